Context: an optimization exercise on an open-source flow, tuned for small area. The choices shown serve that exercise and are no tape-out recipe. Where RTL was checked, it was by simulation tests only, not by an equivalence proof against the original. Runs are listed by start time; runs that overlapped did not see each other's results, and the first one shown may already differ from the original design. Not every run is shown, and edits may drop behaviour that the tests do not exercise. Function not checked in runs 1 and 2: the RTL went through the layout flow alone. The clock cells of run 10 come from the design's own scripts or RTL, not from TritonCTS. The clock input has no modelled driver; a real chip could not lean on it and would need a root buffer or a full tree. Power figures rest on the tool's default switching activity, not on a simulated workload.

==> flow/design.v <==
module puzzle (clk, rst, direction, cells_flat, solved);
input           clk, rst;
input [1:0]     direction;
output [63:0]   cells_flat;  
output          solved;
reg[3:0]        cells[0:15];    
reg[1:0]        empty_x;  
reg[1:0]        empty_y;  
always @ (posedge clk) begin
  if (~rst) begin
    cells[4'd0] <= 4'd0;
    cells[4'd1] <= 4'd1;
    cells[4'd2] <= 4'd2;
    cells[4'd3] <= 4'd3;
    cells[4'd4] <= 4'd6;
    cells[4'd5] <= 4'd7;
    cells[4'd6] <= 4'd8;
    cells[4'd7] <= 4'd4;
    cells[4'd8] <= 4'd5;
    cells[4'd9] <= 4'd14;
    cells[4'd10] <= 4'd10;
    cells[4'd11] <= 4'd12;
    cells[4'd12] <= 4'd9;
    cells[4'd13] <= 4'd13;
    cells[4'd14] <= 4'd11;
    cells[4'd15] <= 4'd15;
    empty_x <= 2'd0;
    empty_y <= 2'd0;
  end else begin
    if (direction == 2'b00 && empty_y > 2'd0) begin  
        cells[{empty_x, empty_y}] <= cells[{empty_x, empty_y-2'd1}];
        cells[{empty_x, empty_y-2'd1}] <= 4'd0;
        empty_y <= empty_y-2'd1;
    end
    if (direction == 2'b01 && empty_y < 2'd3) begin  
        cells[{empty_x, empty_y}] <= cells[{empty_x, empty_y+2'd1}];
        cells[{empty_x, empty_y+2'd1}] <= 4'd0;
        empty_y <= empty_y+2'd1;
    end
    if (direction == 2'b10 && empty_x > 2'd0) begin  
        cells[{empty_x, empty_y}] <= cells[{empty_x-2'd1, empty_y}];
        cells[{empty_x-2'd1, empty_y}] <= 4'd0;
        empty_x <= empty_x-2'd1;
    end
    if (direction == 2'b11 && empty_x < 2'd3) begin  
        cells[{empty_x, empty_y}] <= cells[{empty_x+2'd1, empty_y}];
        cells[{empty_x+2'd1, empty_y}] <= 4'd0;
        empty_x <= empty_x+2'd1;
    end
  end
end
wire solution = cells[4'd0] == 4'd1 &
                cells[4'd1] == 4'd2 &
                cells[4'd2] == 4'd3 &
                cells[4'd3] == 4'd4 &
                cells[4'd4] == 4'd5 &
                cells[4'd5] == 4'd6 &
                cells[4'd6] == 4'd7 &
                cells[4'd7] == 4'd8 &
                cells[4'd8] == 4'd9 &
                cells[4'd9] == 4'd10 &
                cells[4'd10] == 4'd11 &
                cells[4'd11] == 4'd12 &
                cells[4'd12] == 4'd13 &
                cells[4'd13] == 4'd14 &
                cells[4'd14] == 4'd15 &
                cells[4'd15] == 4'd0;
assign solved = solution;
genvar gx, gy;
generate
  for (gx = 0; gx < 4; gx = gx + 1) begin : g_x
    for (gy = 0; gy < 4; gy = gy + 1) begin : g_y
      assign cells_flat[(gx*4+gy)*4 +: 4] = cells[4'(gx*4+gy)];
    end
  end
endgenerate
endmodule
==> flow/run.sh <==
#!/bin/bash
# synth_recipe.tcl (not shown) runs the flow's synth.tcl, then flattens the netlist and writes it again
# the make line also repeats each setting of config.mk as NAME=value (left out here)
make -C /OpenROAD-flow-scripts/flow DESIGN_CONFIG=/design/flow/config.mk WORK_HOME=/design/flow/orfs CLKGATE_MAP_FILE= SYNTH_SCRIPT=/design/flow/synth_recipe.tcl finish
==> flow/config.mk <==
export PLATFORM = sky130hd
export DESIGN_NAME = puzzle
export DESIGN_NICKNAME = puzzle
export VERILOG_FILES = /design/flow/design.v
export SDC_FILE = /design/flow/constraint.sdc
export NUM_CORES = 4
export LEC_CHECK = 0
export CAP_MARGIN = 20
export CORE_MARGIN = 2
export CORE_UTILIZATION = 40
export PLACE_DENSITY = 0.6
export SLEW_MARGIN = 20
==> flow/constraint.sdc <==
create_clock -name core_clock -period 5.0 [get_ports {clk}]
set_input_delay 1.0000 -clock core_clock [delete_from_list [all_inputs] [get_ports {clk}]]
set_output_delay 1.0000 -clock core_clock [all_outputs]
set_load 0.01 [all_outputs]
==> qor.yml, run 1 <==
grt_usage_pct: 29.9
syn_to_final_growth_pct: 19.9
peakVddDrop_v: 0.000176
fillCellCount: 1199
die_area_mm2: 0.0138
die_w_um: 117
seqPwrFrac_pct: 34.3
tritoncts: "built"
p_total_mw: 1.84
hold_slack_ns: 0.579
synth-seq-cells: 68
hold_violations: 0
comb_power_share_pct: 33.5
ant_nets: 0
syn_area_per_cell_um2: 9.37
period_share_pct: 76.7
synthArstFlopShare_pct: 0
worstMarginPinSlew_ns: 0.954
grt_pass1_wl_um: 31200
regArea_mm2: 0.00136
synthesis.nets: 561
max_cap_viol_count: 0
start_util_pct: 40.9
synth_ff_type: "dfxtp_1"
switching_share_pct: 37.1
layout_setup_ws_ns: 1.16
cts_max_level: 3
wl_per_cell_um: 26.6
worstPathCellList: "or4b_2, nor4_1, nand4_1, nor3_1, clkdlybuf4s50_1"
hp-class: "reg2reg"
grt_pass1_vias: 4902
drt-total-wl_um: 20600
critPathKind: "reg2out"
slew_viol_final: 0
layout_min_cycle_time_ns: 3.84
clock_latency_ns: 0.35
drt-initial-drc-count: 573
boundaryPins: 69
yosys_warnings: 1
grt_max_degree: 46
synth_edf_count: 0
layout_commonest_cell: "clkdlybuf4s50_1"
fp.coreArea_mm2: 0.0126
clock_power_share_pct: 32.2
outcome: "no timing/DRC/antenna violations"
tns_ns: 0
netlist_instances: 549
mostFrequentLayoutCells: "clkdlybuf4s50_1, dfxtp_1, nand2_1, mux2i_1, nor3_1"
nets: 610
place_ws_ns: 1.03
port-buffer-count: 68
worst_path_max_delay_cell: "or4b_2"
row_count: 41
post-synth-top-area-cell: "dfxtp_1"
ys_seq_area_share_pct: 26.5
syn_area_mm2: 0.00514
via_per_inst: 6.62
cts_num_sinks: 68
grt_setup_unrepaired: "false"
cpPeakStageDelay_ns: 0.62
critPathMaxFanout: 6
drc: 0
vias: 5128
cts_buffer_depth: 2
setup_viol: 0
dp_hpwl_um: 14600
endpoint_kind: "primary output"
die_h_um: 117
critPathLaunchType: "flop"
fin_skew_ns: 0.0110
antenna_found_initial: 0
cts_resized: 0
slew_headroom_pct: 34.6
path_clk_slew_ns: 0.06
place_congestion: 0.977
ys_types: 61
cts_hold_buffers: 0
p_sw_mw: 0.682
p_per_area_mw_per_mm2: 298
final_layout_size_suffix_gt1_share_pct: 14.6
fmax_ghz: 0.261
dp_cells: 759
cts_buffers: 9
instances_no_fill: 775
gr-total-overflow: 0
internal-power_mw: 1.16
post_cts_buffers: 0
cellLeakagePower_nw: 2.11
arrival_ns: 2.84
synth_area_leaders: "dfxtp_1, mux4_2, mux2i_1"
root_buffer: "clkbuf_16"
synth_top_area_share_pct: 26.5
crit_required_ns: 4.00
drtPass1Iterations: 7
multi_input_area_mm2: 0.00351
critical path, delay by kind of cell, from the launching register on:
| kind | cells | cell delay [ns] |
|---|---|---|
| DFF | 1 | 0.54 |
| buffers and inverters | 1 | 0.60 |
| and+or+nand+nor | 4 | 1.35 |
final timing paths:
kind	start	to	slack, ns	cells past startpoint
setup / recovery	cells[12][3]$_SDFFE_PP0P_	solved	1.16	5
hold / removal	cells[8][1]$_SDFFE_PP0P_	cells[8][1]$_SDFFE_PP0P_	0.58	2
setup reg to reg	empty_y[1]$_SDFFE_PN0P_	cells[9][0]$_SDFFE_PP0P_	1.31	8
hold reg to reg	cells[8][1]$_SDFFE_PP0P_	cells[8][1]$_SDFFE_PP0P_	0.58	2
per-stage QoR:
step	utilization [%]	instance area (um^2)
finish	49.0	6160
global route	49.0	6160
CTS	49.0	6160
detailed placement	46.9	5890
global placement	46.9	5890
floorplan	-	5140
registers in the layout (all words and copies together) (netlist names):
name / flops
empty_x: 2
empty_y: 2
cells: 64
synth_stat cells, types with 2 or more instances:
cell type  number
nor4_1          7
buf_2          13
nand2b_1        2
clkinv_1        3
a21oi_1        21
nor3_1         28
buf_1           3
a211oi_1       13
ha_1            8
a311oi_1        2
and3_1         26
or4b_2          2
mux2i_1        36
and2_1         15
and4b_1         2
o21a_1         12
nand2_1        56
nand3_1        18
mux4_2         23
o22ai_1         6
dfxtp_1        68
a211oi_2       11
clkbuf_1       18
o21ai_2         4
o31a_1          2
buf_6           3
nor2b_1         5
mux4_1         11
nor2_1         17
a22oi_1         6
nand4_1        21
nand4b_1        7
buf_12          2
a21o_1          2
inv_1           4
o311a_1         7
o22ai_2         2
o31ai_1         9
buf_4           4
and3b_1         2
o21ai_0        19
nor3b_1         4
nand3b_1        3
mux2_2          5
cell families after synthesis:
family | count (synthesis) | synth area share, %
DFF | 68 | 26.5
buffers and inverters | 50 | 5.33
muxes | 75 | 23.8
AOI/OAI and AO/OA | 125 | 18.7
and+or+nand+nor | 223 | 23.8
adders and majority gates | 8 | 1.95
power groups by stage:
stage / sequential [mW] / clock [mW] / combinational, mW
after global placement: 0.640 / 0 / 0.593
after CTS: 0.629 / 0.599 / 0.600
after detailed placement: 0.640 / 0 / 0.600
after floorplan: 0.623 / 0 / 0.424
final: 0.631 / 0.593 / 0.616
after global routing: 0.633 / 0.619 / 0.645
routing by layer:
| metal | part of all wire (%) | vias up | track usage, % |
|---|---|---|---|
| li1 | - | 2256 | - |
| met2 | 45 | 303 | 45.2 |
| met5 | 0 | - | 0 |
| met4 | 2.8 | 0 | 10.5 |
| met1 | 42 | 2531 | 41.1 |
| met3 | 10 | 38 | 8.32 |
layout make-up:
cell class | count | share of cell area [%]
Clock buffer | 9 | 3.65
Tap cell | 172 | 3.49
Sequential cell | 68 | 22.1
Antenna cell | 1 | 0.0406
Clock inverter | 6 | 0.690
Multi-Input combinational cell | 431 | 56.9
Inverter | 7 | 0.426
Timing Repair Buffer | 81 | 12.6
==> run 2, diff against run 1 <==
==> flow/design.v (replaced) <==
module puzzle (clk, rst, direction, cells_flat, solved);
input           clk, rst;
input [1:0]     direction;
output [63:0]   cells_flat;  
output          solved;
reg  [3:0]      cells[0:15];
localparam [63:0] INIT = {4'd15, 4'd11, 4'd13, 4'd9,
                          4'd12, 4'd10, 4'd14, 4'd5,
                          4'd4,  4'd8,  4'd7,  4'd6,
                          4'd3,  4'd2,  4'd1,  4'd0};
wire mv_l = direction == 2'd0;
wire mv_r = direction == 2'd1;
wire mv_u = direction == 2'd2;
wire mv_d = direction == 2'd3;
wire mv_h = ~direction[1];    
wire mv_v =  direction[1];    
wire [15:0] empty;            
wire [3:0]  erow, ecol;       
wire [3:0]  srow, scol;       
wire [15:0] src;              
genvar i;
generate
  for (i = 0; i < 16; i = i + 1) begin : g_empty
    assign empty[i] = cells[i] == 4'd0;
  end
  for (i = 0; i < 4; i = i + 1) begin : g_rc
    assign erow[i] = |empty[i*4 +: 4];
    assign ecol[i] = empty[i] | empty[4+i] | empty[8+i] | empty[12+i];
  end
endgenerate
assign srow[0] = (mv_h & erow[0]) | (mv_u & erow[1]);
assign srow[1] = (mv_h & erow[1]) | (mv_u & erow[2]) | (mv_d & erow[0]);
assign srow[2] = (mv_h & erow[2]) | (mv_u & erow[3]) | (mv_d & erow[1]);
assign srow[3] = (mv_h & erow[3])                    | (mv_d & erow[2]);
assign scol[0] = (mv_v & ecol[0]) | (mv_l & ecol[1]);
assign scol[1] = (mv_v & ecol[1]) | (mv_l & ecol[2]) | (mv_r & ecol[0]);
assign scol[2] = (mv_v & ecol[2]) | (mv_l & ecol[3]) | (mv_r & ecol[1]);
assign scol[3] = (mv_v & ecol[3])                    | (mv_r & ecol[2]);
reg [3:0] mval;
integer k;
always @* begin
  mval = 4'd0;
  for (k = 0; k < 16; k = k + 1)
    mval = mval | (cells[k] & {4{src[k]}});
end
generate
  for (i = 0; i < 16; i = i + 1) begin : g_cell
    assign src[i] = srow[i/4] & scol[i%4];
    always @(posedge clk) begin
      if (~rst)
        cells[i] <= INIT[i*4 +: 4];
      else if (empty[i])
        cells[i] <= mval;
      else if (src[i])
        cells[i] <= 4'd0;
    end
    assign cells_flat[i*4 +: 4] = cells[i];
  end
endgenerate
assign solved = &{cells[0][0],
                  cells[1][1],
                  cells[2][1], cells[2][0],
                  cells[3][2],
                  cells[4][2], cells[4][0],
                  cells[5][2], cells[5][1],
                  cells[6][2], cells[6][1], cells[6][0],
                  cells[7][3],
                  cells[8][3], cells[8][0],
                  cells[9][3], cells[9][1],
                  cells[10][3], cells[10][1], cells[10][0],
                  cells[11][3], cells[11][2],
                  cells[12][3], cells[12][2], cells[12][0],
                  cells[13][3], cells[13][2], cells[13][1],
                  cells[14][3], cells[14][2], cells[14][1], cells[14][0]};
endmodule
--- a/flow/config.mk
+++ b/flow/config.mk
@@ -7,6 +7,6 @@
 export LEC_CHECK = 0
 export CAP_MARGIN = 20
 export CORE_MARGIN = 2
-export CORE_UTILIZATION = 40
-export PLACE_DENSITY = 0.6
+export CORE_UTILIZATION = 70
+export PLACE_DENSITY = 0.8
 export SLEW_MARGIN = 20
==> qor.yml, run 2 <==
outcome: "no timing/DRC/antenna violations"
ys_types: 62  # +1.6%
layout_commonest_cell: "clkdlybuf4s50_1"
arrival_ns: 4.27  # +1.43 ns
yosys-top-cells-count: "dfxtp_1, a21oi_1, o21ai_0, nand2_1, nor2_1"
syn_area_per_cell_um2: 9.32  # -0.48%
place_congestion: 1.26  # +29%
drt-total-wl_um: 15800  # -23%
grt_max_degree: 37  # -20%
place_ws_ns: 0.788  # -0.244 ns
critPathMaxFanout: 14  # +8
max_cap_viol_count: 0  # unchanged
endpoint_kind: "flop"
hp-class: "reg2reg"
slew_viol_final: 0  # unchanged
row_count: 28  # -32%
port-buffer-count: 68  # unchanged
fmax_ghz: 0.248  # -4.8%
place_area_mm2: 0.00506  # -14%
regMostFlops: "cells"
period_share_pct: 80.6  # +3.9 points
cp_top_family: "simple AND/OR/NAND/NOR gates"
synthMuxAreaShare_pct: 0.230  # -24 points
cts_buffers: 9  # unchanged
die_area_mm2: 0.00685  # -50%
biggestRegsByFlops: "cells: 64 flops"
layout_min_cycle_time_ns: 4.03  # +0.193 ns
boundaryPins: 69  # unchanged
finalInstanceArea_mm2: 0.00525  # -15%
synth_top_area_share_pct: 29.5  # +3.0 points
syn_area_mm2: 0.00434  # -16%
grt_pass1_wl_um: 24900  # -20%
drtPass1Iterations: 10  # +3
setup_viol: 0  # unchanged
synth-adder-area-share_pct: 0  # -1.9 points
yosysMostFrequentCell: "dfxtp_1"
hold_path_end: "cells[0][0]$_SDFFE_PN0P_"
ant_nets: 0  # unchanged
critical_path_buf_inv_count: 2  # +1
ys_seq_area_share_pct: 29.5  # +3.0 points
mostFrequentLayoutCells: "clkdlybuf4s50_1, dfxtp_1, a21oi_1, o21ai_0, nand2_1"
synthSimpleGateAreaFrac_pct: 26.7  # +2.9 points
path_clk_slew_ns: 0.07  # about the same
root_buffer: "clkbuf_8"
drc: 0  # unchanged
drt-initial-drc-count: 994  # +73%
rr_startpoint: "cells[2][0]$_SDFFE_PN0P_"
rr_worst_depth: 8  # unchanged
crit_required_ns: 5.24  # +1.24 ns
antenna_found_initial: 0  # unchanged
fin_util_pct: 88.2  # +39 points
die_h_um: 82.8  # -29%
clock_latency_ns: 0.35  # about the same
synth_top_family_by_area: "compound AO/OA/AOI/OAI gates"
cpPeakStageDelay_ns: 0.81  # +0.19 ns
synth-seq-cells: 64  # -5.9%
synth_area_leaders: "dfxtp_1, nor4_4, a21oi_1"
via_per_inst: 8.27  # +25%
cts_max_level: 3  # unchanged
fin_skew_ns: 0.00872  # -0.00232 ns
wl_per_cell_um: 25.8  # -3.2%
insertedDiodeCount: 0  # -1
worst_path_max_delay_cell: "clkdlybuf4s50_1"
tritoncts: "built"
vias: 5088  # -0.78%
cts_resized: 0  # unchanged
cts_hold_buffers: 0  # unchanged
gr-total-overflow: 0  # unchanged
grt_usage_pct: 48.9  # +19 points
start_util_pct: 72.9  # +32 points
syn_to_final_growth_pct: 20.9
post_cts_buffers: 0  # unchanged
peakVddDrop_v: 0.000452  # +160%
timing.reg2reg.setup_slack_ns: 1.26  # -0.05 ns
p_per_area_mw_per_mm2: 504  # +69%
yosys_warnings: 2  # +1
dp_hpwl_um: 10500  # -28%
netlist_instances: 466  # -15%
layout_setup_ws_ns: 0.970  # -0.193 ns
synth_compound_area_share_pct: 38.5  # +20 points
cellLeakagePower_nw: 1.74  # -18%
synthArstFlopShare_pct: 0  # unchanged
cts_num_sinks: 64  # -5.9%
critPathKind: "in2reg"
die_w_um: 82.8  # -29%
synthesis.nets: 470  # -16%
r2r_end: "cells[3][2]$_SDFFE_PN0P_"
worstMarginPinSlew_ns: 1.05  # +0.0983 ns
grt_setup_unrepaired: "false"
largest_register_ffs: 64  # unchanged
worstPathCellList: "clkdlybuf4s50_1, nor2b_1, a22oi_2, and3_1, a32o_1, nor4_4, buf_4, a211oi_1"
grt_pass1_vias: 4656  # -5.0%
final_layout_size_suffix_gt1_share_pct: 17.8  # +3.2 points
synth_edf_count: 0  # unchanged
nets: 540  # -11%
synth_xor_area_share_pct: 0  # unchanged
critPathLaunchType: "input pin"
tns_ns: 0  # unchanged
synth_ff_type: "dfxtp_1"
fp.coreArea_mm2: 0.00596  # -53%
hold_depth: 2  # unchanged
hold_violations: 0  # unchanged
slew_headroom_pct: 29.8  # -4.8 points
cts_buffer_depth: 2  # unchanged
hp-start: "cells[0][0]$_SDFFE_PN0P_"
post-synth-top-area-cell: "dfxtp_1"
[run 2: cell count changes after synthesis, sizes merged, moves of 15 or more]
| cell | previous run | this run |
|---|---|---|
| o21ai | 24 | 55 |
| nor4 | 7 | 25 |
| a21oi | 21 | 54 |
| nor3 | 28 | 13 |
| inv | 4 | 22 |
| and3 | 26 | 2 |
| nand2 | 56 | 24 |
| mux4 | 34 | 0 |
| mux2i | 36 | 1 |
[run 2: power by group]
part	switching [mW]	total (mW)	internal, mW
Combinational	0.899	1.41	0.510
Clock	0.217	0.456	0.239
Sequential	0.184	0.782	0.598
[run 2: logic make-up (layout without fill, tap and decap cells)]
logic type,after synthesis,in the layout
simple gates,156,156
mux,1,1
flops,64,64
compound gates,203,203
buf+inv,42,116
[run 2: worst register-to-register path, delay by kind of cell (launching register included)]
family / cells / cell delay (ns)
AO/OA/AOI/OAI: 3 / 0.74
buffers and inverters: 1 / 0.34
AND/OR/NAND/NOR: 4 / 2.02
flip-flops: 1 / 0.53
[run 2: layout make-up]
type | count | area (um^2)
Sequential cell | 64 | 1280
Inverter | 22 | 82.6
Timing Repair Buffer | 79 | 763
Clock inverter | 4 | 45.0
Multi-Input combinational cell | 360 | 2840
Fill cell | 323 | 704
Tap cell | 75 | 93.8
Clock buffer | 11 | 141
[run 2: worst max path at each step]
| stage | start | to | cells after the start |
|---|---|---|---|
| floorplan | direction[1] | cells[9][2]$_SDFFE_PN1P_ | 10 |
| global placement | direction[1] | cells[3][2]$_SDFFE_PN0P_ | 8 |
| detailed placement | direction[1] | cells[6][1]$_SDFFE_PN0P_ | 8 |
| CTS | direction[1] | cells[3][2]$_SDFFE_PN0P_ | 8 |
| global route | direction[1] | cells[7][3]$_SDFFE_PN0P_ | 7 |
| finish | direction[1] | cells[3][2]$_SDFFE_PN0P_ | 8 |
[run 2: through the flow]
stage / instances / hold WS (ns) / total power, mW
2_1_floorplan: 466 / 0.528 / 1.62
3_3_place_gp: 600 / 0.527 / 2.04
3_5_place_dp: 600 / 0.538 / 2.08
4_1_cts: 615 / 0.550 / 2.54
5_1_grt: 615 / 0.583 / 2.72
6_report: 615 / 0.553 / 2.65
[run 2: routing by layer]
metal	vias up	track usage [%]	routed length, um
met5	-	0	0
met4	0	29.8	1320
met3	177	15.6	2240
met2	576	71.1	6710
met1	2302	62.7	5580
li1	2033	-	-
==> run 3, diff against run 2 <==
==> flow/design.v (replaced) <==
module puzzle_inv   (input a, output y);                  assign y = ~a;                         endmodule
module puzzle_nor2  (input a, b, output y);               assign y = ~(a | b);                   endmodule
module puzzle_nor4  (input a, b, c, d, output y);         assign y = ~(a | b | c | d);           endmodule
module puzzle_or4   (input a, b, c, d, output y);         assign y = a | b | c | d;              endmodule
module puzzle_nand2 (input a, b, output y);               assign y = ~(a & b);                   endmodule
module puzzle_nand3 (input a, b, c, output y);            assign y = ~(a & b & c);               endmodule
module puzzle_nand4 (input a, b, c, d, output y);         assign y = ~(a & b & c & d);           endmodule
module puzzle_and2  (input a, b, output y);               assign y = a & b;                      endmodule
module puzzle_o21a  (input a, b, c, output y);            assign y = (a | b) & c;                endmodule
module puzzle_a22oi (input a, b, c, d, output y);         assign y = ~(a & b | c & d);           endmodule
module puzzle_a222oi(input a, b, c, d, e, f, output y);   assign y = ~(a & b | c & d | e & f);   endmodule
module puzzle_a22o  (input a, b, c, d, output y);         assign y = a & b | c & d;              endmodule
module puzzle_a221o (input a, b, c, d, e, output y);      assign y = a & b | c & d | e;          endmodule
module puzzle_mval (input [15:0] src, input [15:0] bits, input rst,
                    output mval);
  wire [5:0] t;
  wire       na, nb;
  puzzle_a222oi u_t0 (src[0],  bits[0],  src[1],  bits[1],  src[2],  bits[2],  t[0]);
  puzzle_a222oi u_t1 (src[3],  bits[3],  src[4],  bits[4],  src[5],  bits[5],  t[1]);
  puzzle_a222oi u_t2 (src[6],  bits[6],  src[7],  bits[7],  src[8],  bits[8],  t[2]);
  puzzle_a222oi u_t3 (src[9],  bits[9],  src[10], bits[10], src[11], bits[11], t[3]);
  puzzle_a222oi u_t4 (src[12], bits[12], src[13], bits[13], src[14], bits[14], t[4]);
  puzzle_nand2  u_t5 (src[15], bits[15], t[5]);
  puzzle_nand3  u_na (t[0], t[1], t[2], na);
  puzzle_nand3  u_nb (t[3], t[4], t[5], nb);
  puzzle_o21a   u_m  (na, nb, rst, mval);
endmodule
module puzzle (clk, rst, direction, cells_flat, solved);
input           clk, rst;
input [1:0]     direction;
output [63:0]   cells_flat;  
output          solved;
reg  [63:0]     cells;
wire [63:0]     cells_d;
localparam [63:0] INIT = {4'd15, 4'd11, 4'd13, 4'd9,
                          4'd12, 4'd10, 4'd14, 4'd5,
                          4'd4,  4'd8,  4'd7,  4'd6,
                          4'd3,  4'd2,  4'd1,  4'd0};
wire [15:0] empty;            
wire [3:0]  erow, ecol;       
wire [3:0]  nsrow, nscol;     
wire [15:0] src;              
wire [15:0] keep;             
wire [3:0]  mval;             
wire        nrst;
wire mv_h, mv_v, nd0, mv_l, mv_r, mv_u, mv_d;
assign mv_v = direction[1];   
puzzle_inv  u_h  (direction[1], mv_h);  
puzzle_inv  u_d0 (direction[0], nd0);
puzzle_nor2 u_l  (direction[1], direction[0], mv_l);
puzzle_nor2 u_r  (direction[1], nd0, mv_r);
puzzle_nor2 u_u  (mv_h, direction[0], mv_u);
puzzle_nor2 u_dn (mv_h, nd0, mv_d);
puzzle_inv  u_nr (rst, nrst);
genvar i, b;
generate
  for (i = 0; i < 16; i = i + 1) begin : g_empty
    puzzle_nor4 u_z (cells[i*4], cells[i*4+1], cells[i*4+2], cells[i*4+3], empty[i]);
  end
  for (i = 0; i < 4; i = i + 1) begin : g_rc
    puzzle_or4 u_er (empty[i*4], empty[i*4+1], empty[i*4+2], empty[i*4+3], erow[i]);
    puzzle_or4 u_ec (empty[i], empty[4+i], empty[8+i], empty[12+i], ecol[i]);
  end
endgenerate
puzzle_a22oi  u_sr0 (mv_h, erow[0], mv_u, erow[1], nsrow[0]);
puzzle_a222oi u_sr1 (mv_h, erow[1], mv_u, erow[2], mv_d, erow[0], nsrow[1]);
puzzle_a222oi u_sr2 (mv_h, erow[2], mv_u, erow[3], mv_d, erow[1], nsrow[2]);
puzzle_a22oi  u_sr3 (mv_h, erow[3], mv_d, erow[2], nsrow[3]);
puzzle_a22oi  u_sc0 (mv_v, ecol[0], mv_l, ecol[1], nscol[0]);
puzzle_a222oi u_sc1 (mv_v, ecol[1], mv_l, ecol[2], mv_r, ecol[0], nscol[1]);
puzzle_a222oi u_sc2 (mv_v, ecol[2], mv_l, ecol[3], mv_r, ecol[1], nscol[2]);
puzzle_a22oi  u_sc3 (mv_v, ecol[3], mv_r, ecol[2], nscol[3]);
generate
  for (b = 0; b < 4; b = b + 1) begin : g_mval
    wire [15:0] bits;
    for (i = 0; i < 16; i = i + 1) begin : g_bits
      assign bits[i] = cells[i*4+b];
    end
    puzzle_mval u_mval (.src(src), .bits(bits), .rst(rst), .mval(mval[b]));
  end
  for (i = 0; i < 16; i = i + 1) begin : g_cell
    puzzle_nor2 u_src  (nsrow[i/4], nscol[i%4], src[i]);
    puzzle_nor2 u_keep (src[i], nrst, keep[i]);
    for (b = 0; b < 4; b = b + 1) begin : g_bit
      if (INIT[i*4+b]) begin : g_one
        puzzle_a221o u_d (empty[i], mval[b], keep[i], cells[i*4+b], nrst, cells_d[i*4+b]);
      end else begin : g_zero
        puzzle_a22o  u_d (empty[i], mval[b], keep[i], cells[i*4+b], cells_d[i*4+b]);
      end
    end
  end
endgenerate
always @(posedge clk)
  cells <= cells_d;
assign cells_flat = cells;
wire [7:0] ns;
wire [1:0] s;
puzzle_nand4 u_s0 (cells[0*4+0],  cells[1*4+1],  cells[2*4+1],  cells[2*4+0],  ns[0]);
puzzle_nand4 u_s1 (cells[3*4+2],  cells[4*4+2],  cells[4*4+0],  cells[5*4+2],  ns[1]);
puzzle_nand4 u_s2 (cells[5*4+1],  cells[6*4+2],  cells[6*4+1],  cells[6*4+0],  ns[2]);
puzzle_nand4 u_s3 (cells[7*4+3],  cells[8*4+3],  cells[8*4+0],  cells[9*4+3],  ns[3]);
puzzle_nand4 u_s4 (cells[9*4+1],  cells[10*4+3], cells[10*4+1], cells[10*4+0], ns[4]);
puzzle_nand4 u_s5 (cells[11*4+3], cells[11*4+2], cells[12*4+3], cells[12*4+2], ns[5]);
puzzle_nand4 u_s6 (cells[12*4+0], cells[13*4+3], cells[13*4+2], cells[13*4+1], ns[6]);
puzzle_nand4 u_s7 (cells[14*4+3], cells[14*4+2], cells[14*4+1], cells[14*4+0], ns[7]);
puzzle_nor4  u_s8 (ns[0], ns[1], ns[2], ns[3], s[0]);
puzzle_nor4  u_s9 (ns[4], ns[5], ns[6], ns[7], s[1]);
puzzle_and2  u_sd (s[0], s[1], solved);
endmodule
==> flow/flow/run.sh (new file) <==
#!/bin/bash
# Standard layout, with two changes: after the standard synthesis every
# combinational cell gets the smallest drive strength of its kind (the
# placer's repair upsizes any that need it), and the port buffers are buf_1.
set -euo pipefail
R=orfs/results/$FLOW_PLATFORM/puzzle/base
LIB=$FLOW_HOME/platforms/$FLOW_PLATFORM/lib/sky130_fd_sc_hd__tt_025C_1v80.lib
bash standard.sh "$PWD/$R/1_2_yosys.v" > synth.log 2>&1
python3 flow/downsize.py "$LIB" "$R/1_2_yosys.v" > downsize.log 2>&1
export BUFFER_PORTS_ARGS="-buffer_cell sky130_fd_sc_hd__buf_1"
bash standard.sh > layout.log 2>&1
==> flow/flow/downsize.py (new file) <==
#!/usr/bin/env python3
"""Give every combinational cell in a Yosys netlist the smallest drive strength
of its kind (same function and pins, least area). Flip-flops and latches are
left as they are. Usage: downsize.py LIBERTY NETLIST (rewritten in place)."""
import re
import sys

lib, netlist = sys.argv[1], sys.argv[2]
text = open(lib).read()
area = {}
for m in re.finditer(r'cell\s*\(\s*"?(sky130_fd_sc_hd__\w+?)"?\s*\)\s*\{(.{0,4000}?)\barea\s*:\s*([\d.]+)', text, re.S):
    area[m.group(1)] = float(m.group(3))

def kind(cell):
    m = re.fullmatch(r'(sky130_fd_sc_hd__[a-z0-9]+(?:_[a-z]+)*)_(\d+)', cell)
    return (m.group(1), int(m.group(2))) if m else (None, None)

best = {}
for cell, a in area.items():
    k, n = kind(cell)
    if k is None or 'lpflow' in k or 'probe' in k:
        continue
    # prefer the smallest area, then drive 1 over drive 0
    key = (a, 0 if n == 1 else 1, n)
    if k not in best or key < best[k][0]:
        best[k] = (key, cell)

seq = re.compile(r'sky130_fd_sc_hd__(s?e?df|dl|sdl|edf|sedf|conb|tap|fill|decap|diode)')
net = open(netlist).read()
count = {}
def swap(m):
    cell = m.group(1)
    if seq.match(cell):
        return m.group(0)
    k, n = kind(cell)
    if k is None or k not in best:
        return m.group(0)
    new = best[k][1]
    if new != cell:
        count[(cell, new)] = count.get((cell, new), 0) + 1
    return new + m.group(2)
out = []
for line in net.split('\n'):
    m = re.match(r'^(\s*)(sky130_fd_sc_hd__\w+)(\s.*)$', line)
    if m:
        cell = m.group(2)
        k, n = kind(cell)
        if not seq.match(cell) and k in best and best[k][1] != cell:
            new = best[k][1]
            count[(cell, new)] = count.get((cell, new), 0) + 1
            line = m.group(1) + new + m.group(3)
    out.append(line)
open(netlist, 'w').write('\n'.join(out))
for (a, b), c in sorted(count.items()):
    print(f"{c:5d} {a} -> {b}")
==> flow/standard.sh (new file) <==
#!/bin/bash
# synth_recipe.tcl (not shown) runs the flow's synth.tcl, then flattens the netlist and writes it again
# the make line also repeats each setting of config.mk as NAME=value (left out here)
make -C /OpenROAD-flow-scripts/flow DESIGN_CONFIG=/design/flow/config.mk WORK_HOME=/design/flow/orfs CLKGATE_MAP_FILE= SYNTH_SCRIPT=/design/flow/synth_recipe.tcl "${@:-finish}"
--- a/flow/config.mk
+++ b/flow/config.mk
@@ -7,6 +7,8 @@
 export LEC_CHECK = 0
 export CAP_MARGIN = 20
 export CORE_MARGIN = 2
-export CORE_UTILIZATION = 70
-export PLACE_DENSITY = 0.8
+export CORE_UTILIZATION = 40
+export PLACE_DENSITY = 0.6
 export SLEW_MARGIN = 20
+export SYNTH_HIERARCHICAL = 1
+export SYNTH_MINIMUM_KEEP_SIZE = 0
removed: flow/run.sh
==> qor.yml, run 3 <==
cts_resized: 0  # unchanged
post_cts_buffers: 0  # unchanged
outcome: "no timing/DRC/antenna violations"
setup_viol: 0  # unchanged
slew_headroom_pct: 26.8  # -3.0 points
clock_latency_ns: 0.34  # about the same
rr_worst_depth: 9  # +1
arrival_ns: 4.16  # -0.11 ns
die_h_um: 84.8  # +2.5%
peakVddDrop_v: 0.000277  # -39%
root_buffer: "clkbuf_8"
critPathLaunchType: "flop"
fmax_ghz: 0.254  # +2.4%
grt_pass1_vias: 2547  # -45%
timing.reg2reg.setup_slack_ns: 1.06  # -0.20 ns
drt-total-wl_um: 8710  # -45%
cts_num_sinks: 64  # unchanged
die_w_um: 84.8  # +2.5%
layout_min_cycle_time_ns: 3.94  # -0.0943 ns
layout_commonest_cell: "buf_1"
insertedDiodeCount: 0  # unchanged
hold_path_end: "cells[6]$_DFF_P_"
netlist_instances: 246  # -47%
drc: 0  # unchanged
ant_nets: 0  # unchanged
vias: 2851  # -44%
fillCellCount: 607  # +88%
yosys_warnings: 7  # +5
critPathMaxFanout: 16  # +2
path_clk_slew_ns: 0.07  # about the same
drtPass1Iterations: 5  # -5
die_area_mm2: 0.00719  # +5.0%
syn_area_mm2: 0.00261  # -40%
drt-initial-drc-count: 421  # -58%
grt_usage_pct: 23.9  # -25 points
p_total_mw: 2.06  # -22%
largest_register_ffs: 64  # unchanged
start_util_pct: 41.1  # -32 points
gr-total-overflow: 0  # unchanged
grt_pass1_wl_um: 13500  # -46%
cts_hold_buffers: 0  # unchanged
final_layout_size_suffix_gt1_share_pct: 6.21  # -12 points
grt_setup_unrepaired: "false"
mostFrequentLayoutCells: "buf_1, dfxtp_1, nor2_1, a22o_1, a221o_1"
cts_buffer_depth: 2  # unchanged
period_share_pct: 78.7  # -1.9 points
regMostFlops: "cells"
syn_area_per_cell_um2: 10.6  # +14%
dp_hpwl_um: 6020  # -42%
cts_max_level: 3  # unchanged
cts_buffers: 9  # unchanged
grt_max_degree: 49  # +32%
r2r_end: "cells[39]$_DFF_P_"
hold_violations: 0  # unchanged
worstMarginPinSlew_ns: 1.09  # +0.0359 ns
rr_startpoint: "cells[5]$_DFF_P_"
place_congestion: 0.932  # -26%
fin_skew_ns: 0.00464  # -0.00408 ns
tns_ns: 0  # unchanged
hp-start: "cells[6]$_DFF_P_"
biggestRegsByFlops: "cells: 64 flops"
row_count: 29  # +3.6%
slew_viol_final: 0  # unchanged
syn_to_final_growth_pct: 22.6
synthesis.nets: 250  # -47%
crit_required_ns: 5.22  # -0.02 ns
fp.coreArea_mm2: 0.00635  # +6.6%
nets: 337  # -38%
antenna_found_initial: 0  # unchanged
wl_per_cell_um: 21.0  # -19%
cellLeakagePower_nw: 1.17  # -33%
port-buffer-count: 68  # unchanged
boundaryPins: 69  # unchanged
max_cap_viol_count: 0  # unchanged
via_per_inst: 6.87  # -17%
critPathKind: "reg2reg"
endpoint_kind: "flop"
p_per_area_mw_per_mm2: 644  # +28%
tritoncts: "built"
hp-class: "reg2reg"
hold_depth: 1  # -1
[run 3: worst max path at each step]
stage | start | end | slack, ns | depth (start not counted)
final | cells[5]$_DFF_P_ | cells[39]$_DFF_P_ | 1.06 | 9
after global placement | direction[1] | cells[47]$_DFF_P_ | 1.15 | 8
after global routing | cells[5]$_DFF_P_ | cells[39]$_DFF_P_ | 0.99 | 9
after floorplan | direction[1] | cells[12]$_DFF_P_ | 1.98 | 8
after CTS | cells[21]$_DFF_P_ | cells[39]$_DFF_P_ | 1.27 | 8
after detailed placement | direction[1] | cells[43]$_DFF_P_ | 1.13 | 8
[run 3: cell type report]
| class | instances | area [um^2] | share of cell area, % |
|---|---|---|---|
| clock buffer | 12 | 135 | 4.22 |
| multi-input combinational | 179 | 1320 | 41.2 |
| clock inverter | 4 | 45.0 | 1.41 |
| timing repair buffer | 76 | 313 | 9.77 |
| tap | 77 | 96.3 | 3.01 |
| inverter | 3 | 11.3 | 0.352 |
| sequential | 64 | 1280 | 40.0 |
[run 3: stage by stage]
| stage | std cells | hold WS [ns] | instance area (um^2) | worst slack [ns] | util (%) |
|---|---|---|---|---|---|
| floorplan | 246 | 0.551 | 2610 | 1.98 | - |
| global placement | 398 | 0.517 | 3020 | 1.15 | 47.5 |
| detailed placement | 398 | 0.516 | 3020 | 1.13 | 47.5 |
| CTS | 414 | 0.531 | 3200 | 1.27 | 50.3 |
| global route | 415 | 0.555 | 3200 | 0.988 | 50.4 |
| finish | 415 | 0.528 | 3200 | 1.06 | 50.4 |
[run 3: critical path, cell delays in order, from the launching register on]
cell and delay [ns]:
dfxtp_1 0.42, nor4_1 0.13, clkbuf_2 0.16, or4_1 0.56, a222oi_1 0.68, nor2_1 0.24
a222oi_1 0.49, nand3_1 0.18, o21a_1 0.51, a221o_1 0.43
[run 3: where the power goes]
part           leakage [nW]  switching [mW]  internal (mW)  total [mW]
Clock                0.0941           0.191          0.228       0.419
Combinational         0.547           0.547          0.304       0.851
Sequential            0.530           0.156          0.635       0.790
[run 3: metal layers]
metal / vias to the layer above / routed length, um / track usage, %
met5: - / 0 / 0
met4: 0 / 252 / 11.7
met3: 25 / 772 / 4.28
met2: 187 / 3620 / 32.5
met1: 1365 / 4060 / 36.0
li1: 1274 / - / -
==> run 4, diff against run 3 <==
==> flow/run.sh (new file) <==
#!/bin/bash
# synth_recipe.tcl (not shown) runs the flow's synth.tcl, then flattens the netlist and writes it again
# the make line also repeats each setting of config.mk as NAME=value (left out here)
make -C /OpenROAD-flow-scripts/flow DESIGN_CONFIG=/design/flow/config.mk WORK_HOME=/design/flow/orfs CLKGATE_MAP_FILE= SYNTH_SCRIPT=/design/flow/synth_recipe.tcl finish
removed: flow/flow/run.sh
removed: flow/flow/downsize.py
removed: flow/standard.sh
==> qor.yml, run 4 <==
fmax_ghz: 0.249  # -2.1%
mostFrequentLayoutCells: "clkdlybuf4s50_1, dfxtp_1, nor2_1, a22o_1, a221o_1"
dp_hpwl_um: 6220  # +3.3%
fillCellCount: 612  # +0.82%
grt_setup_unrepaired: "false"
insertedDiodeCount: 0  # unchanged
crit_required_ns: 5.22  # about the same
cellLeakagePower_nw: 1.34  # +15%
cts_max_level: 3  # unchanged
clock_latency_ns: 0.34  # about the same
path_clk_slew_ns: 0.07  # about the same
layout_setup_ws_ns: 0.981  # -0.0835 ns
layout_min_cycle_time_ns: 4.02  # +0.0835 ns
fp.coreArea_mm2: 0.00672  # +5.8%
synth_area_leaders: "dfxtp_1, a221o_1, a22o_1"
ant_nets: 0  # unchanged
drt-total-wl_um: 8690  # -0.23%
critPathMaxFanout: 16  # unchanged
rr_worst_depth: 8  # -1
max_cap_viol_count: 0  # unchanged
cts_num_sinks: 64  # unchanged
grt_pass1_wl_um: 13800  # +1.9%
setup.worst_path.start: "direction[1]"
worstMarginPinSlew_ns: 1.00  # -0.0882 ns
vias: 2732  # -4.2%
final_layout_size_suffix_gt1_share_pct: 11.2  # +5.0 points
hold_depth: 1  # unchanged
layout_commonest_cell: "clkdlybuf4s50_1"
synthArstFlopShare_pct: 0
cts_buffer_depth: 2  # unchanged
peakVddDrop_v: 0.000331  # +19%
die_h_um: 86.8  # +2.4%
ys_types: 14
critPathLaunchType: "input pin"
timing.reg2reg.setup_slack_ns: 1.19  # +0.13 ns
synth_edf_count: 0
regMostFlops: "cells"
multi_input_area_mm2: 0.00145  # +10%
setup_viol: 0  # unchanged
endpoint_kind: "flop"
syn_area_mm2: 0.00275  # +5.1%
tns_ns: 0  # unchanged
place_ws_ns: 0.724  # -0.405 ns
outcome: "no timing/DRC/antenna violations"
yosys-top-cells-count: "dfxtp_1, nor2_1, a221o_1, a22o_1, a222oi_1"
gr-total-overflow: 0  # unchanged
yosys_warnings: 7  # unchanged
syn_to_final_growth_pct: 36.7
row_count: 30  # +3.4%
synth-seq-cells: 64
cts_buffers: 9  # unchanged
cts_hold_buffers: 0  # unchanged
biggestRegsByFlops: "cells: 64 flops"
nets: 330  # -2.1%
wl_per_cell_um: 21.2  # +0.99%
synth_top_area_share_pct: 46.7
period_share_pct: 80.4  # +1.7 points
grt_usage_pct: 23.9  # +0.081 points
ys_seq_area_share_pct: 46.7
port-buffer-count: 68  # unchanged
cts_resized: 0  # unchanged
boundaryPins: 69  # unchanged
hold_violations: 0  # unchanged
post-synth-top-area-cell: "dfxtp_1"
start_util_pct: 40.9  # -0.29 points
post_cts_buffers: 0  # unchanged
hold_slack_ns: 0.542  # +0.0139 ns
largest_register_ffs: 64  # unchanged
grt_max_degree: 35  # -29%
slew_headroom_pct: 33.3  # +6.5 points
drc: 0  # unchanged
p_per_area_mw_per_mm2: 612  # -5.0%
hp-class: "reg2reg"
synth_ff_type: "dfxtp_1"
synthesis.nets: 250  # unchanged
crit_end: "cells[17]$_DFF_P_"
r2r_end: "cells[17]$_DFF_P_"
via_per_inst: 6.66  # -3.0%
drtPass1Iterations: 7  # +2
fin_util_pct: 55.9  # +5.4 points
root_buffer: "clkbuf_8"
place_congestion: 0.852  # -8.7%
fin_skew_ns: 0.0105  # +0.00581 ns
netlist_instances: 246  # unchanged
grt_pass1_vias: 2554  # +0.27%
rr_startpoint: "cells[5]$_DFF_P_"
die_w_um: 86.8  # +2.4%
critPathKind: "in2reg"
drt-initial-drc-count: 276  # -34%
antenna_found_initial: 0  # unchanged
yosysMostFrequentCell: "dfxtp_1"
slew_viol_final: 0  # unchanged
regArea_mm2: 0.00128  # unchanged
arrival_ns: 4.24  # +0.08 ns
syn_area_per_cell_um2: 11.2  # +5.1%
die_area_mm2: 0.00754  # +4.8%
tritoncts: "built"
==> run 4: worst min path at each step <==
stage / start / end / slack, ns
3_3_place_gp: cells[23]$_DFF_P_ / cells[23]$_DFF_P_ / 0.54
4_1_cts: cells[3]$_DFF_P_ / cells[3]$_DFF_P_ / 0.55
5_1_grt: cells[3]$_DFF_P_ / cells[3]$_DFF_P_ / 0.58
3_5_place_dp: cells[3]$_DFF_P_ / cells[3]$_DFF_P_ / 0.54
2_1_floorplan: cells[1]$_DFF_P_ / cells[1]$_DFF_P_ / 0.57
6_report: cells[3]$_DFF_P_ / cells[3]$_DFF_P_ / 0.54
==> run 4: logic make-up after synthesis <==
logic type,count (synthesis),synth area share (%)
AO/OA/AOI/OAI,96,33.5
AND/OR/NAND/NOR,83,19.4
flip-flops,64,46.7
buffers and inverters,3,0.410
==> run 4: power breakdown <==
group          internal [mW]  switching [mW]  total, mW
registers              0.635           0.176      0.811
logic                  0.451           0.541      0.992
clock network          0.305           0.188      0.493
total                   1.39           0.905       2.30
==> run 4: per-layer routing <==
layer	routed length (um)	part of all wire, %	up-vias	GRT usage [%]
li1	-	-	1262	-
met3	602	6.9	10	5.24
met2	3940	45	120	34.1
met4	105	1.2	0	7.67
met5	0	0	-	0
met1	4040	46	1340	35.7
==> run 4: Yosys stat by module, one instance, submodules excluded, excerpt <==
module | flops+latches | cell area (um^2) | times used
puzzle_nand4 | 0 | 6.26 | 8
puzzle_a221o | 0 | 10.0 | 32
puzzle_a22o | 0 | 8.76 | 32
puzzle_o21a | 0 | 7.51 | 4
puzzle_a22oi | 0 | 12.5 | 4
puzzle_nand2 | 0 | 3.75 | 4
puzzle | 64 | 1280 | 1
puzzle_and2 | 0 | 6.26 | 1
puzzle_inv | 0 | 3.75 | 3
puzzle_nor4 | 0 | 12.5 | 18
==> run 4: area by class of cell <==
type	count	area share (%)
clock buffer	12	4.13
clock inverter	3	1.73
inverter	3	0.300
multi-input combinational	179	38.7
sequential	64	34.1
tap	80	2.67
timing repair buffer	69	18.3
==> run 4: per-stage QoR <==
stage	std cells	instance area [um^2]	power [mW]
3_5_place_dp	395	3530	1.81
6_report	410	3750	2.30
4_1_cts	410	3750	2.30
2_1_floorplan	246	2750	1.35
3_3_place_gp	395	3530	1.81
5_1_grt	410	3750	2.42
==> run 4: critical path, cell delays in order <==
cell and delay, ns:
clkdlybuf4s50_1 0.53, inv_1 0.22, nor2_1 0.11, a222oi_1 0.57, nor2_1 0.22, a222oi_1 0.48
nand3_1 0.19, o21a_1 0.49, a221o_1 0.42
==> run 5, diff against run 4 <==
==> flow/flow/run.sh (new file) <==
#!/bin/bash
# Standard layout, with these changes: after the standard synthesis every
# combinational cell gets the smallest drive strength of its kind (the
# placer's repair upsizes any that need it), the port buffers are buf_1, and
# clock tree synthesis adds no dummy loads.
set -euo pipefail
R=orfs/results/$FLOW_PLATFORM/puzzle/base
LIB=$FLOW_HOME/platforms/$FLOW_PLATFORM/lib/sky130_fd_sc_hd__tt_025C_1v80.lib
bash standard.sh "$PWD/$R/1_2_yosys.v" > synth.log 2>&1
python3 flow/downsize.py "$LIB" "$R/1_2_yosys.v" > downsize.log 2>&1
export BUFFER_PORTS_ARGS="-buffer_cell sky130_fd_sc_hd__buf_1"
export CTS_ARGS="-sink_clustering_enable -repair_clock_nets -dont_use_dummy_load -buf_list sky130_fd_sc_hd__clkbuf_8"
bash standard.sh > layout.log 2>&1
==> flow/flow/downsize.py (new file) <==
#!/usr/bin/env python3
"""Give every combinational cell in a Yosys netlist the smallest drive strength
of its kind (same function and pins, least area). Flip-flops and latches are
left as they are. Usage: downsize.py LIBERTY NETLIST (rewritten in place)."""
import re
import sys

lib, netlist = sys.argv[1], sys.argv[2]
text = open(lib).read()
area = {}
for m in re.finditer(r'cell\s*\(\s*"?(sky130_fd_sc_hd__\w+?)"?\s*\)\s*\{(.{0,4000}?)\barea\s*:\s*([\d.]+)', text, re.S):
    area[m.group(1)] = float(m.group(3))

def kind(cell):
    m = re.fullmatch(r'(sky130_fd_sc_hd__[a-z0-9]+(?:_[a-z]+)*)_(\d+)', cell)
    return (m.group(1), int(m.group(2))) if m else (None, None)

best = {}
for cell, a in area.items():
    k, n = kind(cell)
    if k is None or 'lpflow' in k or 'probe' in k:
        continue
    # prefer the smallest area, then drive 1 over drive 0
    key = (a, 0 if n == 1 else 1, n)
    if k not in best or key < best[k][0]:
        best[k] = (key, cell)

seq = re.compile(r'sky130_fd_sc_hd__(s?e?df|dl|sdl|edf|sedf|conb|tap|fill|decap|diode)')
net = open(netlist).read()
count = {}
def swap(m):
    cell = m.group(1)
    if seq.match(cell):
        return m.group(0)
    k, n = kind(cell)
    if k is None or k not in best:
        return m.group(0)
    new = best[k][1]
    if new != cell:
        count[(cell, new)] = count.get((cell, new), 0) + 1
    return new + m.group(2)
out = []
for line in net.split('\n'):
    m = re.match(r'^(\s*)(sky130_fd_sc_hd__\w+)(\s.*)$', line)
    if m:
        cell = m.group(2)
        k, n = kind(cell)
        if not seq.match(cell) and k in best and best[k][1] != cell:
            new = best[k][1]
            count[(cell, new)] = count.get((cell, new), 0) + 1
            line = m.group(1) + new + m.group(3)
    out.append(line)
open(netlist, 'w').write('\n'.join(out))
for (a, b), c in sorted(count.items()):
    print(f"{c:5d} {a} -> {b}")
==> flow/standard.sh (new file) <==
#!/bin/bash
# synth_recipe.tcl (not shown) runs the flow's synth.tcl, then flattens the netlist and writes it again
# the make line also repeats each setting of config.mk as NAME=value (left out here)
make -C /OpenROAD-flow-scripts/flow DESIGN_CONFIG=/design/flow/config.mk WORK_HOME=/design/flow/orfs CLKGATE_MAP_FILE= SYNTH_SCRIPT=/design/flow/synth_recipe.tcl "${@:-finish}"
--- a/flow/config.mk
+++ b/flow/config.mk
@@ -5,10 +5,10 @@
 export SDC_FILE = /design/flow/constraint.sdc
 export NUM_CORES = 4
 export LEC_CHECK = 0
-export CAP_MARGIN = 20
+export CAP_MARGIN = 0
 export CORE_MARGIN = 2
 export CORE_UTILIZATION = 40
 export PLACE_DENSITY = 0.6
-export SLEW_MARGIN = 20
+export SLEW_MARGIN = 0
 export SYNTH_HIERARCHICAL = 1
 export SYNTH_MINIMUM_KEEP_SIZE = 0
removed: flow/run.sh
==> qor.yml, run 5 <==
max_cap_viol_count: 0  # unchanged
critPathMaxFanout: 16  # unchanged
grt_usage_pct: 23.5  # -0.43 points
start_util_pct: 41.1  # +0.29 points
cpPeakStageDelay_ns: 0.67  # +0.10 ns
cts_hold_buffers: 0  # unchanged
insertedDiodeCount: 0  # unchanged
dp_hpwl_um: 6020  # -3.2%
grt_pass1_vias: 2520  # -1.3%
grt_setup_unrepaired: "false"
post_cts_buffers: 0  # unchanged
critPathKind: "reg2reg"
path_clk_slew_ns: 0.06  # about the same
worst_path_max_delay_cell: "a222oi_1"
hold_depth: 1  # unchanged
period_share_pct: 77.9  # -2.5 points
p_total_mw: 1.96  # -14%
tritoncts: "built"
netlist_instances: 246  # unchanged
syn_to_final_growth_pct: 20.2
rr_startpoint: "cells[21]$_DFF_P_"
die_w_um: 84.8  # -2.3%
cellLeakagePower_nw: 1.14  # -15%
grt_pass1_wl_um: 13400  # -2.6%
rr_worst_depth: 8  # unchanged
dp_cells: 398  # +0.76%
hold_slack_ns: 0.525  # -0.0178 ns
hp-class: "reg2reg"
cts_buffers: 9  # unchanged
slew_viol_final: 0  # unchanged
regMostFlops: "cells"
final_layout_size_suffix_gt1_share_pct: 4.85  # -6.4 points
boundaryPins: 69  # unchanged
slew_headroom_pct: 28.2  # -5.0 points
crit_required_ns: 5.21  # about the same
endpoint_kind: "flop"
row_count: 29  # -3.3%
setup_viol: 0  # unchanged
die_area_mm2: 0.00719  # -4.6%
place_ws_ns: 1.13  # +0.405 ns
multi_input_area_mm2: 0.00132  # -9.1%
layout_commonest_cell: "buf_1"
via_per_inst: 6.99  # +4.9%
tns_ns: 0  # unchanged
hold_path_end: "cells[6]$_DFF_P_"
regArea_mm2: 0.00128  # unchanged
vias: 2846  # +4.2%
layout_min_cycle_time_ns: 3.89  # -0.126 ns
gr-total-overflow: 0  # unchanged
grt_max_degree: 49  # +40%
ant_nets: 0  # unchanged
cts_max_level: 3  # unchanged
synthesis.nets: 250  # unchanged
drtPass1Iterations: 7  # unchanged
cts_buffer_depth: 2  # unchanged
p_per_area_mw_per_mm2: 626  # +2.3%
outcome: "no timing/DRC/antenna violations"
worstPathCellList: "nor4_1, or4_1, a222oi_1, nor2_1, a222oi_1, nand3_1, o21a_1, a221o_1"
syn_area_per_cell_um2: 10.6  # -4.8%
biggestRegsByFlops: "cells: 64 flops"
place_congestion: 0.932  # +9.5%
critPathLaunchType: "flop"
worstMarginPinSlew_ns: 1.07  # +0.0667 ns
yosys_warnings: 7  # unchanged
nets: 336  # +1.8%
drt-initial-drc-count: 337  # +22%
syn_area_mm2: 0.00261  # -4.8%
fin_skew_ns: 0.0145  # +0.00400 ns
clock_latency_ns: 0.33  # about the same
wl_per_cell_um: 21.3  # +0.51%
critical_path_buf_inv_count: 0  # -2
crit_top_cell: "a222oi_1"
port-buffer-count: 68  # unchanged
peakVddDrop_v: 0.000286  # -14%
fp.coreArea_mm2: 0.00635  # -5.5%
mostFrequentLayoutCells: "buf_1, dfxtp_1, nor2_1, a22o_1, a221o_1"
fmax_ghz: 0.257  # +3.2%
drt-total-wl_um: 8670  # -0.23%
drc: 0  # unchanged
timing.reg2reg.setup_slack_ns: 1.11  # -0.08 ns
hp-start: "cells[6]$_DFF_P_"
cts_num_sinks: 64  # unchanged
r2r_end: "cells[39]$_DFF_P_"
cp_top_family: "compound AO/OA/AOI/OAI gates"
hold_violations: 0  # unchanged
root_buffer: "clkbuf_8"
fillCellCount: 606  # -0.98%
die_h_um: 84.8  # -2.3%
cts_resized: 0  # unchanged
layout_setup_ws_ns: 1.11  # +0.126 ns
instances_no_fill: 407  # -0.73%
largest_register_ffs: 64  # unchanged
arrival_ns: 4.10  # -0.14 ns
antenna_found_initial: 0  # unchanged
run 5: worst max path at each step:
stage / from / to / slack (ns) / depth (start not counted)
floorplan: direction[1] / cells[12]$_DFF_P_ / 1.98 / 8
global placement: direction[1] / cells[47]$_DFF_P_ / 1.15 / 8
detailed placement: direction[1] / cells[43]$_DFF_P_ / 1.13 / 8
CTS: cells[21]$_DFF_P_ / cells[39]$_DFF_P_ / 1.27 / 8
global route: cells[21]$_DFF_P_ / cells[39]$_DFF_P_ / 1.04 / 8
finish: cells[21]$_DFF_P_ / cells[39]$_DFF_P_ / 1.11 / 8
run 5: final cells by class:
| type | instances | area share (%) |
|---|---|---|
| multi-input combinational | 179 | 42.0 |
| inverter | 3 | 0.359 |
| tap | 77 | 3.07 |
| clock buffer | 9 | 3.94 |
| timing repair buffer | 75 | 9.80 |
| sequential | 64 | 40.8 |
run 5: layer usage:
layer / vias up / GRT usage, % / part of all wire [%]
li1: 1264 / - / -
met5: - / 0 / 0
met1: 1393 / 35.8 / 47
met2: 168 / 32.4 / 43
met3: 21 / 4.28 / 7.7
met4: 0 / 9.96 / 2.5
run 5: power by group:
| group | leakage, nW | switching [mW] | internal, mW | total [mW] |
|---|---|---|---|---|
| Combinational | 0.542 | 0.549 | 0.301 | 0.850 |
| Sequential | 0.530 | 0.155 | 0.635 | 0.790 |
| Clock | 0.0647 | 0.164 | 0.160 | 0.324 |
| Total | 1.14 | 0.868 | 1.10 | 1.96 |
run 5: per-stage QoR:
stage	instance area (um^2)	utilization (%)
after detailed placement	3020	47.5
after floorplan	2610	-
after global routing	3140	49.5
after global placement	3020	47.5
final	3140	49.5
after CTS	3140	49.5
run 5: worst reg2reg max path: cells and delay by family, from the launching register on:
family | cells | cell delay (ns)
flip-flops | 1 | 0.44
AND/OR/NAND/NOR | 4 | 1.20
AO/OA/AOI/OAI | 4 | 2.14
==> run 6, diff against run 5 <==
--- a/flow/flow/run.sh
+++ b/flow/flow/run.sh
@@ -9,5 +9,5 @@
 bash standard.sh "$PWD/$R/1_2_yosys.v" > synth.log 2>&1
 python3 flow/downsize.py "$LIB" "$R/1_2_yosys.v" > downsize.log 2>&1
 export BUFFER_PORTS_ARGS="-buffer_cell sky130_fd_sc_hd__buf_1"
-export CTS_ARGS="-sink_clustering_enable -repair_clock_nets -dont_use_dummy_load -buf_list sky130_fd_sc_hd__clkbuf_8"
+export CTS_ARGS="-sink_clustering_enable -repair_clock_nets -dont_use_dummy_load -buf_list sky130_fd_sc_hd__clkbuf_8 -sink_clustering_size 32 -sink_clustering_max_diameter 200"
 bash standard.sh > layout.log 2>&1
--- a/flow/config.mk
+++ b/flow/config.mk
@@ -8,6 +8,7 @@
 export CAP_MARGIN = 0
 export CORE_MARGIN = 2
 export CORE_UTILIZATION = 40
+export GPL_TIMING_DRIVEN = 0
 export PLACE_DENSITY = 0.6
 export SLEW_MARGIN = 0
 export SYNTH_HIERARCHICAL = 1
==> qor.yml, run 6 <==
outcome: "no timing/DRC/antenna violations"
syn_area_per_cell_um2: 10.6  # unchanged
wl_per_cell_um: 20.8  # -2.5%
place_congestion: 0.920  # -1.4%
drt-initial-drc-count: 325  # -3.6%
regMostFlops: "cells"
cts_num_sinks: 64  # unchanged
boundaryPins: 69  # unchanged
hp-start: "cells[7]$_DFF_P_"
cellLeakagePower_nw: 1.11  # -2.1%
arrival_ns: 4.07  # -0.03 ns
grt_usage_pct: 22.9  # -0.62 points
fmax_ghz: 0.259  # +0.72%
cts_max_level: 3  # unchanged
worstMarginPinSlew_ns: 1.03  # -0.0406 ns
critPathMaxFanout: 16  # unchanged
grt_pass1_vias: 2506  # -0.56%
drtPass1Iterations: 6  # -1
slew_headroom_pct: 31.0  # +2.7 points
setup_viol: 0  # unchanged
die_w_um: 84.8  # unchanged
critPathLaunchType: "flop"
yosys_warnings: 7  # unchanged
largest_register_ffs: 64  # unchanged
gr-total-overflow: 0  # unchanged
cts_buffer_depth: 2  # unchanged
antenna_found_initial: 0  # unchanged
grt_setup_unrepaired: "false"
post_cts_buffers: 0  # unchanged
fin_skew_ns: 0.0167  # +0.00220 ns
cts_resized: 0  # unchanged
port-buffer-count: 68  # unchanged
drt-total-wl_um: 8330  # -3.9%
row_count: 29  # unchanged
endpoint_kind: "flop"
clock_latency_ns: 0.34  # about the same
path_clk_slew_ns: 0.06  # about the same
grt_pass1_wl_um: 12900  # -4.0%
grt_max_degree: 28  # -43%
layout_min_cycle_time_ns: 3.86  # -0.0279 ns
drc: 0  # unchanged
max_cap_viol_count: 0  # unchanged
syn_area_mm2: 0.00261  # unchanged
mostFrequentLayoutCells: "buf_1, dfxtp_1, nor2_1, a22o_1, a221o_1"
netlist_instances: 246  # unchanged
fillCellCount: 626  # +3.3%
synthesis.nets: 250  # unchanged
syn_to_final_growth_pct: 19.3
rr_startpoint: "cells[21]$_DFF_P_"
insertedDiodeCount: 0  # unchanged
tns_ns: 0  # unchanged
p_total_mw: 1.94  # -1.2%
critPathKind: "reg2reg"
crit_required_ns: 5.21  # about the same
ant_nets: 0  # unchanged
vias: 2765  # -2.8%
slew_viol_final: 0  # unchanged
dp_hpwl_um: 5820  # -3.4%
biggestRegsByFlops: "cells: 64 flops"
root_buffer: "clkbuf_8"
start_util_pct: 41.1  # unchanged
fp.coreArea_mm2: 0.00635  # unchanged
hp-class: "reg2reg"
layout_commonest_cell: "buf_1"
peakVddDrop_v: 0.000300  # +5.0%
final_layout_size_suffix_gt1_share_pct: 3.09  # -1.8 points
cts_buffers: 9  # unchanged
via_per_inst: 6.90  # -1.4%
setup.worst_path.start: "cells[21]$_DFF_P_"
fin_util_pct: 49.1  # -0.39 points
tritoncts: "built"
p_per_area_mw_per_mm2: 623  # -0.41%
timing.reg2reg.setup_slack_ns: 1.14  # +0.03 ns
die_h_um: 84.8  # unchanged
cts_hold_buffers: 0  # unchanged
period_share_pct: 77.3  # -0.56 points
hold_violations: 0  # unchanged
die_area_mm2: 0.00719  # unchanged
nets: 330  # -1.8%
run 6: per-stage QoR:
stage	setup slack (ns)	instances	area [um^2]	hold slack [ns]
detailed placement	1.16	392	2990	0.518
CTS	1.26	401	3120	0.531
global placement	1.12	391	2960	0.519
finish	1.14	401	3120	0.534
global route	1.01	401	3120	0.564
floorplan	1.98	246	2610	0.551
run 6: path summary, 6_finish.rpt:
path                            cells past startpoint                end
worst max-delay path                                8  cells[12]$_DFF_P_
worst min-delay path                                1   cells[7]$_DFF_P_
worst max register to register                      8  cells[12]$_DFF_P_
worst min register to register                      1   cells[7]$_DFF_P_
run 6: cell type report:
| type | instances | area, um^2 | share of cell area (%) |
|---|---|---|---|
| Multi-Input combinational cell | 179 | 1320 | 42.4 |
| Inverter | 3 | 11.3 | 0.361 |
| Tap cell | 77 | 96.3 | 3.09 |
| Sequential cell | 64 | 1280 | 41.1 |
| Clock buffer | 9 | 124 | 3.98 |
| Timing Repair Buffer | 69 | 283 | 9.08 |
run 6: report_power, final:
| group | total [mW] | leakage [nW] | internal [mW] | switching, mW |
|---|---|---|---|---|
| combinational | 0.827 | 0.519 | 0.288 | 0.538 |
| sequential | 0.786 | 0.530 | 0.635 | 0.151 |
| clock | 0.328 | 0.0647 | 0.160 | 0.168 |
run 6: metal layers:
layer / vias to the layer above / routed length [um] / share of wire, % / track usage (%)
li1: 1252 / - / - / -
met1: 1342 / 3930 / 47 / 33.3
met2: 155 / 3580 / 43 / 32.1
met3: 16 / 674 / 8.1 / 4.96
met4: 0 / 143 / 1.7 / 11.3
met5: - / 0 / 0 / 0
run 6: worst max-delay path, cell delays in order (launching register included):
cell and delay (ns):
dfxtp_1 0.45, nor4_1 0.19, or4_1 0.61, a222oi_1 0.69, nor2_1 0.24, a222oi_1 0.48, nand3_1 0.16, o21a_1 0.49
a221o_1 0.42
==> run 7, diff against run 6 <==
--- a/flow/flow/run.sh
+++ b/flow/flow/run.sh
@@ -9,5 +9,5 @@
 bash standard.sh "$PWD/$R/1_2_yosys.v" > synth.log 2>&1
 python3 flow/downsize.py "$LIB" "$R/1_2_yosys.v" > downsize.log 2>&1
 export BUFFER_PORTS_ARGS="-buffer_cell sky130_fd_sc_hd__buf_1"
-export CTS_ARGS="-sink_clustering_enable -repair_clock_nets -dont_use_dummy_load -buf_list sky130_fd_sc_hd__clkbuf_8 -sink_clustering_size 32 -sink_clustering_max_diameter 200"
+export CTS_ARGS="-sink_clustering_enable -repair_clock_nets -dont_use_dummy_load -buf_list sky130_fd_sc_hd__clkbuf_16 -sink_clustering_size 64 -sink_clustering_max_diameter 500"
 bash standard.sh > layout.log 2>&1
==> qor.yml, run 7 <==
outcome: "no timing/DRC/antenna violations"
peakVddDrop_v: 0.000314  # +4.8%
port-buffer-count: 68  # unchanged
fmax_ghz: 0.260  # +0.35%
arrival_ns: 4.05  # -0.02 ns
dp_cells: 392  # unchanged
r2r_end: "cells[20]$_DFF_P_"
drc: 0  # unchanged
layout_min_cycle_time_ns: 3.85  # -0.0133 ns
fin_skew_ns: 0.0124  # -0.00423 ns
p_sw_mw: 0.883  # +3.0%
hp-class: "reg2reg"
critPathMaxFanout: 16  # unchanged
switching_share_pct: 41.6  # -2.5 points
grt_pass1_vias: 2525  # +0.76%
highest_layer: "met4"
drt-total-wl_um: 8450  # +1.4%
worstMarginPinSlew_ns: 1.13  # +0.101 ns
post_cts_buffers: 0  # unchanged
internal-power_mw: 1.24  # +14%
crit_end: "cells[20]$_DFF_P_"
vias: 2762  # -0.11%
rr_startpoint: "cells[21]$_DFF_P_"
grt_usage_pct: 23.2  # +0.28 points
regMostFlops: "cells"
endpoint_kind: "flop"
fin_util_pct: 50.7  # +1.6 points
clock_power_share_pct: 23.6  # +6.7 points
row_count: 29  # unchanged
setup.worst_path.start: "cells[21]$_DFF_P_"
instances_no_fill: 401  # unchanged
cts_resized: 0  # unchanged
fp.coreArea_mm2: 0.00635  # unchanged
cellLeakagePower_nw: 1.16  # +4.1%
root_buffer: "clkbuf_16"
drtPass1Iterations: 5  # -1
period_share_pct: 77.0  # -0.27 points
cts_buffer_depth: 2  # unchanged
setup_viol: 0  # unchanged
finalInstanceArea_mm2: 0.00322  # +3.3%
grt_setup_unrepaired: "false"
p_total_mw: 2.12  # +9.3%
slew_viol_final: 0  # unchanged
synthesis.nets: 250  # unchanged
wl_met3_um: 806  # +20%
grt_max_degree: 28  # unchanged
syn_area_mm2: 0.00261  # unchanged
syn_area_per_cell_um2: 10.6  # unchanged
tns_ns: 0  # unchanged
ant_nets: 0  # unchanged
cts_hold_buffers: 0  # unchanged
boundaryPins: 69  # unchanged
met1_length_um: 3910  # -0.53%
cts_max_level: 3  # unchanged
place_ws_ns: 1.16  # unchanged
max_cap_viol_count: 0  # unchanged
cts_buffers: 9  # unchanged
syn_to_final_growth_pct: 23.1
layout_setup_ws_ns: 1.15  # +0.0133 ns
seqPwrFrac_pct: 37.1  # -3.4 points
netlist_instances: 246  # unchanged
die_h_um: 84.8  # unchanged
hold_slack_ns: 0.535  # +0.000928 ns
start_util_pct: 41.1  # unchanged
place_area_mm2: 0.00299  # unchanged
yosys_warnings: 7  # unchanged
gr-total-overflow: 0  # unchanged
layout_commonest_cell: "buf_1"
nets: 330  # unchanged
die_w_um: 84.8  # unchanged
critPathLaunchType: "flop"
biggestRegsByFlops: "cells: 64 flops"
dp_hpwl_um: 5820  # unchanged
hold_violations: 0  # unchanged
wl_per_cell_um: 21.1  # +1.4%
drt-initial-drc-count: 368  # +13%
wl_met2_um: 3600  # +0.73%
path_clk_slew_ns: 0.04  # -0.02 ns
final_layout_size_suffix_gt1_share_pct: 3.09  # unchanged
cts_num_sinks: 64  # unchanged
fillCellCount: 618  # -1.3%
via_per_inst: 6.89  # -0.11%
largest_register_ffs: 64  # unchanged
critPathKind: "reg2reg"
timing.reg2reg.setup_slack_ns: 1.15  # about the same
grt_pass1_wl_um: 13000  # +0.91%
insertedDiodeCount: 0  # unchanged
crit_required_ns: 5.20  # about the same
comb_power_share_pct: 39.3  # -3.3 points
p_per_area_mw_per_mm2: 660  # +5.9%
clock_latency_ns: 0.32  # -0.02 ns
slew_headroom_pct: 24.2  # -6.8 points
tritoncts: "built"
die_area_mm2: 0.00719  # unchanged
rr_worst_depth: 8  # unchanged
mostFrequentLayoutCells: "buf_1, dfxtp_1, nor2_1, a22o_1, a221o_1"
place_congestion: 0.920  # unchanged
antenna_found_initial: 0  # unchanged
## run 7: changes by cell type in the layout (fill, tap and decap cells not counted)
cell / previous run / this run
clkbuf_16: 0 / 9
clkbuf_8: 9 / 0
## run 7: layout make-up
| class | instances | area [um^2] | area share, % |
|---|---|---|---|
| timing repair buffer | 69 | 283 | 8.79 |
| sequential | 64 | 1280 | 39.8 |
| inverter | 3 | 11.3 | 0.350 |
| tap | 77 | 96.3 | 2.99 |
| multi-input combinational | 179 | 1320 | 41.0 |
| clock buffer | 9 | 225 | 7.00 |
## run 7: how the worst min path moves through the flow
| stage | cells after the start | startpoint | endpoint | slack, ns |
|---|---|---|---|---|
| floorplan | 1 | cells[1]$_DFF_P_ | cells[1]$_DFF_P_ | 0.55 |
| global placement | 1 | cells[15]$_DFF_P_ | cells[15]$_DFF_P_ | 0.52 |
| detailed placement | 1 | cells[15]$_DFF_P_ | cells[15]$_DFF_P_ | 0.52 |
| CTS | 1 | cells[15]$_DFF_P_ | cells[15]$_DFF_P_ | 0.53 |
| global route | 1 | cells[6]$_DFF_P_ | cells[6]$_DFF_P_ | 0.56 |
| finish | 1 | cells[15]$_DFF_P_ | cells[15]$_DFF_P_ | 0.53 |
## run 7: critical path, cell delays in order, from the launching register on
cell	delay, ns
dfxtp_1	0.45
nor4_1	0.18
or4_1	0.61
a222oi_1	0.66
nor2_1	0.23
a222oi_1	0.51
nand3_1	0.18
o21a_1	0.49
a221o_1	0.42
## run 7: layer usage
metal	track usage [%]	up-vias
met2	32.5	161
met4	11.4	0
met3	5.54	12
met5	0	-
li1	-	1252
met1	33.3	1337
## run 7: power groups by stage
stage | clock network [mW] | logic (mW) | registers [mW]
2_1_floorplan | 0 | 0.487 | 0.814
3_3_place_gp | 0 | 0.809 | 0.794
3_5_place_dp | 0 | 0.815 | 0.793
4_1_cts | 0.506 | 0.818 | 0.785
5_1_grt | 0.529 | 0.895 | 0.806
6_report | 0.501 | 0.833 | 0.788
==> run 8, diff against run 7 <==
--- a/flow/flow/run.sh
+++ b/flow/flow/run.sh
@@ -9,5 +9,5 @@
 bash standard.sh "$PWD/$R/1_2_yosys.v" > synth.log 2>&1
 python3 flow/downsize.py "$LIB" "$R/1_2_yosys.v" > downsize.log 2>&1
 export BUFFER_PORTS_ARGS="-buffer_cell sky130_fd_sc_hd__buf_1"
-export CTS_ARGS="-sink_clustering_enable -repair_clock_nets -dont_use_dummy_load -buf_list sky130_fd_sc_hd__clkbuf_16 -sink_clustering_size 64 -sink_clustering_max_diameter 500"
+export CTS_ARGS="-sink_clustering_enable -repair_clock_nets -dont_use_dummy_load -buf_list sky130_fd_sc_hd__clkbuf_4"
 bash standard.sh > layout.log 2>&1
--- a/flow/config.mk
+++ b/flow/config.mk
@@ -7,9 +7,9 @@
 export LEC_CHECK = 0
 export CAP_MARGIN = 0
 export CORE_MARGIN = 2
-export CORE_UTILIZATION = 40
+export CORE_UTILIZATION = 70
 export GPL_TIMING_DRIVEN = 0
-export PLACE_DENSITY = 0.6
+export PLACE_DENSITY = 0.8
 export SLEW_MARGIN = 0
 export SYNTH_HIERARCHICAL = 1
 export SYNTH_MINIMUM_KEEP_SIZE = 0
==> qor.yml, run 8 <==
biggestRegsByFlops: "cells: 64 flops"
worstPathCellList: "nor4_1, or4_1, a222oi_1, nor2_1, a222oi_1, nand3_1, o21a_1, a221o_1"
gr-total-overflow: 0  # unchanged
cts_hold_buffers: 0  # unchanged
r2r_end: "cells[37]$_DFF_P_"
hp-class: "reg2reg"
worst_path_max_delay_cell: "a222oi_1"
p_sw_mw: 0.841  # -4.7%
critPathKind: "reg2reg"
row_count: 22  # -24%
cts_max_level: 3  # unchanged
cts_resized: 0  # unchanged
fillCellCount: 235  # -62%
tns_ns: 0  # unchanged
grt_usage_pct: 36.7  # +14 points
grt_max_degree: 49  # +75%
drc: 0  # unchanged
p_per_area_mw_per_mm2: 611  # -7.3%
hold_violations: 0  # unchanged
peakVddDrop_v: 0.000343  # +9.0%
multi_input_area_mm2: 0.00132  # unchanged
crit_end: "cells[37]$_DFF_P_"
start_util_pct: 71.9  # +31 points
largest_register_ffs: 64  # unchanged
period_share_pct: 79.0  # +2.0 points
die_h_um: 65.1  # -23%
path_clk_slew_ns: 0.09  # +0.05 ns
nets: 330  # unchanged
root_buffer: "clkbuf_4"
slew_viol_final: 0  # unchanged
synthesis.nets: 250  # unchanged
place_congestion: 0.922  # +0.22%
outcome: "no timing/DRC/antenna violations"
worstMarginPinSlew_ns: 1.07  # -0.0526 ns
ant_nets: 0  # unchanged
crit_cells: 8  # unchanged
dp_hpwl_um: 5330  # -8.4%
syn_area_per_cell_um2: 10.6  # unchanged
vias: 2915  # +5.5%
critPathMaxFanout: 16  # unchanged
arrival_ns: 4.20  # +0.15 ns
crit_top_cell: "a222oi_1"
switching_share_pct: 45.5  # +3.9 points
grt.busiest_layer: "met2"
syn_area_mm2: 0.00261  # unchanged
rr_worst_depth: 8  # unchanged
dp_cells: 362  # -7.7%
cp_top_family: "compound AO/OA/AOI/OAI gates"
insertedDiodeCount: 0  # unchanged
grt_util_met2_pct: 56.7  # +24 points
critPathLaunchType: "flop"
mostFrequentLayoutCells: "buf_1, dfxtp_1, nor2_1, a22o_1, a221o_1"
boundaryPins: 69  # unchanged
layout_commonest_cell: "buf_1"
netlist_instances: 246  # unchanged
rr_startpoint: "cells[21]$_DFF_P_"
instances_no_fill: 372  # -7.2%
post_cts_buffers: 0  # unchanged
clock_latency_ns: 0.36  # +0.04 ns
internal-power_mw: 1.01  # -19%
syn_to_final_growth_pct: 15.7
yosys_warnings: 7  # unchanged
final_layout_size_suffix_gt1_share_pct: 3.09  # unchanged
crit_required_ns: 5.25  # +0.05 ns
setup_viol: 0  # unchanged
drtPass1Iterations: 10  # +5
gr-usage-met1_pct: 50.8  # +18 points
cts_num_sinks: 64  # unchanged
place_ws_ns: 1.15  # -0.00994 ns
fmax_ghz: 0.253  # -2.5%
layout_setup_ws_ns: 1.05  # -0.0986 ns
fin_skew_ns: 0.0102  # -0.00224 ns
seqPwrFrac_pct: 42.6  # +5.5 points
drt-total-wl_um: 7820  # -7.4%
regMostFlops: "cells"
tritoncts: "built"
met3_usage_pct: 7.36  # +1.8 points
cellLeakagePower_nw: 1.09  # -6.3%
regArea_mm2: 0.00128  # unchanged
cpPeakStageDelay_ns: 0.75  # +0.09 ns
hp-start: "cells[3]$_DFF_P_"
endpoint_kind: "flop"
grt_setup_unrepaired: "false"
via_per_inst: 7.84  # +14%
cts_buffer_depth: 2  # unchanged
layout_min_cycle_time_ns: 3.95  # +0.0986 ns
clock_power_share_pct: 12.4  # -11 points
slew_headroom_pct: 27.7  # +3.5 points
grt_pass1_vias: 2458  # -2.7%
max_cap_viol_count: 0  # unchanged
die_area_mm2: 0.00424  # -41%
setup.worst_path.start: "cells[21]$_DFF_P_"
critical_path_buf_inv_count: 0  # unchanged
cts_buffers: 9  # unchanged
drt-initial-drc-count: 806  # +120%
die_w_um: 65.1  # -23%
wl_per_cell_um: 21.0  # -0.21%
comb_power_share_pct: 45.0  # +5.7 points
port-buffer-count: 68  # unchanged
antenna_found_initial: 0  # unchanged
grt_pass1_wl_um: 12000  # -7.5%
timing.reg2reg.setup_slack_ns: 1.05  # -0.10 ns
fp.coreArea_mm2: 0.00363  # -43%
[run 8: how the worst min path moves through the flow]
stage                             end  slack (ns)  depth (start not counted)
finish               cells[3]$_DFF_P_        0.54                          1
detailed placement   cells[3]$_DFF_P_        0.51                          1
global placement    cells[11]$_DFF_P_        0.52                          1
global route        cells[29]$_DFF_P_        0.56                          1
floorplan            cells[1]$_DFF_P_        0.55                          1
CTS                  cells[3]$_DFF_P_        0.54                          1
[run 8: layer usage]
| metal | share of wire [%] | vias to the layer above |
|---|---|---|
| met5 | 0 | - |
| met4 | 2.7 | 0 |
| met3 | 14 | 42 |
| met2 | 46 | 289 |
| met1 | 37 | 1336 |
| li1 | - | 1248 |
[run 8: through the flow]
stage                     instance area, um^2  util [%]  hold WS [ns]  power [mW]
after floorplan                          2610         -         0.551        1.30
after global placement                   2930      80.6         0.517        1.56
after detailed placement                 2930      80.6         0.513        1.59
after CTS                                3000      82.4         0.536        1.81
after global routing                     3020      83.2         0.560        1.94
final                                    3020      83.2         0.537        1.85
[run 8: final cells by class]
type / count / area share, %
clock buffer: 9 / 2.24
inverter: 3 / 0.373
multi-input combinational: 179 / 43.7
sequential: 64 / 42.4
tap: 48 / 1.99
timing repair buffer: 69 / 9.35
[run 8: power by group through the flow]
stage / Clock, mW / Sequential, mW / Combinational [mW]
floorplan: 0 / 0.814 / 0.487
global placement: 0 / 0.788 / 0.775
detailed placement: 0 / 0.789 / 0.798
CTS: 0.234 / 0.778 / 0.800
global route: 0.255 / 0.800 / 0.883
finish: 0.229 / 0.787 / 0.831
==> run 9, diff against run 8 <==
--- a/flow/design.v
+++ b/flow/design.v
@@ -42,7 +42,7 @@
 wire [15:0] src;              
 wire [15:0] keep;             
 wire [3:0]  mval;             
-wire        nrst;
+wire [3:0]  nrst;             
 wire mv_h, mv_v, nd0, mv_l, mv_r, mv_u, mv_d;
 assign mv_v = direction[1];   
 puzzle_inv  u_h  (direction[1], mv_h);  
@@ -51,13 +51,13 @@
 puzzle_nor2 u_r  (direction[1], nd0, mv_r);
 puzzle_nor2 u_u  (mv_h, direction[0], mv_u);
 puzzle_nor2 u_dn (mv_h, nd0, mv_d);
-puzzle_inv  u_nr (rst, nrst);
 genvar i, b;
 generate
   for (i = 0; i < 16; i = i + 1) begin : g_empty
     puzzle_nor4 u_z (cells[i*4], cells[i*4+1], cells[i*4+2], cells[i*4+3], empty[i]);
   end
   for (i = 0; i < 4; i = i + 1) begin : g_rc
+    puzzle_inv u_nr (rst, nrst[i]);
     puzzle_or4 u_er (empty[i*4], empty[i*4+1], empty[i*4+2], empty[i*4+3], erow[i]);
     puzzle_or4 u_ec (empty[i], empty[4+i], empty[8+i], empty[12+i], ecol[i]);
   end
@@ -80,10 +80,10 @@
   end
   for (i = 0; i < 16; i = i + 1) begin : g_cell
     puzzle_nor2 u_src  (nsrow[i/4], nscol[i%4], src[i]);
-    puzzle_nor2 u_keep (src[i], nrst, keep[i]);
+    puzzle_nor2 u_keep (src[i], nrst[i/4], keep[i]);
     for (b = 0; b < 4; b = b + 1) begin : g_bit
       if (INIT[i*4+b]) begin : g_one
-        puzzle_a221o u_d (empty[i], mval[b], keep[i], cells[i*4+b], nrst, cells_d[i*4+b]);
+        puzzle_a221o u_d (empty[i], mval[b], keep[i], cells[i*4+b], nrst[i/4], cells_d[i*4+b]);
       end else begin : g_zero
         puzzle_a22o  u_d (empty[i], mval[b], keep[i], cells[i*4+b], cells_d[i*4+b]);
       end
==> qor.yml, run 9 <==
tns_ns: 0  # unchanged
vias: 2897  # -0.62%
biggestRegsByFlops: "cells: 64 flops"
crit_required_ns: 5.28  # +0.03 ns
hp-start: "cells[45]$_DFF_P_"
drt-initial-drc-count: 661  # -18%
dp_hpwl_um: 5380  # +0.89%
critPathMaxFanout: 16  # unchanged
regMostFlops: "cells"
fp.coreArea_mm2: 0.00363  # unchanged
grt_pass1_wl_um: 12400  # +3.4%
die_area_mm2: 0.00425  # +0.40%
endpoint_kind: "flop"
timing.reg2reg.setup_slack_ns: 1.23  # +0.18 ns
antenna_found_initial: 0  # unchanged
cts_hold_buffers: 0  # unchanged
period_share_pct: 75.4  # -3.6 points
insertedDiodeCount: 0  # unchanged
finalInstanceArea_mm2: 0.00301  # -0.54%
mostFrequentLayoutCells: "buf_1, dfxtp_1, nor2_1, a22o_1, a221o_1"
port-buffer-count: 68  # unchanged
cts_num_sinks: 64  # unchanged
grt_pass1_vias: 2504  # +1.9%
p_per_area_mw_per_mm2: 614  # +0.39%
nets: 332  # +0.61%
hold_violations: 0  # unchanged
fmax_ghz: 0.265  # +4.7%
netlist_instances: 249  # +1.2%
row_count: 22  # unchanged
fin_util_pct: 82.7  # -0.45 points
final_layout_size_suffix_gt1_share_pct: 2.76  # -0.33 points
cts_buffer_depth: 2  # unchanged
root_buffer: "clkbuf_4"
cts_resized: 0  # unchanged
wl_per_cell_um: 20.9  # -0.42%
peakVddDrop_v: 0.000348  # +1.5%
layout_commonest_cell: "buf_1"
grt_usage_pct: 38.5  # +1.8 points
cellLeakagePower_nw: 1.09  # +0.65%
die_w_um: 65.2  # +0.20%
post_cts_buffers: 0  # unchanged
grt_setup_unrepaired: "false"
drt-total-wl_um: 7830  # +0.12%
critPathLaunchType: "flop"
place_congestion: 0.966  # +4.8%
drtPass1Iterations: 9  # -1
fin_skew_ns: 0.0316  # +0.0214 ns
via_per_inst: 7.75  # -1.1%
worstMarginPinSlew_ns: 1.11  # +0.0352 ns
tritoncts: "built"
hold_depth: 1  # unchanged
yosys_warnings: 7  # unchanged
slew_viol_final: 0  # unchanged
rr_worst_depth: 8  # unchanged
largest_register_ffs: 64  # unchanged
syn_to_final_growth_pct: 14.6
ant_nets: 0  # unchanged
setup_viol: 0  # unchanged
outcome: "no timing/DRC/antenna violations"
cts_max_level: 3  # unchanged
critPathKind: "reg2reg"
syn_area_per_cell_um2: 10.5  # -0.78%
hold_path_end: "cells[45]$_DFF_P_"
start_util_pct: 72.2  # +0.31 points
grt_max_degree: 17  # -65%
r2r_end: "cells[60]$_DFF_P_"
layout_min_cycle_time_ns: 3.77  # -0.179 ns
gr-total-overflow: 0  # unchanged
die_h_um: 65.2  # +0.20%
boundaryPins: 69  # unchanged
arrival_ns: 4.05  # -0.15 ns
hp-class: "reg2reg"
place_area_mm2: 0.00294  # +0.38%
drc: 0  # unchanged
cts_buffers: 9  # unchanged
clock_latency_ns: 0.42  # +0.06 ns
syn_area_mm2: 0.00262  # +0.43%
rr_startpoint: "cells[8]$_DFF_P_"
slew_headroom_pct: 25.3  # -2.4 points
synthesis.nets: 253  # +1.2%
max_cap_viol_count: 0  # unchanged
path_clk_slew_ns: 0.10  # about the same
[run 9: how the worst max path moves through the flow]
stage	startpoint	to	slack, ns	cells past startpoint
after detailed placement	direction[1]	cells[60]$_DFF_P_	1.26	8
after global routing	cells[21]$_DFF_P_	cells[17]$_DFF_P_	1.05	8
after global placement	direction[1]	cells[12]$_DFF_P_	1.25	8
after CTS	cells[25]$_DFF_P_	cells[60]$_DFF_P_	1.35	8
final	cells[8]$_DFF_P_	cells[60]$_DFF_P_	1.23	8
after floorplan	direction[1]	cells[32]$_DFF_P_	1.98	8
[run 9: cell type report]
| cell class | instances | area, um^2 |
|---|---|---|
| fillers | 224 | 627 |
| flip-flops and latches | 64 | 1280 |
| well taps | 48 | 60.1 |
| clock buffers | 9 | 67.6 |
| inverters | 6 | 22.5 |
| multi-input cells | 179 | 1320 |
| repair buffers | 68 | 255 |
[run 9: metrics by stage]
stage          setup slack, ns  power (mW)  cells  hold slack [ns]
2_1_floorplan             1.98        1.30    249            0.551
3_3_place_gp              1.25        1.56    365            0.507
3_5_place_dp              1.26        1.58    365            0.517
4_1_cts                   1.35        1.81    374            0.533
5_1_grt                   1.05        1.95    374            0.561
6_report                  1.23        1.85    374            0.546
[run 9: worst max-delay path: stages (launching register included)]
cell and delay [ns]:
dfxtp_1 0.44, nor4_1 0.18, or4_1 0.58, a222oi_1 0.67, nor2_1 0.24, a222oi_1 0.46
nand3_1 0.16, o21a_1 0.49, a221o_1 0.42
[run 9: layer usage]
| metal | wire length (um) | global-route usage (%) | share of wire [%] |
|---|---|---|---|
| met5 | 0 | 0 | 0 |
| met4 | 260 | 15.6 | 3.3 |
| met3 | 895 | 11.3 | 11 |
| met2 | 3590 | 58.9 | 46 |
| met1 | 3080 | 51.2 | 39 |
[run 9: power by group]
group	switching, mW	total, mW	internal, mW
clock network	0.159	0.242	0.0834
logic	0.527	0.813	0.286
registers	0.156	0.790	0.634
==> run 10, diff against run 9 <==
==> flow/flow/run.sh (replaced) <==
#!/bin/bash
# Standard layout, with these changes: after the standard synthesis every
# combinational cell gets the smallest drive strength of its kind (the
# placer's repair upsizes any that need it), the port buffers are buf_1, and
# the clock tree is four clkbuf_8 fed by the clock port, one per quadrant
# of flip-flops (flow/cts_tree.tcl, run after clock_tree_synthesis).
set -euo pipefail
R=orfs/results/$FLOW_PLATFORM/puzzle/base
LIB=$FLOW_HOME/platforms/$FLOW_PLATFORM/lib/sky130_fd_sc_hd__tt_025C_1v80.lib
bash standard.sh "$PWD/$R/1_2_yosys.v" > synth.log 2>&1
python3 flow/downsize.py "$LIB" "$R/1_2_yosys.v" > downsize.log 2>&1
export BUFFER_PORTS_ARGS="-buffer_cell sky130_fd_sc_hd__buf_1"
export CTS_ARGS="-sink_clustering_enable -repair_clock_nets -dont_use_dummy_load -buf_list sky130_fd_sc_hd__clkbuf_4"
export POST_CTS_TCL="$PWD/flow/cts_tree.tcl"
bash standard.sh > layout.log 2>&1
==> flow/flow/cts_tree.tcl (new file) <==
# Build the clock tree by hand: the clock port drives N buffers of type
# CTS_MY_BUF, each driving the flip-flops nearest to it (split by position).
proc my_clock_tree {nbuf bufname} {
  set block [ord::get_db_block]
  set clk [$block findNet clk]
  # undo any buffers already on the clock: move their sinks back to clk
  foreach inst [$block getInsts] {
    set m [[$inst getMaster] getName]
    if {[string match "*clkbuf*" $m] || [string match "clkload*" [$inst getName]]} {
      set onet [[$inst findITerm X] getNet]
      if {$onet ne "NULL" && [[$inst findITerm A] getNet] ne "NULL"} {
        foreach it [$onet getITerms] {
          if {[$it getInst] ne $inst} { $it disconnect; $it connect $clk }
        }
        odb::dbInst_destroy $inst
        odb::dbNet_destroy $onet
      }
    }
  }
  set sinks {}
  foreach it [$clk getITerms] {
    set inst [$it getInst]
    set b [$inst getBBox]
    lappend sinks [list $it [expr {([$b xMin]+[$b xMax])/2}] [expr {([$b yMin]+[$b yMax])/2}]]
  }
  # split into nbuf groups: by x for 2, by quadrant for 4
  set groups {}
  if {$nbuf == 1} { set groups [list $sinks] } else {
    set s [lsort -integer -index 1 $sinks]
    set half [expr {[llength $s]/2}]
    set g [list [lrange $s 0 [expr {$half-1}]] [lrange $s $half end]]
    if {$nbuf == 2} { set groups $g } else {
      foreach gg $g {
        set t [lsort -integer -index 2 $gg]; set h [expr {[llength $t]/2}]
        lappend groups [lrange $t 0 [expr {$h-1}]] [lrange $t $h end]
      }
    }
  }
  set master [[ord::get_db] findMaster $bufname]
  set i 0
  foreach g $groups {
    set sx 0; set sy 0
    foreach s $g { incr sx [lindex $s 1]; incr sy [lindex $s 2] }
    set n [llength $g]
    set inst [odb::dbInst_create $block $master "clkbuf_my_$i"]
    set net [odb::dbNet_create $block "clknet_my_$i"]
    $net setSigType CLOCK
    foreach s $g { set it [lindex $s 0]; $it disconnect; $it connect $net }
    [$inst findITerm A] connect $clk
    [$inst findITerm X] connect $net
    $inst setLocation [expr {$sx/$n}] [expr {$sy/$n}]
    $inst setPlacementStatus PLACED
    incr i
  }
}

# Replace the tree clock_tree_synthesis built with four clkbuf_8, each
# driving the flip-flops of one quadrant, then legalize again.
my_clock_tree 4 sky130_fd_sc_hd__clkbuf_8
detailed_placement
check_placement -verbose
estimate_parasitics -placement
report_clock_skew
==> qor.yml, run 10 <==
regMostFlops: "cells"
crit_top_cell: "a222oi_1"
clock_power_share_pct: 10.9  # -2.2 points
arrival_ns: 3.92  # -0.13 ns
mostFrequentLayoutCells: "buf_1, dfxtp_1, nor2_1, a22o_1, a221o_1"
rr_startpoint: "cells[21]$_DFF_P_"
grt_setup_unrepaired: "false"
comb_power_share_pct: 45.4  # +1.3 points
drt-total-wl_um: 7990  # +2.1%
cp_top_family: "compound AO/OA/AOI/OAI gates"
boundaryPins: 69  # unchanged
dp_hpwl_um: 5380  # unchanged
critPathLaunchType: "flop"
syn_area_per_cell_um2: 10.5  # unchanged
max_cap_viol_count: 0  # unchanged
place_congestion: 0.966  # unchanged
netlist_instances: 249  # unchanged
cellLeakagePower_nw: 1.08  # -1.2%
final_layout_size_suffix_gt1_share_pct: 1.25  # -1.5 points
critical_path_buf_inv_count: 0  # unchanged
drc: 0  # unchanged
drt-initial-drc-count: 585  # -11%
antenna_found_initial: 0  # unchanged
path_clk_slew_ns: 0.09  # about the same
layout_setup_ws_ns: 1.13  # -0.102 ns
clock_latency_ns: 0.16  # -0.26 ns
slew_headroom_pct: 21.8  # -3.5 points
cts_num_sinks: 64  # unchanged
crit_cells: 8  # unchanged
die_area_mm2: 0.00425  # unchanged
die_h_um: 65.2  # unchanged
critPathMaxFanout: 16  # unchanged
p_per_area_mw_per_mm2: 605  # -1.4%
period_share_pct: 77.5  # +2.0 points
drtPass1Iterations: 8  # -1
gr-total-overflow: 0  # unchanged
layout_min_cycle_time_ns: 3.87  # +0.102 ns
syn_area_mm2: 0.00262  # unchanged
layout_commonest_cell: "buf_1"
r2r_end: "cells[27]$_DFF_P_"
tns_ns: 0  # unchanged
worstPathCellList: "nor4_1, or4_1, a222oi_1, nor2_1, a222oi_1, nand3_1, o21a_1, a221o_1"
vias: 2880  # -0.59%
fmax_ghz: 0.258  # -2.6%
switching_share_pct: 45.1  # -0.48 points
syn_to_final_growth_pct: 14.1
crit_required_ns: 5.05  # -0.23 ns
instances_no_fill: 369  # -1.3%
critPathKind: "reg2reg"
grt_max_degree: 17  # unchanged
crit_end: "cells[27]$_DFF_P_"
fin_skew_ns: 0.00675  # -0.0248 ns
cpPeakStageDelay_ns: 0.79  # +0.12 ns
insertedDiodeCount: 0  # unchanged
setup.worst_path.start: "cells[21]$_DFF_P_"
seqPwrFrac_pct: 43.7  # +0.9 points
peakVddDrop_v: 0.000331  # -5.0%
slew_viol_final: 0  # unchanged
hold_violations: 0  # unchanged
hp-class: "reg2reg"
die_w_um: 65.2  # unchanged
grt_pass1_wl_um: 12600  # +1.0%
start_util_pct: 72.2  # unchanged
place_ws_ns: 1.26  # unchanged
port-buffer-count: 68  # unchanged
yosys_warnings: 7  # unchanged
largest_register_ffs: 64  # unchanged
synthesis.nets: 253  # unchanged
rr_worst_depth: 8  # unchanged
worst_path_max_delay_cell: "a222oi_1"
biggestRegsByFlops: "cells: 64 flops"
dp_cells: 365  # unchanged
worstMarginPinSlew_ns: 1.16  # +0.0520 ns
row_count: 22  # unchanged
setup_viol: 0  # unchanged
nets: 327  # -1.5%
fp.coreArea_mm2: 0.00363  # unchanged
wl_per_cell_um: 21.7  # +3.5%
via_per_inst: 7.80  # +0.76%
internal-power_mw: 0.994  # -0.93%
grt_pass1_vias: 2540  # +1.4%
outcome: "no timing/DRC/antenna violations"
p_sw_mw: 0.818  # -2.8%
ant_nets: 0  # unchanged
grt_usage_pct: 38.4  # -0.073 points
timing.reg2reg.setup_slack_ns: 1.13  # -0.10 ns
endpoint_kind: "flop"
[run 10: cell types whose count changed in the layout (fill, tap and decap cells not counted)]
| cell | previous run | this run |
|---|---|---|
| clkbuf_8 | 0 | 4 |
| clkbuf_4 | 9 | 0 |
[run 10: worst min path at each step]
stage | slack, ns | depth (start not counted) | endpoint | startpoint
5_1_grt | 0.56 | 1 | cells[6]$_DFF_P_ | cells[6]$_DFF_P_
3_3_place_gp | 0.51 | 1 | cells[44]$_DFF_P_ | cells[44]$_DFF_P_
3_5_place_dp | 0.52 | 1 | cells[45]$_DFF_P_ | cells[45]$_DFF_P_
2_1_floorplan | 0.55 | 1 | cells[1]$_DFF_P_ | cells[1]$_DFF_P_
6_report | 0.53 | 1 | cells[45]$_DFF_P_ | cells[45]$_DFF_P_
[run 10: final cells by class]
class,count,area [um^2]
Timing Repair Buffer,68,255
Tap cell,48,60.1
Sequential cell,64,1280
Buffer,4,55.1
Multi-Input combinational cell,179,1320
Inverter,6,22.5
Fill cell,229,639
[run 10: worst register-to-register path, stage by stage (launching register included)]
cell and delay (ns):
dfxtp_1 0.43, nor4_1 0.17, or4_1 0.60, a222oi_1 0.79, nor2_1 0.27, a222oi_1 0.47, nand3_1 0.18, o21a_1 0.46
a221o_1 0.41
[run 10: per-layer routing]
layer  part of all wire [%]  vias up  GRT usage (%)
met5                      0        -              0
met4                    2.5        0           12.8
met3                     12       27           12.2
met2                     48      235           60.7
met1                     38     1371           50.1
li1                       -     1247              -
[run 10: power groups by stage]
stage | sequential, mW | combinational [mW] | clock, mW
floorplan | 0.814 | 0.487 | 0
global placement | 0.784 | 0.774 | 0
detailed placement | 0.792 | 0.791 | 0
global route | 0.801 | 0.887 | 0.216
finish | 0.791 | 0.823 | 0.198
[run 10: per-stage QoR]
| stage | total power [mW] | instance area [um^2] | util (%) | hold WS [ns] |
|---|---|---|---|---|
| floorplan | 1.30 | 2620 | - | 0.551 |
| global placement | 1.56 | 2940 | 80.9 | 0.507 |
| detailed placement | 1.58 | 2940 | 80.9 | 0.517 |
| global route | 1.90 | 2990 | 82.4 | 0.563 |
| finish | 1.81 | 2990 | 82.4 | 0.535 |

afterwards: timing with drivers on the ports:
Ports are ideal in the flow. The routed layouts listed here were re-timed in OpenROAD.
Step 1 (the two cells are an assumption about what drives the block):
set clk [get_ports {clk}]
set_driving_cell -lib_cell sky130_fd_sc_hd__clkbuf_16 $clk
set_driving_cell -lib_cell sky130_fd_sc_hd__buf_2 [delete_from_list [all_inputs] $clk]
Step 2 moves the port delays by t, midway between the first and last clock arrival at a register: inputs arrive t later, outputs are due t later. That takes back most of the time a late clock gives input paths.
a / b / c = ideal / step 1 / step 2; a / b = the first two.
run | t (ns) | setup WS [ns] | worst data-port slew with drivers (ns) | pins driven straight from the clock port
run 1 | 0.385 | 1.163 / 1.123 / 0.869 | 0.03 | 1
run 2 | 0.385 | 0.970 / 0.980 / 0.596 | 0.03 | 1
run 3 | 0.360 | 1.065 / 1.065 / 0.973 | 0.04 | 1
run 4 | 0.361 | 0.981 / 0.986 / 0.625 | 0.03 | 1
run 5 | 0.347 | 1.107 / 1.107 / 0.936 | 0.04 | 1
run 6 | 0.356 | 1.135 / 1.135 / 0.992 | 0.05 | 1
run 7 | 0.351 | 1.149 / 1.149 / 0.989 | 0.05 | 1
run 8 | 0.383 | 1.050 / 1.050 / 0.908 | 0.04 | 1
run 9 | 0.426 | 1.229 / 1.229 / 1.101 | 0.04 | 1
run 10 | 0.210 | 1.127 / 1.127 / 0.998 | 0.04 | 4
After both steps setup and hold are still met in every run listed. The setup slack of run 2, which loses most, moves by +0.010 ns with the drivers and by -0.374 ns with both steps.
